Background: an optimization exercise with open tools, aiming at small area and a short achievable clock period. Do not read the settings as production practice. Function was checked by simulation only, so behaviour that the tests miss may differ from the original. Order is by start time. A run may have started before the one above it ended, and the first run may already hold edits. Not every run is shown, and edits may drop behaviour that the tests do not exercise. No activity file was given, so power comes from the tool's default toggle rates.

$ cat design/flow/run.sh
#!/bin/bash
# synth_recipe.tcl (not shown) runs the flow's synth.tcl, then flattens the netlist and writes it again
# the make line also repeats each setting of config.mk as NAME=value (left out here)
make -C /OpenROAD-flow-scripts/flow DESIGN_CONFIG=/design/flow/config.mk WORK_HOME=/design/flow/orfs CLKGATE_MAP_FILE= SYNTH_SCRIPT=/design/flow/synth_recipe.tcl finish
$ cat design/flow/config.mk
export PLATFORM = sky130hd
export DESIGN_NAME = Project_VMU
export DESIGN_NICKNAME = Project_VMU
export VERILOG_FILES = /design/flow/design.v
export SDC_FILE = /design/flow/constraint.sdc
export NUM_CORES = 8
export LEC_CHECK = 0
export CAP_MARGIN = 20
export CORE_MARGIN = 2
export CORE_UTILIZATION = 40
export SLEW_MARGIN = 20
$ cat design/flow/constraint.sdc
create_clock -name core_clock -period 5.5 [get_ports {clk}]
set_input_delay 1.1000 -clock core_clock [delete_from_list [all_inputs] [get_ports {clk}]]
set_output_delay 1.1000 -clock core_clock [all_outputs]
set_load 0.01 [all_outputs]
$ cat design/flow/design.v
module Project_VMU(pixel, weight, preset, clk, reset, memory);
input [63:0] pixel;
input [63:0] weight;
input preset, clk, reset;
output [1023:0] memory;
wire [7:0] pixel0;
wire [7:0] pixel1;
wire [7:0] pixel2;
wire [7:0] pixel3;
wire [7:0] pixel4;
wire [7:0] pixel5;
wire [7:0] pixel6;
wire [7:0] pixel7;
wire [7:0] weight0;
wire [7:0] weight1;
wire [7:0] weight2;
wire [7:0] weight3;
wire [7:0] weight4;
wire [7:0] weight5;
wire [7:0] weight6;
wire [7:0] weight7;
wire [15:0] convolution_ping0;
wire [15:0] convolution_ping1;
wire [15:0] convolution_ping2;
wire [15:0] convolution_ping3;
wire [15:0] convolution_ping4;
wire [15:0] convolution_ping5;
wire [15:0] convolution_ping6;
wire [15:0] convolution_ping7;
wire [15:0] convolution_ping8;
wire [15:0] convolution_ping9;
wire [15:0] convolution_ping10;
wire [15:0] convolution_ping11;
wire [15:0] convolution_ping12;
wire [15:0] convolution_ping13;
wire [15:0] convolution_ping14;
wire [15:0] convolution_ping15;
wire [15:0] convolution_ping16;
wire [15:0] convolution_ping17;
wire [15:0] convolution_ping18;
wire [15:0] convolution_ping19;
wire [15:0] convolution_ping20;
wire [15:0] convolution_ping21;
wire [15:0] convolution_ping22;
wire [15:0] convolution_ping23;
wire [15:0] convolution_ping24;
wire [15:0] convolution_ping25;
wire [15:0] convolution_ping26;
wire [15:0] convolution_ping27;
wire [15:0] convolution_ping28;
wire [15:0] convolution_ping29;
wire [15:0] convolution_ping30;
wire [15:0] convolution_ping31;
wire [15:0] convolution_ping32;
wire [15:0] convolution_ping33;
wire [15:0] convolution_ping34;
wire [15:0] convolution_ping35;
wire [15:0] convolution_ping36;
wire [15:0] convolution_ping37;
wire [15:0] convolution_ping38;
wire [15:0] convolution_ping39;
wire [15:0] convolution_ping40;
wire [15:0] convolution_ping41;
wire [15:0] convolution_ping42;
wire [15:0] convolution_ping43;
wire [15:0] convolution_ping44;
wire [15:0] convolution_ping45;
wire [15:0] convolution_ping46;
wire [15:0] convolution_ping47;
wire [15:0] convolution_ping48;
wire [15:0] convolution_ping49;
wire [15:0] convolution_ping50;
wire [15:0] convolution_ping51;
wire [15:0] convolution_ping52;
wire [15:0] convolution_ping53;
wire [15:0] convolution_ping54;
wire [15:0] convolution_ping55;
wire [15:0] convolution_ping56;
wire [15:0] convolution_ping57;
wire [15:0] convolution_ping58;
wire [15:0] convolution_ping59;
wire [15:0] convolution_ping60;
wire [15:0] convolution_ping61;
wire [15:0] convolution_ping62;
wire [15:0] convolution_ping63;
wire [15:0] convolution_pong0;
wire [15:0] convolution_pong1;
wire [15:0] convolution_pong2;
wire [15:0] convolution_pong3;
wire [15:0] convolution_pong4;
wire [15:0] convolution_pong5;
wire [15:0] convolution_pong6;
wire [15:0] convolution_pong7;
wire [15:0] convolution_pong8;
wire [15:0] convolution_pong9;
wire [15:0] convolution_pong10;
wire [15:0] convolution_pong11;
wire [15:0] convolution_pong12;
wire [15:0] convolution_pong13;
wire [15:0] convolution_pong14;
wire [15:0] convolution_pong15;
wire [15:0] convolution_pong16;
wire [15:0] convolution_pong17;
wire [15:0] convolution_pong18;
wire [15:0] convolution_pong19;
wire [15:0] convolution_pong20;
wire [15:0] convolution_pong21;
wire [15:0] convolution_pong22;
wire [15:0] convolution_pong23;
wire [15:0] convolution_pong24;
wire [15:0] convolution_pong25;
wire [15:0] convolution_pong26;
wire [15:0] convolution_pong27;
wire [15:0] convolution_pong28;
wire [15:0] convolution_pong29;
wire [15:0] convolution_pong30;
wire [15:0] convolution_pong31;
wire [15:0] convolution_pong32;
wire [15:0] convolution_pong33;
wire [15:0] convolution_pong34;
wire [15:0] convolution_pong35;
wire [15:0] convolution_pong36;
wire [15:0] convolution_pong37;
wire [15:0] convolution_pong38;
wire [15:0] convolution_pong39;
wire [15:0] convolution_pong40;
wire [15:0] convolution_pong41;
wire [15:0] convolution_pong42;
wire [15:0] convolution_pong43;
wire [15:0] convolution_pong44;
wire [15:0] convolution_pong45;
wire [15:0] convolution_pong46;
wire [15:0] convolution_pong47;
wire [15:0] convolution_pong48;
wire [15:0] convolution_pong49;
wire [15:0] convolution_pong50;
wire [15:0] convolution_pong51;
wire [15:0] convolution_pong52;
wire [15:0] convolution_pong53;
wire [15:0] convolution_pong54;
wire [15:0] convolution_pong55;
wire [15:0] convolution_pong56;
wire [15:0] convolution_pong57;
wire [15:0] convolution_pong58;
wire [15:0] convolution_pong59;
wire [15:0] convolution_pong60;
wire [15:0] convolution_pong61;
wire [15:0] convolution_pong62;
wire [15:0] convolution_pong63;
wire [1023:0] pingout;
wire [1023:0] pongout;
wire [1023:0] storage;
assign pixel0 = pixel[7:0];
assign pixel1 = pixel[15:8];
assign pixel2 = pixel[23:16];
assign pixel3 = pixel[31:24];
assign pixel4 = pixel[39:32];
assign pixel5 = pixel[47:40];
assign pixel6 = pixel[55:48];
assign pixel7 = pixel[63:56];
assign weight0 = weight[7:0];
assign weight1 = weight[15:8];
assign weight2 = weight[23:16];
assign weight3 = weight[31:24];
assign weight4 = weight[39:32];
assign weight5 = weight[47:40];
assign weight6 = weight[55:48];
assign weight7 = weight[63:56];
VMU_with_PingPong VMU0(pixel0, weight0, preset, clk, reset, convolution_ping0, convolution_pong0);
VMU_with_PingPong VMU1(pixel1, weight0, preset, clk, reset, convolution_ping1, convolution_pong1);
VMU_with_PingPong VMU2(pixel2, weight0, preset, clk, reset, convolution_ping2, convolution_pong2);
VMU_with_PingPong VMU3(pixel3, weight0, preset, clk, reset, convolution_ping3, convolution_pong3);
VMU_with_PingPong VMU4(pixel4, weight0, preset, clk, reset, convolution_ping4, convolution_pong4);
VMU_with_PingPong VMU5(pixel5, weight0, preset, clk, reset, convolution_ping5, convolution_pong5);
VMU_with_PingPong VMU6(pixel6, weight0, preset, clk, reset, convolution_ping6, convolution_pong6);
VMU_with_PingPong VMU7(pixel7, weight0, preset, clk, reset, convolution_ping7, convolution_pong7);
VMU_with_PingPong VMU8(pixel0, weight1, preset, clk, reset, convolution_ping8, convolution_pong8);
VMU_with_PingPong VMU9(pixel1, weight1, preset, clk, reset, convolution_ping9, convolution_pong9);
VMU_with_PingPong VMU10(pixel2, weight1, preset, clk, reset, convolution_ping10, convolution_pong10);
VMU_with_PingPong VMU11(pixel3, weight1, preset, clk, reset, convolution_ping11, convolution_pong11);
VMU_with_PingPong VMU12(pixel4, weight1, preset, clk, reset, convolution_ping12, convolution_pong12);
VMU_with_PingPong VMU13(pixel5, weight1, preset, clk, reset, convolution_ping13, convolution_pong13);
VMU_with_PingPong VMU14(pixel6, weight1, preset, clk, reset, convolution_ping14, convolution_pong14);
VMU_with_PingPong VMU15(pixel7, weight1, preset, clk, reset, convolution_ping15, convolution_pong15);
VMU_with_PingPong VMU16(pixel0, weight2, preset, clk, reset, convolution_ping16, convolution_pong16);
VMU_with_PingPong VMU17(pixel1, weight2, preset, clk, reset, convolution_ping17, convolution_pong17);
VMU_with_PingPong VMU18(pixel2, weight2, preset, clk, reset, convolution_ping18, convolution_pong18);
VMU_with_PingPong VMU19(pixel3, weight2, preset, clk, reset, convolution_ping19, convolution_pong19);
VMU_with_PingPong VMU20(pixel4, weight2, preset, clk, reset, convolution_ping20, convolution_pong20);
VMU_with_PingPong VMU21(pixel5, weight2, preset, clk, reset, convolution_ping21, convolution_pong21);
VMU_with_PingPong VMU22(pixel6, weight2, preset, clk, reset, convolution_ping22, convolution_pong22);
VMU_with_PingPong VMU23(pixel7, weight2, preset, clk, reset, convolution_ping23, convolution_pong23);
VMU_with_PingPong VMU24(pixel0, weight3, preset, clk, reset, convolution_ping24, convolution_pong24);
VMU_with_PingPong VMU25(pixel1, weight3, preset, clk, reset, convolution_ping25, convolution_pong25);
VMU_with_PingPong VMU26(pixel2, weight3, preset, clk, reset, convolution_ping26, convolution_pong26);
VMU_with_PingPong VMU27(pixel3, weight3, preset, clk, reset, convolution_ping27, convolution_pong27);
VMU_with_PingPong VMU28(pixel4, weight3, preset, clk, reset, convolution_ping28, convolution_pong28);
VMU_with_PingPong VMU29(pixel5, weight3, preset, clk, reset, convolution_ping29, convolution_pong29);
VMU_with_PingPong VMU30(pixel6, weight3, preset, clk, reset, convolution_ping30, convolution_pong30);
VMU_with_PingPong VMU31(pixel7, weight3, preset, clk, reset, convolution_ping31, convolution_pong31);
VMU_with_PingPong VMU32(pixel0, weight4, preset, clk, reset, convolution_ping32, convolution_pong32);
VMU_with_PingPong VMU33(pixel1, weight4, preset, clk, reset, convolution_ping33, convolution_pong33);
VMU_with_PingPong VMU34(pixel2, weight4, preset, clk, reset, convolution_ping34, convolution_pong34);
VMU_with_PingPong VMU35(pixel3, weight4, preset, clk, reset, convolution_ping35, convolution_pong35);
VMU_with_PingPong VMU36(pixel4, weight4, preset, clk, reset, convolution_ping36, convolution_pong36);
VMU_with_PingPong VMU37(pixel5, weight4, preset, clk, reset, convolution_ping37, convolution_pong37);
VMU_with_PingPong VMU38(pixel6, weight4, preset, clk, reset, convolution_ping38, convolution_pong38);
VMU_with_PingPong VMU39(pixel7, weight4, preset, clk, reset, convolution_ping39, convolution_pong39);
VMU_with_PingPong VMU40(pixel0, weight5, preset, clk, reset, convolution_ping40, convolution_pong40);
VMU_with_PingPong VMU41(pixel1, weight5, preset, clk, reset, convolution_ping41, convolution_pong41);
VMU_with_PingPong VMU42(pixel2, weight5, preset, clk, reset, convolution_ping42, convolution_pong42);
VMU_with_PingPong VMU43(pixel3, weight5, preset, clk, reset, convolution_ping43, convolution_pong43);
VMU_with_PingPong VMU44(pixel4, weight5, preset, clk, reset, convolution_ping44, convolution_pong44);
VMU_with_PingPong VMU45(pixel5, weight5, preset, clk, reset, convolution_ping45, convolution_pong45);
VMU_with_PingPong VMU46(pixel6, weight5, preset, clk, reset, convolution_ping46, convolution_pong46);
VMU_with_PingPong VMU47(pixel7, weight5, preset, clk, reset, convolution_ping47, convolution_pong47);
VMU_with_PingPong VMU48(pixel0, weight6, preset, clk, reset, convolution_ping48, convolution_pong48);
VMU_with_PingPong VMU49(pixel1, weight6, preset, clk, reset, convolution_ping49, convolution_pong49);
VMU_with_PingPong VMU50(pixel2, weight6, preset, clk, reset, convolution_ping50, convolution_pong50);
VMU_with_PingPong VMU51(pixel3, weight6, preset, clk, reset, convolution_ping51, convolution_pong51);
VMU_with_PingPong VMU52(pixel4, weight6, preset, clk, reset, convolution_ping52, convolution_pong52);
VMU_with_PingPong VMU53(pixel5, weight6, preset, clk, reset, convolution_ping53, convolution_pong53);
VMU_with_PingPong VMU54(pixel6, weight6, preset, clk, reset, convolution_ping54, convolution_pong54);
VMU_with_PingPong VMU55(pixel7, weight6, preset, clk, reset, convolution_ping55, convolution_pong55);
VMU_with_PingPong VMU56(pixel0, weight7, preset, clk, reset, convolution_ping56, convolution_pong56);
VMU_with_PingPong VMU57(pixel1, weight7, preset, clk, reset, convolution_ping57, convolution_pong57);
VMU_with_PingPong VMU58(pixel2, weight7, preset, clk, reset, convolution_ping58, convolution_pong58);
VMU_with_PingPong VMU59(pixel3, weight7, preset, clk, reset, convolution_ping59, convolution_pong59);
VMU_with_PingPong VMU60(pixel4, weight7, preset, clk, reset, convolution_ping60, convolution_pong60);
VMU_with_PingPong VMU61(pixel5, weight7, preset, clk, reset, convolution_ping61, convolution_pong61);
VMU_with_PingPong VMU62(pixel6, weight7, preset, clk, reset, convolution_ping62, convolution_pong62);
VMU_with_PingPong VMU63(pixel7, weight7, preset, clk, reset, convolution_ping63, convolution_pong63);
assign pongout = {convolution_pong63, convolution_pong62, convolution_pong61, convolution_pong60, convolution_pong59, convolution_pong58, convolution_pong57, convolution_pong56,
					convolution_pong55, convolution_pong54, convolution_pong53, convolution_pong52, convolution_pong51, convolution_pong50, 
					convolution_pong49, convolution_pong48, convolution_pong47, convolution_pong46, convolution_pong45, convolution_pong44, convolution_pong43, convolution_pong42, convolution_pong41, convolution_pong40, 
					convolution_pong39, convolution_pong38, convolution_pong37, convolution_pong36, convolution_pong35, convolution_pong34, convolution_pong33, convolution_pong32, convolution_pong31, convolution_pong30, 
					convolution_pong29, convolution_pong28, convolution_pong27, convolution_pong26, convolution_pong25, convolution_pong24, convolution_pong23, convolution_pong22, convolution_pong21, convolution_pong20, 
					convolution_pong19, convolution_pong18, convolution_pong17, convolution_pong16, convolution_pong15, convolution_pong14, convolution_pong13, convolution_pong12, convolution_pong11, convolution_pong10, 
					convolution_pong9, convolution_pong8, convolution_pong7, convolution_pong6, convolution_pong5, convolution_pong4, convolution_pong3, convolution_pong2, convolution_pong1, convolution_pong0};
assign pingout = {convolution_ping63, convolution_ping62, convolution_ping61, convolution_ping60, convolution_ping59, convolution_ping58, convolution_ping57, convolution_ping56,
					convolution_ping55, convolution_ping54, convolution_ping53, convolution_ping52, convolution_ping51, convolution_ping50, 
					convolution_ping49, convolution_ping48, convolution_ping47, convolution_ping46, convolution_ping45, convolution_ping44, convolution_ping43, convolution_ping42, convolution_ping41, convolution_ping40, 
					convolution_ping39, convolution_ping38, convolution_ping37, convolution_ping36, convolution_ping35, convolution_ping34, convolution_ping33, convolution_ping32, convolution_ping31, convolution_ping30, 
					convolution_ping29, convolution_ping28, convolution_ping27, convolution_ping26, convolution_ping25, convolution_ping24, convolution_ping23, convolution_ping22, convolution_ping21, convolution_ping20, 
					convolution_ping19, convolution_ping18, convolution_ping17, convolution_ping16, convolution_ping15, convolution_ping14, convolution_ping13, convolution_ping12, convolution_ping11, convolution_ping10, 
					convolution_ping9, convolution_ping8, convolution_ping7, convolution_ping6, convolution_ping5, convolution_ping4, convolution_ping3, convolution_ping2, convolution_ping1, convolution_ping0};
MUX MUX1(pingout, pongout, preset, storage);
assign memory = storage;
endmodule
module MUX(pingout, pongout, preset, storage);
input [1023:0] pingout;
input [1023:0] pongout;
input preset;
output [1023:0] storage;
assign storage = preset ? pingout : pongout;
endmodule
module VMU_with_PingPong(pixel, weight, preset, clk, reset, accum1out, accum2out);
input [7:0] pixel;
input [7:0] weight;
input clk,reset,preset;
output reg [15:0] accum1out;
output reg [15:0] accum2out;
reg [15:0] Mul0;
always@(posedge clk)
begin
	Mul0 <= pixel * weight;
end
wire [15:0] Q1;
wire [15:0] Q2;
ACC_Ping ACC1(clk, reset, preset, Mul0, Q1); 
ACC_Pong ACC2(clk, reset, preset, Mul0, Q2); 
always@(posedge clk)
begin
	if(reset == 1'b1) begin
		accum2out <= 16'd0;
	    accum1out <= 16'd0;
	end
	else begin
		accum2out <= Q2;
		accum1out <= Q1;
	end
end
endmodule
module ACC_Ping (clk, reset, preset, D, Q); 
input clk, reset, preset; 
input  [15:0] D; 
output [15:0] Q; 
reg    [15:0] tmp;  
wire [15:0] bk_tmp;
wire [15:0] S;
assign bk_tmp = tmp;
brent_kung bk1(bk_tmp, D, S);
always @(posedge clk) 
	begin 
      if (reset) 
        tmp <= 16'd0; 
	  else if (preset)
		tmp <= tmp;
      else 
		tmp <= S;
end 
assign Q = tmp; 
endmodule
module ACC_Pong (clk, reset, preset, D, Q); 
input clk, reset, preset; 
input  [15:0] D; 
output [15:0] Q; 
reg    [15:0] tmp;  
wire [15:0] bk_tmp;
wire [15:0] S;
assign bk_tmp = tmp;
brent_kung bk1(bk_tmp, D, S);
always @(posedge clk) 
	begin 
      if (reset) 
        tmp <= 16'd0; 
	  else if (!preset)
		tmp <= tmp;
      else 
		tmp <= S;
end 
assign Q = tmp; 
endmodule
module brent_kung(A, B, S);
    input  [15:0] A;
    input  [15:0] B;
	output [15:0] S;
    wire   [15:0] A;
    wire   [15:0] B;
	wire   [15:0] S;
    wire [15:0] p;
    wire [15:0] g;
    wire [15:0] C;
    wire [7:0] level1_g;
    wire [7:0] level1_p;
    wire [3:0] level2_g;
    wire [3:0] level2_p;
    wire [1:0] level3_g;
    wire [1:0] level3_p;
    wire       level4_g;
    wire       level4_p;
    wire       level5_g;
    wire       level5_p;
    wire [2:0] level6_g;
    wire [2:0] level6_p;
    wire [7:0] level7_g;
    wire [7:0] level7_p;
    genvar i;
    generate
    	for (i=0; i<16; i=i+1) begin
    		pg_gen pg_gen_ins(
    			.a(A[i]),
    			.b(B[i]),
    			.p(p[i]),
    			.g(g[i])
    		);
    	end
    endgenerate
    generate
    	for (i=0; i<8; i=i+1) begin
    		dot_operation dot_operation_instance_level1(
    			.g1(g[i*2]),
    			.p1(p[i*2]),
    			.g2(g[i*2+1]),
    			.p2(p[i*2+1]),
    			.gout(level1_g[i]),
    			.pout(level1_p[i])
    		);
    	end
    endgenerate
    generate
    	for (i=0; i<4; i=i+1) begin
    		dot_operation dot_operation_instance_level2(
    			.g1(level1_g[i*2]),
    			.p1(level1_p[i*2]),
    			.g2(level1_g[i*2+1]),
    			.p2(level1_p[i*2+1]),
    			.gout(level2_g[i]),
    			.pout(level2_p[i])
    		);    		
    	end
    endgenerate
    generate
    	for (i=0; i<2; i=i+1) begin
    		dot_operation dot_operation_instance_level3(
    			.g1(level2_g[i*2]),
    			.p1(level2_p[i*2]),
    			.g2(level2_g[i*2+1]),
    			.p2(level2_p[i*2+1]),
    			.gout(level3_g[i]),
    			.pout(level3_p[i])
    		);    		
    	end
    endgenerate
	dot_operation dot_operation_instance_level4(
		.g1(level3_g[0]),
		.p1(level3_p[0]),
		.g2(level3_g[1]),
		.p2(level3_p[1]),
		.gout(level4_g),
		.pout(level4_p)
	);    		
	dot_operation dot_operation_instance_level5(
		.g1(level3_g[0]),
		.p1(level3_p[0]),
		.g2(level2_g[2]),
		.p2(level2_p[2]),
		.gout(level5_g),
		.pout(level5_p)
	);   
	dot_operation dot_operation_instance_level6_0(  
		.g1(level2_g[0]),
		.p1(level2_p[0]),
		.g2(level1_g[2]),
		.p2(level1_p[2]),
		.gout(level6_g[0]),
		.pout(level6_p[0])
	); 
	dot_operation dot_operation_instance_level6_1(  
		.g1(level3_g[0]),
		.p1(level3_p[0]),
		.g2(level1_g[4]),
		.p2(level1_p[4]),
		.gout(level6_g[1]),
		.pout(level6_p[1])
	); 
	dot_operation dot_operation_instance_level6_2(  
		.g1(level5_g),
		.p1(level5_p),
		.g2(level1_g[6]),
		.p2(level1_p[6]),
		.gout(level6_g[2]),
		.pout(level6_p[2])
	); 
    assign level7_g[0] = g[0];
    assign level7_p[0] = 0;
	dot_operation dot_operation_instance_level7_1(  
		.g1(level1_g[0]),
		.p1(level1_p[0]),
		.g2(g[2]),
		.p2(p[2]),
		.gout(level7_g[1]),
		.pout(level7_p[1])
	); 	
	dot_operation dot_operation_instance_level7_2(  
		.g1(level2_g[0]),
		.p1(level2_p[0]),
		.g2(g[4]),
		.p2(p[4]),
		.gout(level7_g[2]),
		.pout(level7_p[2])
	); 	
	dot_operation dot_operation_instance_level7_3(  
		.g1(level6_g[0]),
		.p1(level6_p[0]),
		.g2(g[6]),
		.p2(p[6]),
		.gout(level7_g[3]),
		.pout(level7_p[3])
	); 	
	dot_operation dot_operation_instance_level7_4(  
		.g1(level3_g[0]),
		.p1(level3_p[0]),
		.g2(g[8]),
		.p2(p[8]),
		.gout(level7_g[4]),
		.pout(level7_p[4])
	); 	
	dot_operation dot_operation_instance_level7_5(  
		.g1(level6_g[1]),
		.p1(level6_p[1]),
		.g2(g[10]),
		.p2(p[10]),
		.gout(level7_g[5]),
		.pout(level7_p[5])
	); 	
	dot_operation dot_operation_instance_level7_6(  
		.g1(level5_g),
		.p1(level5_p),
		.g2(g[12]),
		.p2(p[12]),
		.gout(level7_g[6]),
		.pout(level7_p[6])
	); 	
	dot_operation dot_operation_instance_level7_7(  
		.g1(level6_g[2]),
		.p1(level6_p[2]),
		.g2(g[14]),
		.p2(p[14]),
		.gout(level7_g[7]),
		.pout(level7_p[7])
	); 	
    assign C = {level4_g,    level7_g[7], level6_g[2], level7_g[6],
                level5_g,    level7_g[5], level6_g[1], level7_g[4],
                level3_g[0], level7_g[3], level6_g[0], level7_g[2],
                level2_g[0], level7_g[1], level1_g[0], level7_g[0]};
	assign S[0] = p[0];
	generate
		for (i=1; i<16; i=i+1) begin
			assign S[i] = C[i-1] ^ p[i];
		end
	endgenerate
endmodule
module dot_operation(g1, p1, g2, p2, gout, pout
	);
    input  g1;
    input  p1;
    input  g2;
    input  p2;
    output gout;
    output pout;
    wire   g1;
    wire   p1;
    wire   g2;
    wire   p2;
    wire  gout;
    wire  pout;
    assign gout = g2 + (p2 & g1);
    assign pout = p2 & p1;
endmodule
module pg_gen(a, b, p, g
	);
    input  a;
    input  b;
    output g;
    output p;
    wire   a;
    wire   b;
    wire   p;
    wire   g;
	assign g = a & b;
	assign p = a ^ b;
endmodule
==> out/qor.yml, run 1 <==
timing:
  setup_viol: 0
  rsz0062_at_grt: "no"
  worst_pin_slew_ns: 1.020
  slew_violations: 0
  whs_ns: 0.3494
  hold_viol_final: 0
  slew_headroom: 0.3200
  skew_ns: 0.07376
  fmax_ghz: 0.1941
  min_period_ns: 5.152
  min_period_over_period: 0.9366
yosys:
  yosysSeqAreaShare: 0.2564
  synth_warnings: 3
  yosysTopAreaCell: "dfxtp_1"
  avgSynthCellArea_um2: 9.219
  synth_seq_cells: 5120
  yosysMostFrequentCell: "dfxtp_1"
  postSynth.asyncResetShare: 0
  synth.area.top_cells: "dfxtp_1 26%, fa_1 17%, ha_1 12%"
  ys_types: 74
  synth_ff_type: "dfxtp_1"
  synth_edf_count: 0
  synthTopCellsByCount: "5120 x dfxtp_1, 5099 x inv_1, 4106 x nor2_1"
  synth.top_cell.area_share: 0.2564
  syn-cell-area_um2: 399800
  syn_inst: 43370
cts:
  cts_sinks: 5120
  clockBufferDepth: 5
  clockRootBuffer: "clkbuf_16"
  path_clk_slew_ns: 0.06
  cts_tree: "built"
  clk-insertion-delay-late_ns: 1.14
  cts_made_buffers: 617
  postCtsSetupBuffers: 0
  cts_htree_levels: 6
placed_design:
  place_congestion: 0.8812
  dp_hpwl_mm: 928.3
  port_buffers: 1154
global_routing:
  grt-ovfl-total: 0
  grt_usage: 0.2274
  grt_pass1_wl_mm: 1797
  grt_max_degree: 172
  grt_pass1_vias: 307400
  antenna_found_initial: 177
worst_setup_path:
  crit_path_top_delay_cell: "o21ai_0"
  crit_type: "register to register"
  end_kind: "register"
  cp-start-kind: "register"
  crit_chain: "ha_1 > fa_1 > and3b_1 > o21ai_0 > xor2_1 > o2111a_1 > o32a_1 > nor3_1 > xnor2_1 > and2_1 > o21ai_1 > mux2_2 > a41oi_1 > nor3_1 > fa_1 > xor2_1 > or3_1 > a21oi_1"
  cpLargestDelayFamily: "compound AO/OA/AOI/OAI gates"
  path_buf_inv: 0
  crit_fanout: 4
  crit_arrival_ns: 6.21
  crit_required_ns: 6.56
  slowest_delay_ns: 0.50
route:
  dr.pass1.iters: 7
  routedWlPerCell_um: 19.76
  drt-initial-drc-count: 19700
  num_vias: 305500
  viasPerCell: 5.156
  drc_errors: 0
  drt-total-wl_mm: 1171
  ant_nets: 0
floorplanning:
  initial_utilization: 0.4008
  dieWidth_mm: 1.004
  io_pins: 1155
  core_area_um2: 997400
  die_area_um2: 1007000
  die_h_mm: 1.004
  row_count: 367
power:
  p_leak_nw: 209.5
  peakVddDrop_mv: 0.3320
  total_power_w: 0.2275
  power.density_nw_per_um2: 491.5
status:
  status: "complete, no violations"
run:
  cap_violations: 0
cells_and_area:
  nets: 52790
  area_growth_syn_to_layout_pct: 15.79
  drive_above_1_share: 0.1023
worst_hold_path:
  hold_class: "input pin to register"
## worst reg2reg max path: cells and delay by family, from the launching register on
| kind | cells | cell delay [ns] |
|---|---|---|
| AND/OR/NAND/NOR | 5 | 1.08 |
| XOR/XNOR | 3 | 0.56 |
| AO/OA/AOI/OAI | 6 | 1.67 |
| multiplexers | 1 | 0.39 |
| flip-flops | 1 | 0.40 |
| adder cells (fa/ha/maj) | 3 | 1.06 |
## repair_timing
action,4_1_cts,5_1_grt
resized for setup,0,10
setup endpoints to repair,0,11
hold buffers,0,0
## where the power goes
part	internal, W	switching, W	total [W]
Combinational	0.0589	0.0673	0.126
Clock	0.0251	0.0178	0.0430
Sequential	0.0484	0.00992	0.0584
Total	0.132	0.0950	0.228
## cell usage in the layout (no fill, tap or decap), drive strengths merged, types with 133 or more instances in the layout
master         Yosys  routed
and4b            162     162
ha              3968    3968
a211oi           492     492
nor4bb           324     324
mux2            1049    1049
or3              133     133
xnor2           1365    1365
a21boi           352     352
nand4b           414     414
nor3b            138     138
and3             137     137
and3b            154     154
nor2            4106    4106
clkinv             0     145
fa              3328    3328
mux2i            810     810
and4             205     205
a31oi            177     177
buf              412    2554
nor3             354     354
nand3b           284     284
and2            3448    3448
clkbuf          1785     843
nand2           2135    2135
inv             5099    5143
nand3            399     399
o21ai            805     805
dfxtp           5120    5120
xor2             950     950
a21oi           1172    1172
o2111ai          238     238
nand4            265     265
nor2b           1725    1725
clkdlybuf4s50      0    1022
nand2b           263     263
## metrics by stage
stage / area (µm²) / TNS [ns] / utilization / std cells / setup WS, ns
after global routing: 462700 / 0 / 0.4640 / 59190 / 0.002131
after global placement: 441400 / -125.29 / 0.4426 / 58030 / -0.8634
after floorplan: 400500 / -0.1502 / - / 43370 / -0.03654
after detailed placement: 441400 / -137.82 / 0.4426 / 58030 / -0.8631
after CTS: 462600 / 0 / 0.4639 / 59150 / 0.2316
final: 462900 / 0 / 0.4642 / 59260 / 0.3485
## layout make-up
class / count / area (µm²)
diodes: 111 / 277.8
flip-flops and latches: 5120 / 102500
well taps: 13280 / 16620
clock buffers: 842 / 17550
multi-input cells: 30950 / 269900
repair buffers: 3577 / 33250
inverters: 5099 / 19140
fillers: 93770 / 534400
clock inverters: 278 / 3666
## path summary, 6_finish.rpt
path	from	endpoint	slack (ns)	cells past startpoint
min	pixel[56]	VMU23.Mul0[0]	0.35	2
min reg2reg	VMU32.ACC2.tmp[0]	VMU32.accum2out[0]	0.44	1
max reg2reg	VMU3.Mul0[0]	VMU3.ACC1.tmp[15]	0.35	18
max	VMU3.Mul0[0]	VMU3.ACC1.tmp[15]	0.35	18
## layer usage
metal | GRT usage | vias up | routed length, µm
met5 | 0 | - | 146
met1 | 0.3014 | 149400 | 515600
met2 | 0.3661 | 7293 | 526600
met4 | 0.1055 | 22 | 61280
met3 | 0.03421 | 1714 | 67250
li1 | - | 147100 | -
## cells by family after synthesis
group | after synthesis | share of synthesized area
compound gates | 4537 | 0.07881
xor+xnor | 2315 | 0.05072
fa+ha+maj | 7296 | 0.2908
buf+inv | 7296 | 0.06851
flops | 5120 | 0.2564
mux | 1859 | 0.04987
simple gates | 14940 | 0.2049
==> run 2, diff against run 1 <==
==> design/flow/design.v (replaced) <==
module Project_VMU(pixel, weight, preset, clk, reset, memory);
input [63:0] pixel;
input [63:0] weight;
input preset, clk, reset;
output [1023:0] memory;
reg [63:0] px1, wt1;
reg [63:0] px2;
reg [79:0] p3_2;
reg [31:0] s1_2, s2_2, s3_2;
integer n, d;
always @(posedge clk) begin
  px1 <= pixel;
  wt1 <= weight;
  px2 <= px1;
  for (n = 0; n < 8; n = n + 1) begin
    p3_2[10*n +: 10] <= {2'b00, px1[8*n +: 8]} + {1'b0, px1[8*n +: 8], 1'b0};
    for (d = 0; d < 4; d = d + 1) begin
      s1_2[4*n+d] <= (wt1[8*n+2*d +: 2] == 2'd1);
      s2_2[4*n+d] <= (wt1[8*n+2*d +: 2] == 2'd2);
      s3_2[4*n+d] <= (wt1[8*n+2*d +: 2] == 2'd3);
    end
  end
end
reg pr1;     
reg z;       
always @(posedge clk) begin
  pr1 <= preset;
  z <= reset;
end
wire same = ~(preset ^ pr1);      
wire na = ~(same & ~z);           
wire nb = ~(~same & ~z);          
wire ga = z | ~same;
wire gh = z | same;
vmu_cell c0 (.clk(clk), .px(px2[7:0]), .p3(p3_2[9:0]), .s1(s1_2[3:0]), .s2(s2_2[3:0]), .s3(s3_2[3:0]), .na(na), .nb(nb), .ga(ga), .gh(gh), .mem(memory[15:0]));
vmu_cell c1 (.clk(clk), .px(px2[15:8]), .p3(p3_2[19:10]), .s1(s1_2[3:0]), .s2(s2_2[3:0]), .s3(s3_2[3:0]), .na(na), .nb(nb), .ga(ga), .gh(gh), .mem(memory[31:16]));
vmu_cell c2 (.clk(clk), .px(px2[23:16]), .p3(p3_2[29:20]), .s1(s1_2[3:0]), .s2(s2_2[3:0]), .s3(s3_2[3:0]), .na(na), .nb(nb), .ga(ga), .gh(gh), .mem(memory[47:32]));
vmu_cell c3 (.clk(clk), .px(px2[31:24]), .p3(p3_2[39:30]), .s1(s1_2[3:0]), .s2(s2_2[3:0]), .s3(s3_2[3:0]), .na(na), .nb(nb), .ga(ga), .gh(gh), .mem(memory[63:48]));
vmu_cell c4 (.clk(clk), .px(px2[39:32]), .p3(p3_2[49:40]), .s1(s1_2[3:0]), .s2(s2_2[3:0]), .s3(s3_2[3:0]), .na(na), .nb(nb), .ga(ga), .gh(gh), .mem(memory[79:64]));
vmu_cell c5 (.clk(clk), .px(px2[47:40]), .p3(p3_2[59:50]), .s1(s1_2[3:0]), .s2(s2_2[3:0]), .s3(s3_2[3:0]), .na(na), .nb(nb), .ga(ga), .gh(gh), .mem(memory[95:80]));
vmu_cell c6 (.clk(clk), .px(px2[55:48]), .p3(p3_2[69:60]), .s1(s1_2[3:0]), .s2(s2_2[3:0]), .s3(s3_2[3:0]), .na(na), .nb(nb), .ga(ga), .gh(gh), .mem(memory[111:96]));
vmu_cell c7 (.clk(clk), .px(px2[63:56]), .p3(p3_2[79:70]), .s1(s1_2[3:0]), .s2(s2_2[3:0]), .s3(s3_2[3:0]), .na(na), .nb(nb), .ga(ga), .gh(gh), .mem(memory[127:112]));
vmu_cell c8 (.clk(clk), .px(px2[7:0]), .p3(p3_2[9:0]), .s1(s1_2[7:4]), .s2(s2_2[7:4]), .s3(s3_2[7:4]), .na(na), .nb(nb), .ga(ga), .gh(gh), .mem(memory[143:128]));
vmu_cell c9 (.clk(clk), .px(px2[15:8]), .p3(p3_2[19:10]), .s1(s1_2[7:4]), .s2(s2_2[7:4]), .s3(s3_2[7:4]), .na(na), .nb(nb), .ga(ga), .gh(gh), .mem(memory[159:144]));
vmu_cell c10 (.clk(clk), .px(px2[23:16]), .p3(p3_2[29:20]), .s1(s1_2[7:4]), .s2(s2_2[7:4]), .s3(s3_2[7:4]), .na(na), .nb(nb), .ga(ga), .gh(gh), .mem(memory[175:160]));
vmu_cell c11 (.clk(clk), .px(px2[31:24]), .p3(p3_2[39:30]), .s1(s1_2[7:4]), .s2(s2_2[7:4]), .s3(s3_2[7:4]), .na(na), .nb(nb), .ga(ga), .gh(gh), .mem(memory[191:176]));
vmu_cell c12 (.clk(clk), .px(px2[39:32]), .p3(p3_2[49:40]), .s1(s1_2[7:4]), .s2(s2_2[7:4]), .s3(s3_2[7:4]), .na(na), .nb(nb), .ga(ga), .gh(gh), .mem(memory[207:192]));
vmu_cell c13 (.clk(clk), .px(px2[47:40]), .p3(p3_2[59:50]), .s1(s1_2[7:4]), .s2(s2_2[7:4]), .s3(s3_2[7:4]), .na(na), .nb(nb), .ga(ga), .gh(gh), .mem(memory[223:208]));
vmu_cell c14 (.clk(clk), .px(px2[55:48]), .p3(p3_2[69:60]), .s1(s1_2[7:4]), .s2(s2_2[7:4]), .s3(s3_2[7:4]), .na(na), .nb(nb), .ga(ga), .gh(gh), .mem(memory[239:224]));
vmu_cell c15 (.clk(clk), .px(px2[63:56]), .p3(p3_2[79:70]), .s1(s1_2[7:4]), .s2(s2_2[7:4]), .s3(s3_2[7:4]), .na(na), .nb(nb), .ga(ga), .gh(gh), .mem(memory[255:240]));
vmu_cell c16 (.clk(clk), .px(px2[7:0]), .p3(p3_2[9:0]), .s1(s1_2[11:8]), .s2(s2_2[11:8]), .s3(s3_2[11:8]), .na(na), .nb(nb), .ga(ga), .gh(gh), .mem(memory[271:256]));
vmu_cell c17 (.clk(clk), .px(px2[15:8]), .p3(p3_2[19:10]), .s1(s1_2[11:8]), .s2(s2_2[11:8]), .s3(s3_2[11:8]), .na(na), .nb(nb), .ga(ga), .gh(gh), .mem(memory[287:272]));
vmu_cell c18 (.clk(clk), .px(px2[23:16]), .p3(p3_2[29:20]), .s1(s1_2[11:8]), .s2(s2_2[11:8]), .s3(s3_2[11:8]), .na(na), .nb(nb), .ga(ga), .gh(gh), .mem(memory[303:288]));
vmu_cell c19 (.clk(clk), .px(px2[31:24]), .p3(p3_2[39:30]), .s1(s1_2[11:8]), .s2(s2_2[11:8]), .s3(s3_2[11:8]), .na(na), .nb(nb), .ga(ga), .gh(gh), .mem(memory[319:304]));
vmu_cell c20 (.clk(clk), .px(px2[39:32]), .p3(p3_2[49:40]), .s1(s1_2[11:8]), .s2(s2_2[11:8]), .s3(s3_2[11:8]), .na(na), .nb(nb), .ga(ga), .gh(gh), .mem(memory[335:320]));
vmu_cell c21 (.clk(clk), .px(px2[47:40]), .p3(p3_2[59:50]), .s1(s1_2[11:8]), .s2(s2_2[11:8]), .s3(s3_2[11:8]), .na(na), .nb(nb), .ga(ga), .gh(gh), .mem(memory[351:336]));
vmu_cell c22 (.clk(clk), .px(px2[55:48]), .p3(p3_2[69:60]), .s1(s1_2[11:8]), .s2(s2_2[11:8]), .s3(s3_2[11:8]), .na(na), .nb(nb), .ga(ga), .gh(gh), .mem(memory[367:352]));
vmu_cell c23 (.clk(clk), .px(px2[63:56]), .p3(p3_2[79:70]), .s1(s1_2[11:8]), .s2(s2_2[11:8]), .s3(s3_2[11:8]), .na(na), .nb(nb), .ga(ga), .gh(gh), .mem(memory[383:368]));
vmu_cell c24 (.clk(clk), .px(px2[7:0]), .p3(p3_2[9:0]), .s1(s1_2[15:12]), .s2(s2_2[15:12]), .s3(s3_2[15:12]), .na(na), .nb(nb), .ga(ga), .gh(gh), .mem(memory[399:384]));
vmu_cell c25 (.clk(clk), .px(px2[15:8]), .p3(p3_2[19:10]), .s1(s1_2[15:12]), .s2(s2_2[15:12]), .s3(s3_2[15:12]), .na(na), .nb(nb), .ga(ga), .gh(gh), .mem(memory[415:400]));
vmu_cell c26 (.clk(clk), .px(px2[23:16]), .p3(p3_2[29:20]), .s1(s1_2[15:12]), .s2(s2_2[15:12]), .s3(s3_2[15:12]), .na(na), .nb(nb), .ga(ga), .gh(gh), .mem(memory[431:416]));
vmu_cell c27 (.clk(clk), .px(px2[31:24]), .p3(p3_2[39:30]), .s1(s1_2[15:12]), .s2(s2_2[15:12]), .s3(s3_2[15:12]), .na(na), .nb(nb), .ga(ga), .gh(gh), .mem(memory[447:432]));
vmu_cell c28 (.clk(clk), .px(px2[39:32]), .p3(p3_2[49:40]), .s1(s1_2[15:12]), .s2(s2_2[15:12]), .s3(s3_2[15:12]), .na(na), .nb(nb), .ga(ga), .gh(gh), .mem(memory[463:448]));
vmu_cell c29 (.clk(clk), .px(px2[47:40]), .p3(p3_2[59:50]), .s1(s1_2[15:12]), .s2(s2_2[15:12]), .s3(s3_2[15:12]), .na(na), .nb(nb), .ga(ga), .gh(gh), .mem(memory[479:464]));
vmu_cell c30 (.clk(clk), .px(px2[55:48]), .p3(p3_2[69:60]), .s1(s1_2[15:12]), .s2(s2_2[15:12]), .s3(s3_2[15:12]), .na(na), .nb(nb), .ga(ga), .gh(gh), .mem(memory[495:480]));
vmu_cell c31 (.clk(clk), .px(px2[63:56]), .p3(p3_2[79:70]), .s1(s1_2[15:12]), .s2(s2_2[15:12]), .s3(s3_2[15:12]), .na(na), .nb(nb), .ga(ga), .gh(gh), .mem(memory[511:496]));
vmu_cell c32 (.clk(clk), .px(px2[7:0]), .p3(p3_2[9:0]), .s1(s1_2[19:16]), .s2(s2_2[19:16]), .s3(s3_2[19:16]), .na(na), .nb(nb), .ga(ga), .gh(gh), .mem(memory[527:512]));
vmu_cell c33 (.clk(clk), .px(px2[15:8]), .p3(p3_2[19:10]), .s1(s1_2[19:16]), .s2(s2_2[19:16]), .s3(s3_2[19:16]), .na(na), .nb(nb), .ga(ga), .gh(gh), .mem(memory[543:528]));
vmu_cell c34 (.clk(clk), .px(px2[23:16]), .p3(p3_2[29:20]), .s1(s1_2[19:16]), .s2(s2_2[19:16]), .s3(s3_2[19:16]), .na(na), .nb(nb), .ga(ga), .gh(gh), .mem(memory[559:544]));
vmu_cell c35 (.clk(clk), .px(px2[31:24]), .p3(p3_2[39:30]), .s1(s1_2[19:16]), .s2(s2_2[19:16]), .s3(s3_2[19:16]), .na(na), .nb(nb), .ga(ga), .gh(gh), .mem(memory[575:560]));
vmu_cell c36 (.clk(clk), .px(px2[39:32]), .p3(p3_2[49:40]), .s1(s1_2[19:16]), .s2(s2_2[19:16]), .s3(s3_2[19:16]), .na(na), .nb(nb), .ga(ga), .gh(gh), .mem(memory[591:576]));
vmu_cell c37 (.clk(clk), .px(px2[47:40]), .p3(p3_2[59:50]), .s1(s1_2[19:16]), .s2(s2_2[19:16]), .s3(s3_2[19:16]), .na(na), .nb(nb), .ga(ga), .gh(gh), .mem(memory[607:592]));
vmu_cell c38 (.clk(clk), .px(px2[55:48]), .p3(p3_2[69:60]), .s1(s1_2[19:16]), .s2(s2_2[19:16]), .s3(s3_2[19:16]), .na(na), .nb(nb), .ga(ga), .gh(gh), .mem(memory[623:608]));
vmu_cell c39 (.clk(clk), .px(px2[63:56]), .p3(p3_2[79:70]), .s1(s1_2[19:16]), .s2(s2_2[19:16]), .s3(s3_2[19:16]), .na(na), .nb(nb), .ga(ga), .gh(gh), .mem(memory[639:624]));
vmu_cell c40 (.clk(clk), .px(px2[7:0]), .p3(p3_2[9:0]), .s1(s1_2[23:20]), .s2(s2_2[23:20]), .s3(s3_2[23:20]), .na(na), .nb(nb), .ga(ga), .gh(gh), .mem(memory[655:640]));
vmu_cell c41 (.clk(clk), .px(px2[15:8]), .p3(p3_2[19:10]), .s1(s1_2[23:20]), .s2(s2_2[23:20]), .s3(s3_2[23:20]), .na(na), .nb(nb), .ga(ga), .gh(gh), .mem(memory[671:656]));
vmu_cell c42 (.clk(clk), .px(px2[23:16]), .p3(p3_2[29:20]), .s1(s1_2[23:20]), .s2(s2_2[23:20]), .s3(s3_2[23:20]), .na(na), .nb(nb), .ga(ga), .gh(gh), .mem(memory[687:672]));
vmu_cell c43 (.clk(clk), .px(px2[31:24]), .p3(p3_2[39:30]), .s1(s1_2[23:20]), .s2(s2_2[23:20]), .s3(s3_2[23:20]), .na(na), .nb(nb), .ga(ga), .gh(gh), .mem(memory[703:688]));
vmu_cell c44 (.clk(clk), .px(px2[39:32]), .p3(p3_2[49:40]), .s1(s1_2[23:20]), .s2(s2_2[23:20]), .s3(s3_2[23:20]), .na(na), .nb(nb), .ga(ga), .gh(gh), .mem(memory[719:704]));
vmu_cell c45 (.clk(clk), .px(px2[47:40]), .p3(p3_2[59:50]), .s1(s1_2[23:20]), .s2(s2_2[23:20]), .s3(s3_2[23:20]), .na(na), .nb(nb), .ga(ga), .gh(gh), .mem(memory[735:720]));
vmu_cell c46 (.clk(clk), .px(px2[55:48]), .p3(p3_2[69:60]), .s1(s1_2[23:20]), .s2(s2_2[23:20]), .s3(s3_2[23:20]), .na(na), .nb(nb), .ga(ga), .gh(gh), .mem(memory[751:736]));
vmu_cell c47 (.clk(clk), .px(px2[63:56]), .p3(p3_2[79:70]), .s1(s1_2[23:20]), .s2(s2_2[23:20]), .s3(s3_2[23:20]), .na(na), .nb(nb), .ga(ga), .gh(gh), .mem(memory[767:752]));
vmu_cell c48 (.clk(clk), .px(px2[7:0]), .p3(p3_2[9:0]), .s1(s1_2[27:24]), .s2(s2_2[27:24]), .s3(s3_2[27:24]), .na(na), .nb(nb), .ga(ga), .gh(gh), .mem(memory[783:768]));
vmu_cell c49 (.clk(clk), .px(px2[15:8]), .p3(p3_2[19:10]), .s1(s1_2[27:24]), .s2(s2_2[27:24]), .s3(s3_2[27:24]), .na(na), .nb(nb), .ga(ga), .gh(gh), .mem(memory[799:784]));
vmu_cell c50 (.clk(clk), .px(px2[23:16]), .p3(p3_2[29:20]), .s1(s1_2[27:24]), .s2(s2_2[27:24]), .s3(s3_2[27:24]), .na(na), .nb(nb), .ga(ga), .gh(gh), .mem(memory[815:800]));
vmu_cell c51 (.clk(clk), .px(px2[31:24]), .p3(p3_2[39:30]), .s1(s1_2[27:24]), .s2(s2_2[27:24]), .s3(s3_2[27:24]), .na(na), .nb(nb), .ga(ga), .gh(gh), .mem(memory[831:816]));
vmu_cell c52 (.clk(clk), .px(px2[39:32]), .p3(p3_2[49:40]), .s1(s1_2[27:24]), .s2(s2_2[27:24]), .s3(s3_2[27:24]), .na(na), .nb(nb), .ga(ga), .gh(gh), .mem(memory[847:832]));
vmu_cell c53 (.clk(clk), .px(px2[47:40]), .p3(p3_2[59:50]), .s1(s1_2[27:24]), .s2(s2_2[27:24]), .s3(s3_2[27:24]), .na(na), .nb(nb), .ga(ga), .gh(gh), .mem(memory[863:848]));
vmu_cell c54 (.clk(clk), .px(px2[55:48]), .p3(p3_2[69:60]), .s1(s1_2[27:24]), .s2(s2_2[27:24]), .s3(s3_2[27:24]), .na(na), .nb(nb), .ga(ga), .gh(gh), .mem(memory[879:864]));
vmu_cell c55 (.clk(clk), .px(px2[63:56]), .p3(p3_2[79:70]), .s1(s1_2[27:24]), .s2(s2_2[27:24]), .s3(s3_2[27:24]), .na(na), .nb(nb), .ga(ga), .gh(gh), .mem(memory[895:880]));
vmu_cell c56 (.clk(clk), .px(px2[7:0]), .p3(p3_2[9:0]), .s1(s1_2[31:28]), .s2(s2_2[31:28]), .s3(s3_2[31:28]), .na(na), .nb(nb), .ga(ga), .gh(gh), .mem(memory[911:896]));
vmu_cell c57 (.clk(clk), .px(px2[15:8]), .p3(p3_2[19:10]), .s1(s1_2[31:28]), .s2(s2_2[31:28]), .s3(s3_2[31:28]), .na(na), .nb(nb), .ga(ga), .gh(gh), .mem(memory[927:912]));
vmu_cell c58 (.clk(clk), .px(px2[23:16]), .p3(p3_2[29:20]), .s1(s1_2[31:28]), .s2(s2_2[31:28]), .s3(s3_2[31:28]), .na(na), .nb(nb), .ga(ga), .gh(gh), .mem(memory[943:928]));
vmu_cell c59 (.clk(clk), .px(px2[31:24]), .p3(p3_2[39:30]), .s1(s1_2[31:28]), .s2(s2_2[31:28]), .s3(s3_2[31:28]), .na(na), .nb(nb), .ga(ga), .gh(gh), .mem(memory[959:944]));
vmu_cell c60 (.clk(clk), .px(px2[39:32]), .p3(p3_2[49:40]), .s1(s1_2[31:28]), .s2(s2_2[31:28]), .s3(s3_2[31:28]), .na(na), .nb(nb), .ga(ga), .gh(gh), .mem(memory[975:960]));
vmu_cell c61 (.clk(clk), .px(px2[47:40]), .p3(p3_2[59:50]), .s1(s1_2[31:28]), .s2(s2_2[31:28]), .s3(s3_2[31:28]), .na(na), .nb(nb), .ga(ga), .gh(gh), .mem(memory[991:976]));
vmu_cell c62 (.clk(clk), .px(px2[55:48]), .p3(p3_2[69:60]), .s1(s1_2[31:28]), .s2(s2_2[31:28]), .s3(s3_2[31:28]), .na(na), .nb(nb), .ga(ga), .gh(gh), .mem(memory[1007:992]));
vmu_cell c63 (.clk(clk), .px(px2[63:56]), .p3(p3_2[79:70]), .s1(s1_2[31:28]), .s2(s2_2[31:28]), .s3(s3_2[31:28]), .na(na), .nb(nb), .ga(ga), .gh(gh), .mem(memory[1023:1008]));
endmodule
module vmu_cell(
  input clk,
  input [7:0] px,       
  input [9:0] p3,       
  input [3:0] s1,       
  input [3:0] s2,       
  input [3:0] s3,       
  input na, nb,          
  input ga, gh,          
  output [15:0] mem
);
  reg [15:0] ny;         
  reg [15:0] nw;         
  wire x0 = ny[0];
  wire x1 = ny[1];
  wire x2 = ny[2];
  wire x3 = ny[3];
  wire x4 = ny[4];
  wire x5 = ny[5];
  wire x6 = ny[6];
  wire x7 = ny[7];
  wire x8 = ny[8];
  wire x9 = ny[9];
  wire x10 = ny[10];
  wire x11 = ny[11];
  wire x12 = ny[12];
  wire x13 = ny[13];
  wire x14 = ny[14];
  wire x15 = ny[15];
  wire pp0_0 = ~((s1[0] & px[0]) | (s3[0] & p3[0]));
  wire pp0_1 = ~((s1[0] & px[1]) | (s2[0] & px[0]) | (s3[0] & p3[1]));
  wire pp0_2 = ~((s1[0] & px[2]) | (s2[0] & px[1]) | (s3[0] & p3[2]));
  wire pp0_3 = ~((s1[0] & px[3]) | (s2[0] & px[2]) | (s3[0] & p3[3]));
  wire pp0_4 = ~((s1[0] & px[4]) | (s2[0] & px[3]) | (s3[0] & p3[4]));
  wire pp0_5 = ~((s1[0] & px[5]) | (s2[0] & px[4]) | (s3[0] & p3[5]));
  wire pp0_6 = ~((s1[0] & px[6]) | (s2[0] & px[5]) | (s3[0] & p3[6]));
  wire pp0_7 = ~((s1[0] & px[7]) | (s2[0] & px[6]) | (s3[0] & p3[7]));
  wire pp0_8 = ~((s2[0] & px[7]) | (s3[0] & p3[8]));
  wire pp0_9 = ~((s3[0] & p3[9]));
  wire pp1_0 = ~((s1[1] & px[0]) | (s3[1] & p3[0]));
  wire pp1_1 = ~((s1[1] & px[1]) | (s2[1] & px[0]) | (s3[1] & p3[1]));
  wire pp1_2 = ~((s1[1] & px[2]) | (s2[1] & px[1]) | (s3[1] & p3[2]));
  wire pp1_3 = ~((s1[1] & px[3]) | (s2[1] & px[2]) | (s3[1] & p3[3]));
  wire pp1_4 = ~((s1[1] & px[4]) | (s2[1] & px[3]) | (s3[1] & p3[4]));
  wire pp1_5 = ~((s1[1] & px[5]) | (s2[1] & px[4]) | (s3[1] & p3[5]));
  wire pp1_6 = ~((s1[1] & px[6]) | (s2[1] & px[5]) | (s3[1] & p3[6]));
  wire pp1_7 = ~((s1[1] & px[7]) | (s2[1] & px[6]) | (s3[1] & p3[7]));
  wire pp1_8 = ~((s2[1] & px[7]) | (s3[1] & p3[8]));
  wire pp1_9 = ~((s3[1] & p3[9]));
  wire pp2_0 = ~((s1[2] & px[0]) | (s3[2] & p3[0]));
  wire pp2_1 = ~((s1[2] & px[1]) | (s2[2] & px[0]) | (s3[2] & p3[1]));
  wire pp2_2 = ~((s1[2] & px[2]) | (s2[2] & px[1]) | (s3[2] & p3[2]));
  wire pp2_3 = ~((s1[2] & px[3]) | (s2[2] & px[2]) | (s3[2] & p3[3]));
  wire pp2_4 = ~((s1[2] & px[4]) | (s2[2] & px[3]) | (s3[2] & p3[4]));
  wire pp2_5 = ~((s1[2] & px[5]) | (s2[2] & px[4]) | (s3[2] & p3[5]));
  wire pp2_6 = ~((s1[2] & px[6]) | (s2[2] & px[5]) | (s3[2] & p3[6]));
  wire pp2_7 = ~((s1[2] & px[7]) | (s2[2] & px[6]) | (s3[2] & p3[7]));
  wire pp2_8 = ~((s2[2] & px[7]) | (s3[2] & p3[8]));
  wire pp2_9 = ~((s3[2] & p3[9]));
  wire pp3_0 = ~((s1[3] & px[0]) | (s3[3] & p3[0]));
  wire pp3_1 = ~((s1[3] & px[1]) | (s2[3] & px[0]) | (s3[3] & p3[1]));
  wire pp3_2 = ~((s1[3] & px[2]) | (s2[3] & px[1]) | (s3[3] & p3[2]));
  wire pp3_3 = ~((s1[3] & px[3]) | (s2[3] & px[2]) | (s3[3] & p3[3]));
  wire pp3_4 = ~((s1[3] & px[4]) | (s2[3] & px[3]) | (s3[3] & p3[4]));
  wire pp3_5 = ~((s1[3] & px[5]) | (s2[3] & px[4]) | (s3[3] & p3[5]));
  wire pp3_6 = ~((s1[3] & px[6]) | (s2[3] & px[5]) | (s3[3] & p3[6]));
  wire pp3_7 = ~((s1[3] & px[7]) | (s2[3] & px[6]) | (s3[3] & p3[7]));
  wire pp3_8 = ~((s2[3] & px[7]) | (s3[3] & p3[8]));
  wire pp3_9 = ~((s3[3] & p3[9]));
  wire fs1, fc2;
  vmu_fa ufs1 (.a(x6), .b(pp0_6), .c(pp1_4), .s(fs1), .co(fc2));
  wire fs3, fc4;
  vmu_fa ufs3 (.a(x7), .b(pp0_7), .c(pp1_5), .s(fs3), .co(fc4));
  wire fs5, fc6;
  vmu_fa ufs5 (.a(x8), .b(pp0_8), .c(pp1_6), .s(fs5), .co(fc6));
  wire fs7, fc8;
  vmu_fa ufs7 (.a(x9), .b(pp0_9), .c(pp1_7), .s(fs7), .co(fc8));
  wire fs9, fc10;
  vmu_fa ufs9 (.a(x10), .b(pp1_8), .c(pp2_6), .s(fs9), .co(fc10));
  wire fs11, fc12;
  vmu_fa ufs11 (.a(x11), .b(pp1_9), .c(pp2_7), .s(fs11), .co(fc12));
  wire fs13, fc14;
  vmu_fa ufs13 (.a(x4), .b(pp0_4), .c(pp1_2), .s(fs13), .co(fc14));
  wire fs15, fc16;
  vmu_fa ufs15 (.a(x5), .b(pp0_5), .c(pp1_3), .s(fs15), .co(fc16));
  wire fs17, fc18;
  vmu_fa ufs17 (.a(pp2_2), .b(pp3_0), .c(fs1), .s(fs17), .co(fc18));
  wire fs19, fc20;
  vmu_fa ufs19 (.a(pp2_3), .b(pp3_1), .c(fc2), .s(fs19), .co(fc20));
  wire fs21, fc22;
  vmu_fa ufs21 (.a(pp2_4), .b(pp3_2), .c(fc4), .s(fs21), .co(fc22));
  wire fs23, fc24;
  vmu_fa ufs23 (.a(pp2_5), .b(pp3_3), .c(fc6), .s(fs23), .co(fc24));
  wire fs25, fc26;
  vmu_fa ufs25 (.a(pp3_4), .b(fc8), .c(fs9), .s(fs25), .co(fc26));
  wire fs27, fc28;
  vmu_fa ufs27 (.a(pp3_5), .b(fc10), .c(fs11), .s(fs27), .co(fc28));
  wire fs29, fc30;
  vmu_fa ufs29 (.a(x12), .b(pp2_8), .c(pp3_6), .s(fs29), .co(fc30));
  wire fs31, fc32;
  vmu_fa ufs31 (.a(x13), .b(pp2_9), .c(pp3_7), .s(fs31), .co(fc32));
  wire fs33, fc34;
  vmu_fa ufs33 (.a(x2), .b(pp0_2), .c(pp1_0), .s(fs33), .co(fc34));
  wire fs35, fc36;
  vmu_fa ufs35 (.a(x3), .b(pp0_3), .c(pp1_1), .s(fs35), .co(fc36));
  wire fs37, fc38;
  vmu_fa ufs37 (.a(pp2_0), .b(fs13), .c(1'b1), .s(fs37), .co(fc38));
  wire fs39, fc40;
  vmu_fa ufs39 (.a(pp2_1), .b(fc14), .c(fs15), .s(fs39), .co(fc40));
  wire fs41, fc42;
  vmu_fa ufs41 (.a(fc16), .b(fs17), .c(1'b1), .s(fs41), .co(fc42));
  wire fs43, fc44;
  vmu_fa ufs43 (.a(fs3), .b(fc18), .c(fs19), .s(fs43), .co(fc44));
  wire fs45, fc46;
  vmu_fa ufs45 (.a(fs5), .b(fc20), .c(fs21), .s(fs45), .co(fc46));
  wire fs47, fc48;
  vmu_fa ufs47 (.a(fs7), .b(fc22), .c(fs23), .s(fs47), .co(fc48));
  wire fs49, fc50;
  vmu_fa ufs49 (.a(fc24), .b(fs25), .c(1'b1), .s(fs49), .co(fc50));
  wire fs51, fc52;
  vmu_fa ufs51 (.a(fc26), .b(fs27), .c(1'b1), .s(fs51), .co(fc52));
  wire fs53, fc54;
  vmu_fa ufs53 (.a(fc12), .b(fs29), .c(fc28), .s(fs53), .co(fc54));
  wire fs55, fc56;
  vmu_fa ufs55 (.a(fc30), .b(fs31), .c(1'b1), .s(fs55), .co(fc56));
  wire fs57, fc58;
  vmu_fa ufs57 (.a(x14), .b(pp3_8), .c(fc32), .s(fs57), .co(fc58));
  wire fs59 = ~(x15 ^ pp3_9);
  wire [16:0] ta = {fs59, fc56, fs55, fc52, fc50, fs49, fc46, fc44, fc42, fc40, fc38, fc36, fc34, fs33, x1, x0, 1'b1};
  wire [16:0] tb = {fc58, fs57, fc54, fs53, fs51, fc48, fs47, fs45, fs43, fs41, fs39, fs37, fs35, 1'b1, pp0_1, pp0_0, 1'b1};
  wire [16:0] g0 = ta & tb;
  wire [16:0] p0 = ta ^ tb;
  wire pg60 = g0[1] | (p0[1] & g0[0]);
  wire pp_61 = p0[1] & p0[0];
  wire pg62 = g0[3] | (p0[3] & g0[2]);
  wire pp_63 = p0[3] & p0[2];
  wire pg64 = g0[5] | (p0[5] & g0[4]);
  wire pp_65 = p0[5] & p0[4];
  wire pg66 = g0[7] | (p0[7] & g0[6]);
  wire pp_67 = p0[7] & p0[6];
  wire pg68 = g0[9] | (p0[9] & g0[8]);
  wire pp_69 = p0[9] & p0[8];
  wire pg70 = g0[11] | (p0[11] & g0[10]);
  wire pp_71 = p0[11] & p0[10];
  wire pg72 = g0[13] | (p0[13] & g0[12]);
  wire pp_73 = p0[13] & p0[12];
  wire pg74 = g0[15] | (p0[15] & g0[14]);
  wire pp_75 = p0[15] & p0[14];
  wire pg76 = pg62 | (pp_63 & pg60);
  wire pp_77 = pp_63 & pp_61;
  wire pg78 = pg66 | (pp_67 & pg64);
  wire pp_79 = pp_67 & pp_65;
  wire pg80 = pg70 | (pp_71 & pg68);
  wire pp_81 = pp_71 & pp_69;
  wire pg82 = pg74 | (pp_75 & pg72);
  wire pp_83 = pp_75 & pp_73;
  wire pg84 = pg78 | (pp_79 & pg76);
  wire pp_85 = pp_79 & pp_77;
  wire pg86 = pg82 | (pp_83 & pg80);
  wire pp_87 = pp_83 & pp_81;
  wire pg88 = pg86 | (pp_87 & pg84);
  wire pp_89 = pp_87 & pp_85;
  wire pg90 = pg80 | (pp_81 & pg84);
  wire pp_91 = pp_81 & pp_85;
  wire pg92 = pg64 | (pp_65 & pg76);
  wire pp_93 = pp_65 & pp_77;
  wire pg94 = pg68 | (pp_69 & pg84);
  wire pp_95 = pp_69 & pp_85;
  wire pg96 = pg72 | (pp_73 & pg90);
  wire pp_97 = pp_73 & pp_91;
  wire pg98 = g0[2] | (p0[2] & pg60);
  wire pp_99 = p0[2] & pp_61;
  wire pg100 = g0[4] | (p0[4] & pg76);
  wire pp_101 = p0[4] & pp_77;
  wire pg102 = g0[6] | (p0[6] & pg92);
  wire pp_103 = p0[6] & pp_93;
  wire pg104 = g0[8] | (p0[8] & pg84);
  wire pp_105 = p0[8] & pp_85;
  wire pg106 = g0[10] | (p0[10] & pg94);
  wire pp_107 = p0[10] & pp_95;
  wire pg108 = g0[12] | (p0[12] & pg90);
  wire pp_109 = p0[12] & pp_91;
  wire pg110 = g0[14] | (p0[14] & pg96);
  wire pp_111 = p0[14] & pp_97;
  wire pg112 = g0[16] | (p0[16] & pg88);
  wire pp_113 = p0[16] & pp_89;
  wire [16:0] cc = {pg88, pg110, pg96, pg108, pg90, pg106, pg94, pg104, pg84, pg102, pg92, pg100, pg76, pg98, pg60, g0[0], 1'b0};
  wire [16:0] sum17 = p0 ^ cc;
  wire [15:0] nnew = sum17[16:1];
  always @(posedge clk) begin
    ny <= (nnew | {16{na}}) & (nw | {16{nb}});
    nw <= (nw | {16{na}}) & (nnew | {16{nb}});
  end
  assign mem = ~((ny | {16{gh}}) & (nw | {16{ga}}));
endmodule
module vmu_fa(input a, input b, input c, output s, output co);
  assign s = a ^ b ^ c;
  assign co = (a & b) | (a & c) | (b & c);
endmodule
module vmu_ha(input a, input b, output s, output co);
  assign s = ~(a ^ b);
  assign co = a | b;
endmodule
==> design/flow/flow/run.sh (new file) <==
#!/bin/bash
# Standard layout (standard synthesis and steps), except that the ports get
# sky130_fd_sc_hd__buf_2 buffers instead of the default delay-cell buffers.
set -euo pipefail
export BUFFER_PORTS_ARGS="-buffer_cell sky130_fd_sc_hd__buf_2"
bash standard.sh finish > flow_make.log 2>&1
==> design/flow/standard.sh (new file) <==
#!/bin/bash
# synth_recipe.tcl (not shown) runs the flow's synth.tcl, then flattens the netlist and writes it again
# the make line also repeats each setting of config.mk as NAME=value (left out here)
make -C /OpenROAD-flow-scripts/flow DESIGN_CONFIG=/design/flow/config.mk WORK_HOME=/design/flow/orfs CLKGATE_MAP_FILE= SYNTH_SCRIPT=/design/flow/synth_recipe.tcl "${@:-finish}"
--- a/design/flow/config.mk
+++ b/design/flow/config.mk
@@ -10,2 +10,5 @@
 export CORE_UTILIZATION = 40
+export PLACE_DENSITY = 0.5
 export SLEW_MARGIN = 20
+export SYNTH_HIERARCHICAL = 1
+export SYNTH_MINIMUM_KEEP_SIZE = 0
removed: design/flow/run.sh
==> out/qor.yml, run 2 <==
timing:
  min_period_over_period: 0.9443  # +0.007668
  slew_headroom: 0.2316  # -0.08839
  slew_violations: 0  # unchanged
  tns_ns: 0  # unchanged
  min_period_ns: 5.194  # +0.04218 ns
  skew_ns: 0.07553  # +0.001772 ns
  fmax_ghz: 0.1925  # -0.81%
  worst_pin_slew_ns: 1.153  # +0.1326 ns
  hold_viol_final: 0  # unchanged
  layout_setup_ws_ns: 0.3063  # -0.04218 ns
  setup_viol: 0  # unchanged
  rsz0062_at_grt: "no"
worst_setup_path:
  end_kind: "register"
  setup.worst_path.start: "s1_2[6]"
  crit_path_top_delay_cell: "a222oi_1"
  crit_chain: "buf_12 > a222oi_1 > fa_1 > fa_1 > fa_1 > ha_1 > and4_1 > o21ai_0 > a21oi_2 > nor2_1 > o21ai_0 > fa_1 > o22a_1"
  crit_fanout: 14  # +10
  cp-start-kind: "register"
  crit_type: "register to register"
  r2r-start: "s1_2[6]"
  cp_common_cell: "fa_1"
  rrSetupSlack_ns: 0.31  # -0.04 ns
  crit_arrival_ns: 6.08  # -0.13 ns
  slowest_delay_ns: 0.99  # +0.49 ns
  path_buf_inv: 1  # +1
  cpLargestDelayFamily: "adder cells"
  crit_required_ns: 6.38  # -0.18 ns
power:
  internal-power_w: 0.07467  # -44%
  switchingPower_w: 0.06228  # -34%
  power.density_nw_per_um2: 637.2  # +30%
  peakVddDrop_mv: 0.3463  # +4.3%
  p_leak_nw: 81.42  # -61%
  seqPwrFrac: 0.200  # -0.056
  netSwitchingFraction: 0.4548  # +0.03707
  combPwrFrac: 0.642  # +0.087
  p_clk_frac: 0.158  # -0.031
cells_and_area:
  final_cell_mix: "2312 x fa_1, 2236 x dfxtp_1, 1792 x a222oi_1, 1536 x o22a_1, 1154 x buf_2"
  largest_reg_flops: 80
  nets: 21810  # -59%
  multi_input_area_um2: 128700  # -52%
  max_flop_register: "p3_2"
  drive_above_1_share: 0.1735  # +0.07122
  register_area_um2: 48720  # -52%
  area_growth_syn_to_layout_pct: 15.54
  fillCellCount: 43720  # -53%
  reg_top3: "p3_2 (80), px1 (64), wt1 (64)"
  mostFrequentLayoutCell: "fa_1"
route:
  routedWlPerCell_um: 32.09  # +62%
  dr.pass1.iters: 23  # +16
  viasPerCell: 6.547  # +27%
  drt-initial-drc-count: 28040  # +42%
  num_vias: 162700  # -47%
  drc_errors: 0  # unchanged
  drt-total-wl_mm: 797.7  # -32%
  ant_nets: 0  # unchanged
yosys:
  synth_warnings: 8  # +5
  yosysTopAreaCell: "dfxtp_1"
  synth_edf_count: 0  # unchanged
  synth_seq_cells: 2410  # -53%
  syn_inst: 17580  # -59%
  ys_types: 52  # -30%
  postSynth.asyncResetShare: 0  # unchanged
  syn-cell-area_um2: 186000  # -53%
  yosysMostFrequentCell: "dfxtp_1"
  synth.area.top_cells: "dfxtp_1 26%, fa_1 25%, a222oi_1 9.6%"
  synth_ff_type: "dfxtp_1"
  avgSynthCellArea_um2: 10.58  # +15%
  synth.top_cell.area_share: 0.2593  # +0.002943
  synthTopCellsByCount: "2410 x dfxtp_1, 2312 x fa_1, 1792 x a222oi_1"
  yosysSeqAreaShare: 0.2593  # +0.002943
placed_design:
  dp_hpwl_mm: 589.2  # -37%
  port_buffers: 1154  # unchanged
  dp_slack_ns: 0.3618  # +1.225 ns
  place_congestion: 0.9106  # +3.3%
floorplanning:
  die_h_um: 686.0  # -32%
  dieWidth_um: 686.0  # -32%
  io_pins: 1155  # unchanged
  core_area_um2: 463300  # -54%
  initial_utilization: 0.4016  # +0.0007583
  die_area_um2: 470600  # -53%
  row_count: 250  # -32%
cts:
  cts_hold_buf: 0  # unchanged
  clk-insertion-delay-late_ns: 1.03  # -0.11 ns
  postCtsSetupBuffers: 0  # unchanged
  cts_resized: 0  # unchanged
  cts_made_buffers: 313  # -49%
  cts_sinks: 2410  # -53%
  clockBufferDepth: 4  # -1
  cts_htree_levels: 5  # -1
  clockRootBuffer: "clkbuf_16"
  cts_tree: "built"
  path_clk_slew_ns: 0.06  # about the same
global_routing:
  grt-ovfl-total: 0  # unchanged
  grt_pass1_wl_mm: 1133  # -37%
  grt_max_degree: 137  # -20%
  grt_pass1_vias: 159100  # -48%
  grt_usage: 0.3272  # +0.09978
  antenna_found_initial: 88  # -50%
run:
  cap_violations: 0  # unchanged
status:
  status: "complete, no violations"
worst_hold_path:
  hold_class: "input pin to register"
  holdCritStartpoint: "weight[63]"
-- run 2: changes by cell type in the layout (fill, tap and decap cells not counted), moves of 1026 or more --
cell      change
a222oi_1   +1792
and2_1     -3414
buf_2      +1109
buf_4      -1420
dfxtp_1    -2884
ha_1       -3000
inv_1      -4424
mux2_2     -1044
nand2_1    -1619
nor2_1     -3256
nor2b_1    -1591
o22a_1     +1536
o22ai_1    +1026
xnor2_1    -1207
-- run 2: Yosys stat by module, one instance, submodules excluded --
| module | flops+latches | cells inside | copies in the design | cell area (µm²) |
|---|---|---|---|---|
| vmu_cell | 32 | 234 | 64 | 2167 |
| Project_VMU | 362 | 750 | 1 | 10200 |
| vmu_fa | 0 | 1 | 1856 | 20.02 |
-- run 2: worst reg2reg max path, cell delays in order (launching register included) --
cell      delay, ns
dfxtp_4        0.48
buf_12         0.24
a222oi_1       1.01
fa_1           0.58
fa_1           0.52
fa_1           0.42
ha_1           0.35
and4_1         0.18
o21ai_0        0.10
a21oi_2        0.21
nor2_1         0.09
o21ai_0        0.23
fa_1           0.48
o22a_1         0.18
-- run 2: kinds of logic after synthesis --
logic type               count (synthesis)  synth area share
AO/OA/AOI/OAI                         6873            0.2961
XOR/XNOR                               621           0.03182
adder cells (fa/ha/maj)               3280            0.3139
buffers and inverters                 2595           0.05408
flip-flops                            2410            0.2593
other                                   64          0.001291
AND/OR/NAND/NOR                       1739           0.04352
-- run 2: per-layer routing --
| layer | wire length [µm] | vias up | part of all wire | track usage |
|---|---|---|---|---|
| met1 | 315600 | 81740 | 0.40 | 0.4310 |
| met2 | 333000 | 9725 | 0.42 | 0.4764 |
| li1 | - | 69700 | - | - |
| met5 | 260 | - | 0.00033 | 0.0007143 |
| met4 | 50590 | 36 | 0.063 | 0.1789 |
| met3 | 98200 | 1557 | 0.12 | 0.1031 |
-- run 2: per-stage QoR --
stage / hold WS, ns / util / power, W / cells / area [µm²]
6_report: 0.1626 / 0.4640 / 0.1370 / 24860 / 214900
3_5_place_dp: 0.3427 / 0.4408 / 0.1146 / 24260 / 204200
4_1_cts: 0.08430 / 0.4638 / 0.1371 / 24820 / 214900
2_1_floorplan: 0.3368 / - / 0.09086 / 17840 / 187000
3_3_place_gp: 0.3469 / 0.4408 / 0.1141 / 24260 / 204200
5_1_grt: 0.1341 / 0.4639 / 0.1492 / 24840 / 214900
-- run 2: path summary, 6_finish.rpt --
check,to,cells after the start
max reg2reg,c14.ny[13],13
min reg2reg,p3_2[20],0
min,wt1[63],1
max,c14.ny[13],13
-- run 2: area by class of cell --
class	count	area share
Antenna cell	37	0.0004307
Clock buffer	427	0.04159
Clock inverter	135	0.007899
Inverter	675	0.01179
Multi-Input combinational cell	12830	0.5988
Sequential cell	2410	0.2267
Tap cell	6174	0.03594
Timing Repair Buffer	2166	0.07688
-- run 2: power groups by stage --
stage / Sequential [W] / Combinational (W) / Clock [W]
after CTS: 0.0273 / 0.0877 / 0.0221
after global routing: 0.0280 / 0.0986 / 0.0227
after detailed placement: 0.0277 / 0.0869 / 0
final: 0.0274 / 0.0880 / 0.0216
after floorplan: 0.0261 / 0.0648 / 0
after global placement: 0.0276 / 0.0865 / 0
==> run 3, diff against run 2 <==
--- a/design/flow/config.mk
+++ b/design/flow/config.mk
@@ -11,4 +11,6 @@
 export PLACE_DENSITY = 0.5
-export SLEW_MARGIN = 20
+export SETUP_SLACK_MARGIN = 1.5
+export SLEW_MARGIN = 50
 export SYNTH_HIERARCHICAL = 1
 export SYNTH_MINIMUM_KEEP_SIZE = 0
+export TNS_END_PERCENT = 0
==> out/qor.yml, run 3 <==
cts:
  clk-insertion-delay-late_ns: 1.03  # about the same
  path_clk_slew_ns: 0.06  # about the same
  cts_hold_buf: 0  # unchanged
  cts_htree_levels: 5  # unchanged
  cts_tree: "built"
  cts_sinks: 2410  # unchanged
  cts_made_buffers: 315  # +0.64%
  clockRootBuffer: "clkbuf_16"
  clockBufferDepth: 4  # unchanged
timing:
  hold_viol_final: 0  # unchanged
  fmax_ghz: 0.2164  # +12%
  skew_ns: 0.07611  # +0.0005795 ns
  slew_violations: 0  # unchanged
  slew_headroom: 0.4438  # +0.2122
  min_period_over_period: 0.8401  # -0.1042
  tns_ns: 0  # unchanged
  worst_pin_slew_ns: 0.8343  # -0.3184 ns
  min_period_ns: 4.620  # -0.5733 ns
  setup_viol: 0  # unchanged
  rsz0062_at_grt: "yes"
yosys:
  yosysSeqAreaShare: 0.2593  # unchanged
  synth_edf_count: 0  # unchanged
  yosysTopAreaCell: "dfxtp_1"
  ys_types: 52  # unchanged
  synth_warnings: 8  # unchanged
  avgSynthCellArea_um2: 10.58  # unchanged
  synth_ff_type: "dfxtp_1"
  syn-cell-area_um2: 186000  # unchanged
  yosysMostFrequentCell: "dfxtp_1"
  synth_seq_cells: 2410  # unchanged
  syn_inst: 17580  # unchanged
  synth.area.top_cells: "dfxtp_1 26%, fa_1 25%, a222oi_1 9.6%"
  synth.top_cell.area_share: 0.2593  # unchanged
  synthTopCellsByCount: "2410 x dfxtp_1, 2312 x fa_1, 1792 x a222oi_1"
  postSynth.asyncResetShare: 0  # unchanged
floorplanning:
  die_h_um: 686.0  # unchanged
  core_area_um2: 463300  # unchanged
  row_count: 250  # unchanged
  dieWidth_um: 686.0  # unchanged
  initial_utilization: 0.4016  # unchanged
  die_area_um2: 470600  # unchanged
  io_pins: 1155  # unchanged
run:
  cap_violations: 0  # unchanged
worst_setup_path:
  crit_fanout: 32  # +18
  crit_arrival_ns: 5.50  # -0.58 ns
  crit_type: "register to register"
  cp-start-kind: "register"
  r2r-start: "s1_2[17]"
  crit_required_ns: 6.38  # about the same
  end_kind: "register"
  setup.worst_path.start: "s1_2[17]"
global_routing:
  grt-ovfl-total: 0  # unchanged
  grt_pass1_vias: 160200  # +0.69%
  grt_pass1_wl_mm: 1157  # +2.1%
  antenna_found_initial: 98  # +11%
  grt_max_degree: 137  # unchanged
  grt.met2_usage: 0.4843  # +0.007884
  busiest_layer: "met2"
  use_met1: 0.4389  # +0.007842
  gr-usage-met3: 0.1117  # +0.008653
  grt_usage: 0.3368  # +0.009606
route:
  drc_errors: 0  # unchanged
  num_vias: 164600  # +1.2%
  dr.pass1.iters: 17  # -26%
  drt-total-wl_mm: 828.9  # +3.9%
  viasPerCell: 6.547  # about the same
  routedWlPerCell_um: 32.96  # +2.7%
  drt-initial-drc-count: 29190  # +4.1%
  ant_nets: 0  # unchanged
worst_hold_path:
  hold_class: "input pin to register"
  holdCritStartpoint: "pixel[28]"
cells_and_area:
  largest_reg_flops: 80  # unchanged
  max_flop_register: "p3_2"
  reg_top3: "p3_2 (80), px1 (64), wt1 (64)"
  register_area_um2: 48840  # +0.24%
  fillCellCount: 43250  # -1.1%
  drive_above_1_share: 0.1952  # +0.02171
  nets: 22080  # +1.2%
  mostFrequentLayoutCell: "fa_1"
  stdcell_count: 25150  # +1.2%
  multi_input_area_um2: 129800  # +0.87%
  design_area_um2: 220600  # +2.6%
  area_growth_syn_to_layout_pct: 18.58
  final_cell_mix: "2294 x fa_1, 2223 x dfxtp_1, 1792 x a222oi_1, 1536 x o22a_1, 1160 x buf_2"
power:
  power.density_nw_per_um2: 637.8  # about the same
  p_leak_nw: 83.74  # +2.9%
  total_power_w: 0.1407  # +2.7%
  peakVddDrop_mv: 0.3704  # +7.0%
placed_design:
  place_congestion: 0.9094  # -0.13%
  dp_cells: 24260  # -0.012%
  port_buffers: 1154  # unchanged
  dpl_cell_area_um2: 204900  # +0.31%
  dp_hpwl_mm: 598.2  # +1.5%
status:
  status: "complete, no violations"
[run 3: changes by cell type in the layout (fill, tap and decap cells not counted), sizes merged]
| cell | change |
|---|---|
| bufbuf | +6 |
| clkbuf | -5 |
| clkinvlp | +4 |
| diode | +9 |
| bufinv | +11 |
| inv | -3 |
| buf | +252 |
| clkinv | +18 |
[run 3: routing by layer]
metal / wire (µm) / vias to the layer above
met5: 428 / -
met1: 322600 / 82500
met2: 341000 / 9945
met3: 106200 / 1873
li1: - / 70280
met4: 58740 / 44
[run 3: worst max-delay path, cell delays in order, from the launching register on]
cell and delay, ns:
dfxtp_4 0.36, buf_12 0.15, a222oi_1 0.58, fa_1 0.51, fa_1 0.52, fa_1 0.43, ha_1 0.35, a21o_1 0.19
nor2b_1 0.15, a21oi_2 0.10, nor2_1 0.14, o21ai_1 0.10, fa_1 0.38, xor2_1 0.19, o22a_1 0.18
[run 3: what timing repair did]
item                                     CTS  global route
gates cloned                               7             7
setup buffers                            180            72
gates resized for setup                  102           236
endpoints found under the setup margin  2213          2268
pin swaps                                 85           184
[run 3: stage by stage]
| step | setup slack, ns | util | hold WS, ns |
|---|---|---|---|
| finish | 0.8796 | 0.4762 | 0.1702 |
| global route | 0.7331 | 0.4760 | 0.1435 |
| global placement | 0.4144 | 0.4400 | 0.3455 |
| CTS | 0.9443 | 0.4718 | 0.09446 |
| detailed placement | 0.5643 | 0.4422 | 0.3463 |
| floorplan | 0.6802 | - | 0.3368 |
[run 3: cell type report]
type,count,area share
antenna,46,0.0005218
clock buffer,413,0.04012
timing repair buffer,2433,0.09304
inverter,675,0.01149
sequential,2410,0.2214
clock inverter,165,0.009903
tap,6174,0.03502
multi-input combinational,12830,0.5885
[run 3: final timing paths]
| path | cells past startpoint | end | slack (ns) |
|---|---|---|---|
| max | 14 | c37.ny[14] | 0.88 |
| min | 1 | px1[28] | 0.17 |
| max reg2reg | 14 | c37.ny[14] | 0.88 |
| min reg2reg | 0 | p3_2[50] | 0.35 |
[run 3: kinds of logic (layout without fill, tap and decap cells)]
group | count (synthesis) | after routing | synth area share
AOI/OAI and AO/OA | 6873 | 6873 | 0.2961
xor gates and xnor gates | 621 | 621 | 0.03182
other | 64 | 366 | 0.001291
DFF | 2410 | 2410 | 0.2593
and+or+nand+nor | 1739 | 1739 | 0.04352
adders and majority gates | 3280 | 3280 | 0.3139
buffers and inverters | 2595 | 3686 | 0.05408
[run 3: report_power, final]
part	internal (W)	total [W]	switching (W)
Combinational	0.0416	0.0914	0.0498
Clock	0.0132	0.0223	0.00913
Sequential	0.0225	0.0270	0.00448
[run 3: per-module statistics from Yosys, one instance, submodules excluded]
module | copies in the design | cells inside
vmu_fa | 1856 | 1
vmu_cell | 64 | 234
Project_VMU | 1 | 750
==> run 4, diff against run 3 <==
--- a/design/flow/design.v
+++ b/design/flow/design.v
@@ -29,7 +29,7 @@
 end
-wire same = ~(preset ^ pr1);      
-wire na = ~(same & ~z);           
-wire nb = ~(~same & ~z);          
-wire ga = z | ~same;
-wire gh = z | same;
+wire same = ~(preset ^ pr1);                 
+wire na = ~(same & ~z & ~reset);             
+wire nb = ~(~same & ~z & ~reset);            
+wire ga = ~same;
+wire gh = same;
 vmu_cell c0 (.clk(clk), .px(px2[7:0]), .p3(p3_2[9:0]), .s1(s1_2[3:0]), .s2(s2_2[3:0]), .s3(s3_2[3:0]), .na(na), .nb(nb), .ga(ga), .gh(gh), .mem(memory[15:0]));
==> out/qor.yml, run 4 <==
worst_setup_path:
  crit_path_top_delay_cell: "a222oi_1"
  crit_required_ns: 6.38  # about the same
  crit_fanout: 4  # -88%
  end_kind: "register"
  crit_arrival_ns: 5.52  # +0.02 ns
  crit_type: "register to register"
  slowest_delay_ns: 0.52  # -0.06 ns
  cp_common_cell: "fa_1"
  cp-start-kind: "register"
  crit_chain: "buf_12 > a222oi_1 > buf_2 > fa_1 > fa_1 > fa_1 > ha_4 > a21oi_2 > and2_4 > and2_4 > o31ai_1 > fa_1 > o22a_1"
cts:
  cts_tree: "built"
  cts_sinks: 2410  # unchanged
  clk-insertion-delay-late_ns: 1.04  # about the same
  cts_htree_levels: 5  # unchanged
  clockBufferDepth: 4  # unchanged
  cts_made_buffers: 312  # -0.95%
  cts_hold_buf: 0  # unchanged
  clockRootBuffer: "clkbuf_16"
  path_clk_slew_ns: 0.06  # about the same
timing:
  tns_ns: 0  # unchanged
  min_period_over_period: 0.8437  # +0.003592
  min_period_ns: 4.640  # +0.01975 ns
  setup_viol: 0  # unchanged
  slew_headroom: 0.4272  # -0.01658
  hold_viol_final: 0  # unchanged
  worst_pin_slew_ns: 0.8592  # +0.02486 ns
  fmax_ghz: 0.2155  # -0.43%
  rsz0062_at_grt: "yes"
  slew_violations: 0  # unchanged
  skew_ns: 0.09129  # +0.01519 ns
  layout_setup_ws_ns: 0.8598  # -0.01975 ns
route:
  routedWlPerCell_um: 34.80  # +5.6%
  viasPerCell: 6.665  # +1.8%
  drt-initial-drc-count: 28240  # -3.3%
  drc_errors: 0  # unchanged
  dr.pass1.iters: 17  # unchanged
  num_vias: 167000  # +1.5%
  drt-total-wl_mm: 872.2  # +5.2%
  ant_nets: 0  # unchanged
global_routing:
  grt_max_degree: 114  # -17%
  grt_pass1_wl_mm: 1227  # +6.0%
  grt-ovfl-total: 0  # unchanged
  grt_pass1_vias: 165800  # +3.5%
  grt_usage: 0.3515  # +0.01472
  antenna_found_initial: 62  # -37%
placed_design:
  place_congestion: 0.9034  # -0.66%
  dp_slack_ns: 0.4310  # -0.1333 ns
  port_buffers: 1154  # unchanged
  dp_hpwl_mm: 619.4  # +3.5%
  dp_cells: 24130  # -0.51%
cells_and_area:
  final_cell_mix: "2295 x fa_1, 2225 x dfxtp_1, 1792 x a222oi_1, 1536 x o22a_1, 1162 x buf_2"
  max_flop_register: "p3_2"
  drive_above_1_share: 0.2346  # +0.03940
  final_util: 0.4767  # +0.0004880
  stdcell_count: 25060  # -0.34%
  largest_reg_flops: 80  # unchanged
  area_growth_syn_to_layout_pct: 18.91
  nets: 21970  # -0.48%
  reg_top3: "p3_2 (80), px1 (64), wt1 (64)"
  mostFrequentLayoutCell: "fa_1"
yosys:
  yosysTopAreaCell: "dfxtp_1"
  synth_ff_type: "dfxtp_1"
  syn-cell-area_um2: 188600  # +1.4%
  ys_types: 56  # +7.7%
  synth_edf_count: 0  # unchanged
  synth_warnings: 8  # unchanged
  synth_seq_cells: 2410  # unchanged
  synthTopCellsByCount: "2410 x dfxtp_1, 2312 x fa_1, 1792 x a222oi_1"
  syn_inst: 17400  # -1.0%
  avgSynthCellArea_um2: 10.84  # +2.4%
  yosysMostFrequentCell: "dfxtp_1"
  synth.top_cell.area_share: 0.2558  # -0.003503
  synth.area.top_cells: "dfxtp_1 26%, fa_1 25%, a222oi_1 9.5%"
  postSynth.asyncResetShare: 0  # unchanged
  yosysSeqAreaShare: 0.2558  # -0.003503
floorplanning:
  initial_utilization: 0.4009  # -0.0007096
  die_h_um: 690.6  # +0.68%
  io_pins: 1155  # unchanged
  row_count: 252  # +0.80%
  core_area_um2: 470400  # +1.5%
  dieWidth_um: 690.6  # +0.68%
  die_area_um2: 477000  # +1.4%
run:
  cap_violations: 0  # unchanged
worst_hold_path:
  hold_class: "input pin to register"
power:
  power.density_nw_per_um2: 681.4  # +6.8%
  peakVddDrop_mv: 0.3984  # +7.6%
  p_leak_nw: 82.51  # -1.5%
status:
  status: "complete, no violations"
==> run 4: per-stage QoR <==
step | area, µm² | total power (W) | hold WS [ns]
finish | 224300 | 0.1528 | 0.1562
global route | 224200 | 0.1649 | 0.1315
CTS | 222300 | 0.1504 | 0.08935
detailed placement | 206900 | 0.1237 | 0.3416
global placement | 205400 | 0.1229 | 0.3387
floorplan | 189600 | 0.09632 | 0.3368
==> run 4: cell families after synthesis <==
family / after synthesis / synth area share
AO/OA/AOI/OAI: 6493 / 0.2903
adder cells (fa/ha/maj): 3280 / 0.3096
buffers and inverters: 2466 / 0.05545
flip-flops: 2410 / 0.2558
AND/OR/NAND/NOR: 2064 / 0.05871
XOR/XNOR: 621 / 0.02884
other: 64 / 0.001274
==> run 4: Yosys stat by module, one instance, submodules excluded <==
module,times used,flops+latches
Project_VMU,1,362
vmu_cell,64,32
vmu_fa,1856,0
==> run 4: worst paths after layout <==
| kind | startpoint | slack, ns | cells past startpoint | end |
|---|---|---|---|---|
| min | weight[51] | 0.16 | 1 | wt1[51] |
| min reg2reg | px1[0] | 0.35 | 0 | p3_2[0] |
| max reg2reg | s1_2[29] | 0.86 | 13 | c60.ny[9] |
| max | s1_2[29] | 0.86 | 13 | c60.ny[9] |
==> run 4: critical path, delay by kind of cell, from the launching register on <==
| family | cells | cell delay [ns] |
|---|---|---|
| AO/OA/AOI/OAI | 4 | 1.05 |
| buffers and inverters | 2 | 0.44 |
| AND/OR/NAND/NOR | 2 | 0.29 |
| adder cells (fa/ha/maj) | 5 | 2.23 |
| flip-flops | 1 | 0.41 |
==> run 4: metal layers <==
layer | track usage | share of wire | wire [µm]
met5 | 0.004400 | 0.00044 | 382
met4 | 0.2472 | 0.085 | 73920
met3 | 0.1061 | 0.12 | 101800
met2 | 0.5144 | 0.42 | 365800
met1 | 0.4421 | 0.38 | 330300
==> run 4: area by class of cell <==
cell class                      instances  area, µm²
Clock inverter                        139       2044
Tap cell                             6223       7786
Timing Repair inverter                  1      8.758
Clock buffer                          427       8866
Timing Repair Buffer                 2514      21120
Fill cell                           43780     246200
Inverter                              546       2066
Multi-Input combinational cell      12780     133500
Antenna cell                           25      62.56
Sequential cell                      2410      48840
==> run 4: timing repair <==
item,4_1_cts,5_1_grt
pin swaps,229,235
buffers inserted,227,86
gates resized for setup,277,129
endpoints found under the setup margin,2220,2310
cloned,12,4
==> run 4: power by group <==
group	internal [W]	total [W]	switching (W)
registers	0.0224	0.0273	0.00495
clock network	0.0129	0.0222	0.00921
logic	0.0461	0.103	0.0573
==> run 5, diff against run 4 <==
--- a/design/flow/config.mk
+++ b/design/flow/config.mk
@@ -8,4 +8,7 @@
 export CAP_MARGIN = 20
+export CELL_PAD_IN_SITES_DETAIL_PLACEMENT = 1
 export CORE_MARGIN = 2
 export CORE_UTILIZATION = 40
+export CTS_CLUSTER_DIAMETER = 100
+export CTS_CLUSTER_SIZE = 30
 export PLACE_DENSITY = 0.5
==> out/qor.yml, run 5 <==
worst_setup_path:
  crit_chain: "buf_16 > a222oi_1 > buf_2 > fa_1 > fa_1 > fa_1 > ha_4 > a21oi_2 > and2_4 > and2_4 > o31ai_4 > a21bo_2 > fa_2 > xor2_1 > o22a_1"
  cp_common_cell: "fa_1"
  r2r_end: "c60.ny[14]"
  worstRegToRegCells: 15  # +2
  crit_arrival_ns: 5.67  # +0.15 ns
  r2r-start: "s2_2[29]"
  crit_required_ns: 6.39  # about the same
  end_kind: "register"
  cp-start-kind: "register"
  crit_type: "register to register"
  crit_path_top_delay_cell: "a222oi_1"
  slowest_delay_ns: 0.55  # +0.03 ns
  crit_fanout: 20  # +16
  rrSetupSlack_ns: 0.72  # -0.14 ns
cells_and_area:
  largest_reg_flops: 80  # unchanged
  final_cell_mix: "2306 x fa_1, 2226 x dfxtp_1, 1792 x a222oi_1, 1536 x o22a_1, 1163 x buf_2"
  max_flop_register: "p3_2"
  mostFrequentLayoutCell: "fa_1"
  nets: 21710  # -1.2%
  area_growth_syn_to_layout_pct: 15.03
  reg_top3: "p3_2 (80), px1 (64), wt1 (64)"
  drive_above_1_share: 0.2147  # -0.01994
yosys:
  synthTopCellsByCount: "2410 x dfxtp_1, 2312 x fa_1, 1792 x a222oi_1"
  avgSynthCellArea_um2: 10.84  # unchanged
  synth_seq_cells: 2410  # unchanged
  synth_ff_type: "dfxtp_1"
  synth_warnings: 8  # unchanged
  ys_types: 56  # unchanged
  yosysSeqAreaShare: 0.2558  # unchanged
  synth_edf_count: 0  # unchanged
  yosysTopAreaCell: "dfxtp_1"
  syn-cell-area_um2: 188600  # unchanged
  postSynth.asyncResetShare: 0  # unchanged
  synth.top_cell.area_share: 0.2558  # unchanged
  synth.area.top_cells: "dfxtp_1 26%, fa_1 25%, a222oi_1 9.5%"
  syn_inst: 17400  # unchanged
  yosysMostFrequentCell: "dfxtp_1"
floorplanning:
  io_pins: 1155  # unchanged
  dieWidth_um: 690.6  # unchanged
  core_area_um2: 470400  # unchanged
  row_count: 252  # unchanged
  die_h_um: 690.6  # unchanged
  die_area_um2: 477000  # unchanged
  initial_utilization: 0.4009  # unchanged
route:
  dr.pass1.iters: 15  # -2
  viasPerCell: 6.820  # +2.3%
  num_vias: 168300  # +0.77%
  drt-total-wl_mm: 892.5  # +2.3%
  routedWlPerCell_um: 36.16  # +3.9%
  drt-initial-drc-count: 27010  # -4.3%
  ant_nets: 0  # unchanged
  drc_errors: 0  # unchanged
worst_hold_path:
  hold_class: "input pin to register"
  holdCritStartpoint: "pixel[53]"
  hold-path-endpoint: "px1[53]"
  hold_depth: 1  # unchanged
power:
  internal-power_w: 0.07323  # -10%
  p_leak_nw: 79.13  # -4.1%
  combPwrFrac: 0.712  # +0.036
  total_power_w: 0.1444  # -5.5%
  p_clk_frac: 0.099  # -0.046
  netSwitchingFraction: 0.4929  # +0.02548
  seqPwrFrac: 0.190  # +0.011
  peakVddDrop_mv: 0.3799  # -4.6%
  power.density_nw_per_um2: 665.7  # -2.3%
  switchingPower_w: 0.07119  # -0.33%
timing:
  min_period_ns: 4.783  # +0.1426 ns
  skew_ns: 0.06202  # -0.02928 ns
  hold_viol_final: 0  # unchanged
  worst_pin_slew_ns: 0.9330  # +0.07384 ns
  fmax_ghz: 0.2091  # -3.0%
  slew_violations: 0  # unchanged
  tns_ns: 0  # unchanged
  min_period_over_period: 0.8696  # +0.02592
  rsz0062_at_grt: "yes"
  setup_viol: 0  # unchanged
  slew_headroom: 0.3780  # -0.04922
global_routing:
  grt_usage: 0.3602  # +0.008666
  grt_max_degree: 114  # unchanged
  grt_pass1_wl_mm: 1261  # +2.8%
  antenna_found_initial: 88  # +42%
  grt-ovfl-total: 0  # unchanged
  grt_pass1_vias: 172000  # +3.7%
cts:
  path_clk_slew_ns: 0.11  # +0.05 ns
  cts_htree_levels: 4  # -1
  clk-insertion-delay-late_ns: 1.00  # -0.04 ns
  clockBufferDepth: 4  # unchanged
  cts_sinks: 2410  # unchanged
  clockRootBuffer: "clkbuf_16"
  cts_tree: "built"
  cts_made_buffers: 152  # -51%
  cts_hold_buf: 0  # unchanged
run:
  cap_violations: 0  # unchanged
placed_design:
  dp_hpwl_mm: 644.3  # +4.0%
  place_congestion: 0.9034  # unchanged
  port_buffers: 1154  # unchanged
status:
  status: "complete, no violations"
-- run 5: worst max-delay path by stage --
stage             start  slack (ns)  depth (start not counted)      endpoint
6_report       s2_2[29]        0.72                         15    c60.ny[14]
5_1_grt        p3_2[16]        0.71                         15    c49.ny[14]
3_3_place_gp    px2[21]        0.35                         13    c34.ny[13]
4_1_cts        s1_2[29]        0.86                         16    c60.ny[14]
2_1_floorplan    preset        0.79                          5  memory[1000]
3_5_place_dp   s1_2[16]        0.41                         14    c34.ny[13]
-- run 5: logic make-up after synthesis --
logic type	share of synthesized area
compound gates	0.2903
xor+xnor	0.02884
fa+ha+maj	0.3096
buf+inv	0.05545
flops	0.2558
other cells	0.001274
simple gates	0.05871
-- run 5: metrics by stage --
stage	cell area, µm²	cells	util	hold slack (ns)	setup WS, ns
after floorplan	189600	17650	-	0.3368	0.7934
after global placement	205400	24070	0.4365	0.3387	0.3470
after CTS	215900	24600	0.4589	0.1407	0.8639
final	216900	24680	0.4612	0.1919	0.7173
after global routing	216900	24650	0.4610	0.1681	0.7062
after detailed placement	206900	24130	0.4397	0.3393	0.4084
-- run 5: modules after synthesis (local to each module, per instance) --
module       flip-flops and latches  times used  cell area, µm²
Project_VMU                     362           1           10260
vmu_cell                         32          64            2206
vmu_fa                            0        1856           20.02
-- run 5: routing by layer --
metal,GRT usage,wire length [µm],vias up
li1,-,-,69300
met1,0.4525,336400,86820
met2,0.5359,379700,10150
met3,0.09845,99850,2051
met4,0.2531,76260,16
met5,0.0001000,280,-
-- run 5: final cells by class --
type,instances,area (µm²)
timing repair buffer,2408,19950
clock buffer,168,4010
multi-input combinational,12780,132600
antenna,38,95.09
fill,50460,253500
tap,6223,7786
clock inverter,110,1600
inverter,546,2066
sequential,2410,48820
-- run 5: power groups by stage --
| stage | sequential (W) | combinational [W] | clock, W |
|---|---|---|---|
| floorplan | 0.0262 | 0.0701 | 0 |
| global placement | 0.0279 | 0.0950 | 0 |
| detailed placement | 0.0280 | 0.0976 | 0 |
| CTS | 0.0274 | 0.101 | 0.0145 |
| global route | 0.0280 | 0.113 | 0.0151 |
| finish | 0.0274 | 0.103 | 0.0143 |
-- run 5: worst max-delay path, delay by kind of cell (launching register included) --
family | cells | cell delay (ns)
fa+ha+maj | 5 | 2.06
flops | 1 | 0.38
xor+xnor | 1 | 0.18
buf+inv | 2 | 0.44
simple gates | 2 | 0.30
compound gates | 5 | 1.16
-- run 5: what timing repair did --
action | CTS | global route
gates cloned | 10 | 1
buffers inserted | 178 | 35
setup endpoints to repair | 2232 | 2322
resized for setup | 158 | 66
pin swaps | 125 | 92

-- afterwards: timing with drivers on the ports --
No port has a modelled driver above. Below, the same layouts with a new extraction and two added sets of constraints.
Step 1 (the two cells are an assumption about what drives the block):
set clk [get_ports {clk}]
set_driving_cell -lib_cell sky130_fd_sc_hd__clkbuf_16 $clk
set_driving_cell -lib_cell sky130_fd_sc_hd__buf_2 [delete_from_list [all_inputs] $clk]
Step 2 moves the port delays by t, midway between the first and last clock arrival at a register: inputs arrive t later, outputs are due t later. That takes back most of the time a late clock gives input paths.
a / b / c = no drivers / after step 1 / after step 2; a / b = the first two.
run	t (ns)	setup WS [ns]	worst hold slack (ns)	clock arrival spread, ns	worst slew at a driven data input, ns
run 1	1.267	0.348 / 0.293 / -0.974	0.349 / 0.271 / 0.445	0.108 / 0.108	0.35
run 2	1.125	0.306 / 0.306 / 0.306	0.163 / 0.056 / 0.351	0.082 / 0.082	0.25
run 3	1.115	0.880 / 0.877 / 0.880	0.170 / 0.066 / 0.352	0.080 / 0.079	0.25
run 4	1.121	0.860 / 0.786 / 0.860	0.156 / 0.059 / 0.352	0.095 / 0.096	0.12
run 5	1.098	0.717 / 0.684 / 0.717	0.192 / 0.090 / 0.356	0.070 / 0.070	0.14
Met with ideal ports but missed after step 2: setup timing in run 1. The setup slack of run 1, which loses most, moves by -0.055 ns with the drivers and by -1.322 ns with both steps.
